This is an optimization exercise on Yosys and OpenROAD, whose aim is small area, not a production implementation.
Function was checked by simulation only, so behaviour that the tests miss may differ from the original.
Order is by start time. A run may have started before the one above it ended, and the first run may already hold edits.
The series may have gaps, and a smaller design here may also do less where the tests do not look.
No activity file was given, so power comes from the tool's default toggle rates.

**design/flow/run.sh**
```bash
#!/bin/bash
# synth_recipe.tcl (not shown) runs the flow's synth.tcl, then flattens the netlist and writes it again
# the make line also repeats each setting of config.mk as NAME=value (left out here)
make -C /OpenROAD-flow-scripts/flow DESIGN_CONFIG=/design/flow/config.mk WORK_HOME=/design/flow/orfs CLKGATE_MAP_FILE= SYNTH_SCRIPT=/design/flow/synth_recipe.tcl finish
```
**design/flow/design.v**
```verilog
module collector (
    input                      clk,
    input                      rstn,
    input [DATAIN-1:0]         datain,
    output reg [INT_WID-1:0]   int_o,
    output reg [FREC_WID-1:0]  frec_o,
    output reg [FLOAT_WID-1:0] float_o,
    output reg [APP-1:0]       app,
    output reg [SIZE-1:0]      size,
    output reg                 clk_en_1,
    output reg                 clk_en_2,
    output reg                 clk_en_3,
    output reg                 clk_en_4,
    output reg                 clk_en_5,
    output reg                 clk_en_6
);
parameter INT_WID = 40;
parameter FREC_WID = 40;
parameter FLOAT_WID = 80;
parameter DATAIN = 48;
parameter APP = 2;
parameter SIZE = 3;
reg [2:0] packet;
reg [39:0] data;
always @(posedge clk or negedge rstn) begin
  if (~rstn) begin
    int_o <= 0;
    frec_o <= 0;
    float_o <= 0;
    app <= 0;
    size <= 0;
    packet <= 0;
    data <= 0;
    clk_en_1 <= 1'b0;
    clk_en_2 <= 1'b0;
    clk_en_3 <= 1'b0;
    clk_en_4 <= 1'b0;
    clk_en_5 <= 1'b0;
    clk_en_6 <= 1'b0;
  end else begin
    app <= datain[47:46];
    size <= datain[45:43];
    packet <= datain[42:40];
    data <= datain[39:0];
    if (app == 2'b01) begin
        if (size == 3'b001 && packet == 3'b000) begin
            float_o <= data[39:8];
            clk_en_1 <= 1'b1;
            clk_en_2 <= 1'b0;
            clk_en_3 <= 1'b0;
            clk_en_4 <= 1'b0;
            clk_en_5 <= 1'b0;
            clk_en_6 <= 1'b0;
        end else if (size == 3'b010) begin
            if (packet == 3'b001) begin
                float_o[79:40] <= data[39:0];
                clk_en_1 <= 1'b0;
                clk_en_2 <= 1'b1;
                clk_en_3 <= 1'b0;
                clk_en_4 <= 1'b0;
                clk_en_5 <= 1'b0;
                clk_en_6 <= 1'b0;
            end else if (packet == 3'b010) begin
                float_o[39:0] <= data[39:0];
                clk_en_1 <= 1'b0;
                clk_en_2 <= 1'b1;
                clk_en_3 <= 1'b0;
                clk_en_4 <= 1'b0;
                clk_en_5 <= 1'b0;
                clk_en_6 <= 1'b0;
            end
        end else if (size == 3'b011) begin
            if (packet == 3'b001) begin
                float_o[79:40] <= data[39:0];
                clk_en_1 <= 1'b0;
                clk_en_2 <= 1'b0;
                clk_en_3 <= 1'b0;
                clk_en_4 <= 1'b0;
                clk_en_5 <= 1'b0;
                clk_en_6 <= 1'b1;
            end else if (packet == 3'b010) begin
                float_o[39:0] <= data[39:0];
                clk_en_1 <= 1'b0;
                clk_en_2 <= 1'b0;
                clk_en_3 <= 1'b0;
                clk_en_4 <= 1'b0;
                clk_en_5 <= 1'b0;
                clk_en_6 <= 1'b1;
            end
        end else begin
            clk_en_1 <= 1'b0;
            clk_en_2 <= 1'b0;
            clk_en_6 <= 1'b0;
        end
    end else if (app == 2'b10) begin
        if (size == 3'b001 && packet == 3'b000) begin
            int_o <= data[39:24];
            frec_o <= data[23:8];
            clk_en_1 <= 1'b0;
            clk_en_2 <= 1'b0;
            clk_en_3 <= 1'b1;
            clk_en_4 <= 1'b0;
            clk_en_5 <= 1'b0;
            clk_en_6 <= 1'b0;
        end else if (size == 3'b010) begin
            if (packet == 3'b001) begin
                int_o <= data[39:8];
                clk_en_1 <= 1'b0;
                clk_en_2 <= 1'b0;
                clk_en_3 <= 1'b0;
                clk_en_4 <= 1'b1;
                clk_en_5 <= 1'b0;
                clk_en_6 <= 1'b0;
            end else if (packet == 3'b010) begin
                frec_o <= data[39:8];
                clk_en_1 <= 1'b0;
                clk_en_2 <= 1'b0;
                clk_en_3 <= 1'b0;
                clk_en_4 <= 1'b1;
                clk_en_5 <= 1'b0;
                clk_en_6 <= 1'b0;
            end
        end else if (size == 3'b011) begin
            if (packet == 3'b001) begin
                int_o <= data[39:0];
                clk_en_1 <= 1'b0;
                clk_en_2 <= 1'b0;
                clk_en_3 <= 1'b0;
                clk_en_4 <= 1'b0;
                clk_en_5 <= 1'b1;
                clk_en_6 <= 1'b0;
            end else if (packet == 3'b010) begin
                frec_o <= data[39:0];
                clk_en_1 <= 1'b0;
                clk_en_2 <= 1'b0;
                clk_en_3 <= 1'b0;
                clk_en_4 <= 1'b0;
                clk_en_5 <= 1'b1;
                clk_en_6 <= 1'b0;
            end
        end else begin
            clk_en_3 <= 1'b0;
            clk_en_4 <= 1'b0;
            clk_en_5 <= 1'b0;
        end
    end else begin
        clk_en_3 <= 1'b0;
        clk_en_4 <= 1'b0;
        clk_en_1 <= 1'b0;
        clk_en_2 <= 1'b0;
        clk_en_5 <= 1'b0;
        clk_en_6 <= 1'b0;
    end
  end
end
endmodule
module float_to_fixed#(
    parameter FLOAT_FMT ="byte_10" ,
    parameter INT_WID =40  ,
    parameter FRA_WID =40 ,
    parameter FLOAT_WID = FLOAT_FMT == "float" ? 32 : FLOAT_FMT == "double" ? 64 :FLOAT_FMT == "byte_10" ? 80 : 0
) (
    input                             clk,
    input                             rstn,
    input                             clk_en,
    input             [FLOAT_WID-1:0] float_val,
    output reg                        overflow,
    output reg                        underflow,
    output reg                        nan,
    output reg                        infinity,
    output reg                        denorm,
    output reg                        zero,
    output reg        [  FRA_WID-1:0] fixed_fraction,
    output reg signed [  INT_WID-1:0] fixed_integer,
    output reg                        done
);
reg [3:0] count;
localparam SIGN_BIT = FLOAT_FMT == "float" ? 31 : FLOAT_FMT == "double" ? 63 : FLOAT_FMT == "byte_10" ? 79 :0;
localparam EXP_WID = FLOAT_FMT == "float" ? 8 : FLOAT_FMT == "double" ? 11 : FLOAT_FMT == "byte_10" ? 15 : 0;
localparam MANT_WID = FLOAT_FMT == "float" ? 23 : FLOAT_FMT == "double" ? 52 :FLOAT_FMT == "byte_10" ? 64 : 0;
localparam EXP_BIAS = FLOAT_FMT == "float" ? 8'd127 : FLOAT_FMT == "double" ? 11'd1023 : FLOAT_FMT == "byte_10" ? 15'd16383 : 0;
localparam EXP_UPPER_BOUND = INT_WID-1-1;  
localparam EXP_LOWER_BOUND = FRA_WID + 1;   
localparam SHIFT_RNG = EXP_UPPER_BOUND + EXP_LOWER_BOUND;
localparam SHIFT_RNG_WID = $clog2(SHIFT_RNG + 1);
localparam [0:0] MIN_FLOAT_SIGN = 1'd1;
localparam [7:0] MIN_FLOAT_EXPONENT = EXP_BIAS - 1'b1 + INT_WID;
localparam [22:0] MIN_FLOAT_MANTISSA = 23'd0;
localparam [31:0] MIN_FLOAT_VALUE = {MIN_FLOAT_SIGN, MIN_FLOAT_EXPONENT, MIN_FLOAT_MANTISSA};
localparam [0:0] MIN_DOUBLE_SIGN = 1'd1;
localparam [10:0] MIN_DOUBLE_EXPONENT = EXP_BIAS - 1'b1 + INT_WID;
localparam [51:0] MIN_DOUBLE_MANTISSA = 52'd0;
localparam [63:0] MIN_DOUBLE_VALUE = {
    MIN_DOUBLE_SIGN, MIN_DOUBLE_EXPONENT, MIN_DOUBLE_MANTISSA
};
localparam MIN_VALUE = FLOAT_FMT == "float" ? MIN_FLOAT_VALUE : 
                    FLOAT_FMT == "double" ? MIN_DOUBLE_VALUE :
                    0;
localparam NUM_SHIFT_WID_1ST = (SHIFT_RNG_WID / 3);
localparam SHIFT_BIT_WID_2ND = SHIFT_RNG_WID - NUM_SHIFT_WID_1ST;
localparam NUM_SHIFT_WID_2ND = ((SHIFT_RNG_WID - NUM_SHIFT_WID_1ST) / 2);
localparam SHIFT_BIT_WID_LAST = SHIFT_BIT_WID_2ND - NUM_SHIFT_WID_2ND;
localparam DATA_SHIFT_WID_1ST = (1 << NUM_SHIFT_WID_1ST) - 1;
localparam DATA_SHIFT_WID_2ND = (1 << (NUM_SHIFT_WID_1ST + NUM_SHIFT_WID_2ND)) - 1 - DATA_SHIFT_WID_1ST;
localparam DATA_SHIFT_WID_LAST = (1 << SHIFT_RNG_WID) - 1 - DATA_SHIFT_WID_1ST - DATA_SHIFT_WID_2ND;
localparam REM_WID = MANT_WID + 1;
localparam STORE_WID_R1 = REM_WID + DATA_SHIFT_WID_1ST;
localparam STORE_WID_R2 = STORE_WID_R1 + DATA_SHIFT_WID_2ND;
localparam STORE_WID_LAST = STORE_WID_R2 + DATA_SHIFT_WID_LAST;
localparam FRA_PART_WID_R3 = (FRA_WID / 4);
wire sign;
wire [EXP_WID-1:0] exponent;
wire [MANT_WID-1:0] mantissa;
assign sign     = float_val[SIGN_BIT];
assign exponent = float_val[MANT_WID+:EXP_WID];
assign mantissa = float_val[0+:MANT_WID];
reg [STORE_WID_R1-1:0]      mantissa_r1;
reg [SHIFT_BIT_WID_2ND-1:0] shift_bit_r1;
reg                         sign_r1;   
reg                         overflow_r1;
reg                         underflow_r1;
reg                         nan_r1;
reg                         zero_r1;
reg                         inf_r1;
reg                         denorm_r1;
reg                         min_r1;
wire [SHIFT_RNG_WID-1:0] shift_range;
assign shift_range = exponent - (EXP_BIAS - EXP_LOWER_BOUND);
reg  [       STORE_WID_R2-1:0] mantissa_r2;
reg  [ SHIFT_BIT_WID_LAST-1:0] shift_bit_r2;
reg                            sign_r2;
reg                            nan_r2;
reg                            inf_r2;
reg                            denorm_r2;
reg                            zero_r2;
reg                            result_clr_r2;
reg                            result_set_r2;
reg                            overflow_r2;
reg                            underflow_r2;
reg                             overflow_r3;
reg                             underflow_r3;
reg                             sign_r3;
reg                             nan_r3;
reg                             inf_r3;
reg                             denorm_r3;
reg                             zero_r3;
reg                             result_clr_r3;
reg                             result_set_r3;
reg [FRA_PART_WID_R3+1-1:0]     fraction_part_r3;
reg [INT_WID+(FRA_WID+1)-1:0]   mantissa_r3;
wire  [     STORE_WID_LAST-1:0] mantissa_shift_r3;
wire [INT_WID+(FRA_WID+1)-1:0]  mantissa_cut_r3;
assign mantissa_shift_r3 = {{DATA_SHIFT_WID_LAST{1'b0}}, mantissa_r2} << {shift_bit_r2[0+:SHIFT_BIT_WID_LAST], {(NUM_SHIFT_WID_2ND+NUM_SHIFT_WID_1ST){1'b0}}};
assign mantissa_cut_r3 = {1'b0, mantissa_shift_r3[REM_WID-1+:(INT_WID-1)+(FRA_WID+1)]};
reg                 overflow_r4;
reg                 underflow_r4;
reg                 sign_r4;
reg                 nan_r4;
reg                 inf_r4;
reg                 denorm_r4;
reg                 zero_r4;
reg                 result_clr_r4;
reg                 result_set_r4;
reg [  INT_WID-1:0] fixed_integer_r4;
reg [  FRA_WID-1:0] fixed_fraction_r4;
reg [    FRA_WID:0] fixed_fraction_r4_twos;
reg [    FRA_WID:0] fraction_round_comb_r4;
reg [  INT_WID-1:0] integer_comb_r4;
reg [  FRA_WID-1:0] fixed_fraction_r5_comb;
reg [  INT_WID-1:0] fixed_integer_r5_comb;
generate
    if (NUM_SHIFT_WID_1ST == 0) begin
        always @(posedge clk or negedge rstn) begin : stage_1_mantissa
            if (~rstn) begin
                mantissa_r1 <= 0;
            end else if (clk_en) begin
                mantissa_r1 <= {1'b1, mantissa};
            end
        end
    end else begin
        always @(posedge clk or negedge rstn) begin : stage_1_mantissa
            if (~rstn) begin
                mantissa_r1 <= 0;
            end else if (clk_en) begin
                mantissa_r1  <= {{DATA_SHIFT_WID_1ST{1'b0}}, 1'b1, mantissa} << shift_range[0+:NUM_SHIFT_WID_1ST];
            end
        end
    end
endgenerate
always @(posedge clk or negedge rstn) begin : stage_1
    if (~rstn) begin
        shift_bit_r1 <= 0;
        count <= 0;
        done <= 0;
        sign_r1 <= 0;
        overflow_r1 <= 0;
        underflow_r1 <= 0;
        nan_r1 <= 0;
        zero_r1 <= 0;
        inf_r1 <= 0;
        denorm_r1 <= 0;
        min_r1 <= 0;
    end else if (clk_en) begin
        if (exponent == {EXP_WID{1'b0}} && mantissa == {MANT_WID{1'b0}}) zero_r1 <= 1;
        else zero_r1 <= 0;
        if (exponent == {EXP_WID{1'b0}} && mantissa != {MANT_WID{1'b0}}) denorm_r1 <= 1;
        else denorm_r1 <= 0;
        if (exponent == {EXP_WID{1'b1}} && mantissa != {MANT_WID{1'b0}}) nan_r1 <= 1;
        else nan_r1 <= 0;
        if (exponent == {EXP_WID{1'b1}} && mantissa == {MANT_WID{1'b0}}) inf_r1 <= 1;
        else inf_r1 <= 0;
        sign_r1      <= sign;
        shift_bit_r1 <= shift_range[NUM_SHIFT_WID_1ST+:SHIFT_BIT_WID_2ND];
        min_r1       <= 0;
        if (exponent > EXP_UPPER_BOUND + EXP_BIAS) begin
            if (float_val == MIN_VALUE) begin
                overflow_r1 <= 0;
                min_r1      <= 1;
            end else begin
                overflow_r1 <= 1;
            end
        end else begin
            overflow_r1 <= 0;
        end
        if (EXP_BIAS - EXP_LOWER_BOUND > exponent) underflow_r1 <= 1;
        else underflow_r1 <= 0;
        if(count<7)begin
            done <= 0;
            count <= count+1;
        end
         else if(count==7)begin
             done <= 1;
             count <= count+1;
        end
        else if(INT_WID==16 && count==8)begin
            done <= 0;
            count <= count+1;
        end
        else if((INT_WID==32 ||INT_WID==40) && count==8)begin
            done <= 1;
            count <= count+1;
        end
        else if(count>8)begin
            done <= 0;
        end
    end
    else if(!clk_en)count <= 0;
end
generate
    if (NUM_SHIFT_WID_2ND == 0) begin
        always @(posedge clk or negedge rstn) begin : stage_2_mantissa
            if (~rstn) begin
                mantissa_r2 <= 0;
            end else if (clk_en) begin
                mantissa_r2 <= mantissa_r2;
            end
        end
    end else begin
        always @(posedge clk or negedge rstn) begin : stage_2_mantissa
            if (~rstn) begin
                mantissa_r2 <= 0;
            end else if (clk_en) begin
                mantissa_r2  <= {{DATA_SHIFT_WID_2ND{1'b0}}, mantissa_r1} << {shift_bit_r1[0+:NUM_SHIFT_WID_2ND], {NUM_SHIFT_WID_1ST{1'b0}}};
            end
        end
    end
endgenerate
always @(posedge clk or negedge rstn) begin : stage_2
    if (~rstn) begin
        shift_bit_r2 <= 0;
        sign_r2 <= 0;
        nan_r2 <= 0;
        inf_r2 <= 0;
        denorm_r2 <= 0;
        zero_r2 <= 0;
        result_clr_r2 <= 0;
        result_set_r2 <= 0;
        overflow_r2 <= 0;
        underflow_r2 <= 0;
    end else if (clk_en) begin
        nan_r2            <= nan_r1;
        zero_r2           <= zero_r1;
        inf_r2            <= inf_r1;
        sign_r2           <= sign_r1;
        denorm_r2         <= denorm_r1;
        overflow_r2       <= overflow_r1;
        underflow_r2      <= underflow_r1;
        if (zero_r1 | nan_r1 | denorm_r1 | underflow_r1)   
            result_clr_r2 <= 1;
        else result_clr_r2 <= 0;
        if (inf_r1 | overflow_r1 | min_r1) result_set_r2 <= 1;
        else result_set_r2 <= 0;
        shift_bit_r2 <= shift_bit_r1[NUM_SHIFT_WID_2ND+:SHIFT_BIT_WID_LAST];
    end
end
generate
    if (FRA_PART_WID_R3 == 0) begin
        always @(posedge clk or negedge rstn) begin : stage_3_fraction
            if (~rstn)
                fraction_part_r3 <= 0;
            else 
                fraction_part_r3 <= {1'b0, mantissa_cut_r3[0]};
        end
    end else begin
        always @(posedge clk or negedge rstn) begin : stage_3_fraction
            if (~rstn)
                fraction_part_r3 <= 0;
            else 
                fraction_part_r3 <= {1'b0, mantissa_cut_r3[1+:FRA_PART_WID_R3]} + mantissa_cut_r3[0];
        end
    end
endgenerate
always @(posedge clk or negedge rstn) begin : stage_3
    if (~rstn) begin
        overflow_r3 <= 0;
        underflow_r3 <= 0;
        sign_r3 <= 0;
        nan_r3 <= 0;
        inf_r3 <= 0;
        denorm_r3 <= 0;
        zero_r3 <= 0;
        result_clr_r3 <= 0;
        result_set_r3 <= 0;
        mantissa_r3 <= 0;
    end else if (clk_en) begin
        overflow_r3 <= overflow_r2;
        underflow_r3 <= underflow_r2;
        sign_r3 <= sign_r2;
        nan_r3 <= nan_r2;
        zero_r3 <= zero_r2;
        inf_r3 <= inf_r2;
        denorm_r3 <= denorm_r2;
        result_clr_r3 <= result_clr_r2;
        result_set_r3 <= result_set_r2;
        mantissa_r3 <= mantissa_cut_r3;
    end
end
generate
    if (FRA_PART_WID_R3 != 0) begin
        always @(*) begin : stage_4_comb
            fraction_round_comb_r4  = {{1'b0, mantissa_r3[FRA_PART_WID_R3+1 +: (FRA_WID-FRA_PART_WID_R3)] } + fraction_part_r3[FRA_PART_WID_R3], 
                                    fraction_part_r3[0+:FRA_PART_WID_R3]};
            integer_comb_r4 = mantissa_r3[FRA_WID+1 +: INT_WID];
        end
    end else begin
        always @(*) begin : stage_4_comb
            fraction_round_comb_r4  = {{1'b0, mantissa_r3[FRA_PART_WID_R3+1 +: (FRA_WID-FRA_PART_WID_R3)] } + fraction_part_r3[FRA_PART_WID_R3]};
            integer_comb_r4 = mantissa_r3[FRA_WID+1 +: INT_WID];
        end
    end
endgenerate
always @(posedge clk or negedge rstn) begin : stage_4
    if (~rstn) begin
        overflow_r4 <= 0;
        underflow_r4 <= 0;
        sign_r4 <= 0;
        nan_r4 <= 0;
        inf_r4 <= 0;
        denorm_r4 <= 0;
        zero_r4 <= 0;
        result_clr_r4 <= 0;
        result_set_r4 <= 0;
        fixed_integer_r4 <= 0;
        fixed_fraction_r4 <= 0;
        fixed_fraction_r4_twos <= 0;
    end else if (clk_en) begin
        overflow_r4 <= overflow_r3;
        underflow_r4 <= underflow_r3;
        sign_r4 <= sign_r3;
        nan_r4 <= nan_r3;
        zero_r4 <= zero_r3;
        inf_r4 <= inf_r3;
        denorm_r4 <= denorm_r3;
        result_clr_r4 <= result_clr_r3;
        result_set_r4 <= result_set_r3;
        fixed_integer_r4 <= integer_comb_r4 + fraction_round_comb_r4[FRA_WID];  
        fixed_fraction_r4 <= fraction_round_comb_r4[0+:FRA_WID];
        fixed_fraction_r4_twos <= {1'b0, ~(fraction_round_comb_r4[0+:FRA_WID])} + 1'b1;
    end
end
always @(*) begin : stage_5_comb
    if (sign_r4)
        fixed_integer_r5_comb = ~(fixed_integer_r4) + fixed_fraction_r4_twos[FRA_WID];
    else fixed_integer_r5_comb = (fixed_integer_r4);
    if (sign_r4) fixed_fraction_r5_comb = fixed_fraction_r4_twos[0+:FRA_WID];
    else fixed_fraction_r5_comb = (fixed_fraction_r4[0+:FRA_WID]);
end
always @(posedge clk or negedge rstn) begin : stage_5
    if (~rstn) begin
        overflow       <= 0;
        underflow      <= 0;
        nan            <= 0;
        infinity       <= 0;
        denorm         <= 0;
        zero           <= 0;
        fixed_fraction <= 0;
        fixed_integer  <= 0;
    end else if (clk_en) begin
        nan            <= nan_r4;
        infinity       <= inf_r4;
        denorm         <= denorm_r4;
        zero           <= zero_r4;
        if (inf_r4) begin
            overflow  <= 1;
            underflow <= 0;
        end else if (zero_r4 | nan_r4 | denorm_r4) begin
            overflow  <= 0;
            underflow <= 0;
        end else begin
            overflow  <= overflow_r4;
            underflow <= underflow_r4;
        end
        if (result_clr_r4) begin
            fixed_integer  <= 0;
            fixed_fraction <= 0;
        end else if (result_set_r4) begin   
            fixed_integer  <= {1'b0, {(INT_WID - 1) {1'b1}}} + sign_r4;
            fixed_fraction <= {FRA_WID{1'b1}} + sign_r4;
        end else begin
            if (!sign_r4 && fixed_integer_r5_comb[INT_WID-1]) begin   
                fixed_integer  <= {1'b0, {(INT_WID - 1) {1'b1}}};
                fixed_fraction <= {FRA_WID{1'b1}};
            end else begin
                fixed_integer  <= fixed_integer_r5_comb;
                fixed_fraction <= fixed_fraction_r5_comb;
            end
        end
    end
end
endmodule
module fixed_to_float#(
    parameter FLOAT_FMT ="byte_10" ,
    parameter INT_WID =40  ,
    parameter FRA_WID =40 ,
    parameter FLOAT_WID = FLOAT_FMT == "float" ? 32 : FLOAT_FMT == "double" ? 64 :FLOAT_FMT == "byte_10" ? 80 : 0
) (
    input                          clk,
    input                          rstn,
    input                          clk_en,
    input        [FRA_WID-1:0] fixed_fraction,
    input signed [INT_WID-1:0] fixed_integer,
    output [FLOAT_WID-1:0] float_val,
    output reg             done
);
reg [3:0] count;
localparam SIGN_BIT = FLOAT_FMT == "float" ? 31 : FLOAT_FMT == "double" ? 63 : FLOAT_FMT == "byte_10" ? 79 :0;
localparam EXP_WID = FLOAT_FMT == "float" ? 8 : FLOAT_FMT == "double" ? 11 : FLOAT_FMT == "byte_10" ? 15 : 0;
localparam MANT_WID = FLOAT_FMT == "float" ? 23 : FLOAT_FMT == "double" ? 52 :FLOAT_FMT == "byte_10" ? 64 : 0;
localparam EXP_BIAS = FLOAT_FMT == "float" ? 8'd127 : FLOAT_FMT == "double" ? 11'd1023 : FLOAT_FMT == "byte_10" ? 15'd16383 : 0;
localparam FLOAT_EXP_START_PT = EXP_BIAS - (FRA_WID);
localparam SHIFT_RNG = INT_WID + FRA_WID;
localparam SHIFT_RNG_WID = $clog2(SHIFT_RNG);
localparam EXTEND_RNG = (1 << SHIFT_RNG_WID);
localparam MAX_SHIFT_RNG = EXTEND_RNG - 1;
localparam NUM_PAD = EXTEND_RNG - SHIFT_RNG;
localparam NUM_SHIFT_WID_1ST = (SHIFT_RNG_WID / 3);
localparam NUM_SHIFT_REM_WID_1ST = SHIFT_RNG_WID - NUM_SHIFT_WID_1ST;
localparam NUM_BLK_1ST = 1 << NUM_SHIFT_WID_1ST;
localparam BLOCK_WID_1ST = 1 << NUM_SHIFT_REM_WID_1ST;
localparam ACC_SHIFT_RNG_1ST = (1 << SHIFT_RNG_WID) - (1 << (NUM_SHIFT_REM_WID_1ST));
localparam MAX_SHIFT_BLK_1ST = (SHIFT_RNG - 1) / BLOCK_WID_1ST;
localparam NUM_SHIFT_WID_2ND = ((SHIFT_RNG_WID - NUM_SHIFT_WID_1ST) / 2);
localparam NUM_SHIFT_REM_WID_2ND = NUM_SHIFT_REM_WID_1ST - NUM_SHIFT_WID_2ND;
localparam NUM_BLK_2ND = 1 << NUM_SHIFT_WID_2ND;
localparam BLOCK_WID_2ND = 1 << NUM_SHIFT_REM_WID_2ND;
localparam ACC_SHIFT_RNG_2ND = ACC_SHIFT_RNG_1ST + (1<<NUM_SHIFT_REM_WID_1ST) - (1<<NUM_SHIFT_REM_WID_2ND);
localparam NUM_SHIFT_WID_LAST = NUM_SHIFT_REM_WID_2ND;
localparam NUM_BLK_LAST = 1 << NUM_SHIFT_WID_LAST;
localparam BLOCK_WID_LAST = 1 << 0;
localparam ADD_PARTIAL = 16;
localparam NUM_PAD_BACK = (MANT_WID - MAX_SHIFT_RNG) >= 0 ? MANT_WID - MAX_SHIFT_RNG + 1 : 0;
wire [EXTEND_RNG-1:0] fixed;
wire                  sign;
wire                  zero;
assign fixed = {{NUM_PAD{sign}}, fixed_integer, fixed_fraction};
assign sign  = fixed_integer[INT_WID-1];
assign zero  = (fixed_fraction == 0 && fixed_integer == 0) ? 1 : 0;
reg        [                    NUM_SHIFT_WID_1ST-1:0] shift_bit_r1_comb;
reg        [                           EXTEND_RNG-1:0] fixed_r1;
reg                                                    zero_r1;
reg                                                    sign_r1;
reg        [                    NUM_SHIFT_WID_1ST-1:0] shift_bit_r1;
reg        [                          NUM_BLK_2ND-1:0] shift_flag_r2_comb;
reg        [         EXTEND_RNG+ACC_SHIFT_RNG_1ST-1:0] mantissa_r2_comb;
reg        [         EXTEND_RNG+ACC_SHIFT_RNG_1ST-1:0] mantissa_r2_again_comb;
reg        [                    NUM_SHIFT_WID_2ND-1:0] shift_bit_r2_comb;
reg                                                    shift_again_r2_comb;
reg        [                          NUM_BLK_2ND-1:0] shift_flag_r2;
reg                                                    sign_r2;
reg        [         EXTEND_RNG+ACC_SHIFT_RNG_1ST-1:0] mantissa_r2;
reg        [                              EXP_WID-1:0] float_exp_r2;
reg        [       EXTEND_RNG + ACC_SHIFT_RNG_2ND-1:0] mantissa_r3_comb;
reg        [                   NUM_SHIFT_WID_LAST-1:0] shift_bit_r3_comb;
reg                                                    sign_r3;
reg        [       EXTEND_RNG + ACC_SHIFT_RNG_2ND-1:0] mantissa_r3;
reg        [                   NUM_SHIFT_WID_LAST-1:0] shift_bit_r3;
reg        [                              EXP_WID-1:0] float_exp_r3;
reg        [EXTEND_RNG+MAX_SHIFT_RNG+NUM_PAD_BACK-1:0] mantissa_r4_comb;
reg        [EXTEND_RNG+MAX_SHIFT_RNG+NUM_PAD_BACK-1:0] mantissa_r4_inv_comb;
reg                                                    sign_r4;
reg        [                 MANT_WID-ADD_PARTIAL-1:0] mantissa_r4_msb;
reg        [                            ADD_PARTIAL:0] mantissa_r4_lsb;
reg        [                              EXP_WID-1:0] float_exp_r4;
reg        [                               MANT_WID:0] mantissa_round_r5_comb;
reg                                                    float_sign_r5;
reg        [                              EXP_WID-1:0] float_exp_r5;
reg        [                             MANT_WID-1:0] float_mant_r5;
assign float_val = {float_sign_r5, float_exp_r5, float_mant_r5};
always @(*) begin : stage_1_comb
    shift_bit_r1_comb = 0;
    for (integer i = 1; i < NUM_BLK_1ST; i = i + 1) begin
        if (fixed[i*BLOCK_WID_1ST+:BLOCK_WID_1ST] != {BLOCK_WID_1ST{sign}}) begin
            shift_bit_r1_comb = i;
        end
    end
end
always @(posedge clk or negedge rstn) begin : stage_1
    if (~rstn) begin
        fixed_r1               <= 0;
        count <= 0;
        done <= 0;
        zero_r1                <= 1;
        sign_r1                <= 0;
        shift_bit_r1           <= 0;
    end else if (clk_en) begin
        zero_r1                <= zero;
        sign_r1                <= sign;
        fixed_r1               <= fixed - sign;
        shift_bit_r1           <= shift_bit_r1_comb;
        if(count<7)begin
            done <= 0;
            count <= count+1;
        end
        else if(count==7)begin
            done <= 1;
            count <= count+1;
        end
        else if(INT_WID==16 && count==8)begin
            done <= 0;
            count <= count+1;
        end
        else if((INT_WID==32 ||INT_WID==40) && count==8)begin
            done <= 1;
            count <= count+1;
        end
        else if(count>8)begin
            done <= 0;
        end
    end
    else if(!clk_en)count <= 0;
end
always @(*) begin : stage_2_comb
    mantissa_r2_comb = ({fixed_r1, {ACC_SHIFT_RNG_1ST{sign_r1}}}) >> 
                        {shift_bit_r1, {NUM_SHIFT_REM_WID_1ST{1'd0}}};
    if (sign_r1 != mantissa_r2_comb[ACC_SHIFT_RNG_1ST + NUM_BLK_2ND*BLOCK_WID_2ND] && shift_bit_r1 != MAX_SHIFT_BLK_1ST) begin
        mantissa_r2_again_comb = mantissa_r2_comb >> {1'b1, {NUM_SHIFT_REM_WID_1ST{1'd0}}};
        shift_again_r2_comb = 1;
    end else begin
        mantissa_r2_again_comb = mantissa_r2_comb;
        shift_again_r2_comb = 0;
    end
    for (integer i = 1; i < NUM_BLK_2ND; i = i + 1) begin
        if (mantissa_r2_again_comb[ACC_SHIFT_RNG_1ST + i*BLOCK_WID_2ND+:BLOCK_WID_2ND] != {BLOCK_WID_2ND{sign_r1}}) begin
            shift_flag_r2_comb[i] = 1;
        end else begin
            shift_flag_r2_comb[i] = 0;
        end
    end
end
always @(posedge clk or negedge rstn) begin : stage_2
    if (~rstn) begin
        shift_flag_r2          <= 0;
        sign_r2                <= 0;
        mantissa_r2            <= 0;
        float_exp_r2           <= 0;
    end else if (clk_en) begin
        sign_r2                 <= sign_r1;
        mantissa_r2             <= mantissa_r2_again_comb;
        float_exp_r2            <= zero_r1 ? {shift_bit_r1, {NUM_SHIFT_REM_WID_1ST{1'd0}}} : 
                                    FLOAT_EXP_START_PT + {shift_bit_r1 + shift_again_r2_comb, {NUM_SHIFT_REM_WID_1ST{1'd0}}};
        shift_flag_r2           <= shift_flag_r2_comb;
    end
end
always @(*) begin : stage_3_comb
    shift_bit_r2_comb = 0;
    for (integer i = 1; i < NUM_BLK_2ND; i = i + 1) begin
        if (shift_flag_r2[i]) begin
            shift_bit_r2_comb = i;
        end
    end
    mantissa_r3_comb = {
        (mantissa_r2), 
        {(ACC_SHIFT_RNG_2ND - ACC_SHIFT_RNG_1ST){sign_r2}}
    } >> {shift_bit_r2_comb, {{NUM_SHIFT_REM_WID_2ND{1'd0}}}};
    shift_bit_r3_comb = 0;
    for (integer i = 1; i < NUM_BLK_LAST; i = i + 1) begin
        if (mantissa_r3_comb[ACC_SHIFT_RNG_2ND+i*BLOCK_WID_LAST+:BLOCK_WID_LAST] != sign_r2) begin
            shift_bit_r3_comb = i;
        end
    end
end
always @(posedge clk or negedge rstn) begin : stage_3
    if (~rstn) begin
        sign_r3                <= 0;
        mantissa_r3            <= 0;
        shift_bit_r3           <= 0;
        float_exp_r3           <= 0;
    end else if (clk_en) begin
        sign_r3                 <= sign_r2;
        mantissa_r3             <= mantissa_r3_comb;
        float_exp_r3            <= float_exp_r2 + {shift_bit_r2_comb, {NUM_SHIFT_REM_WID_2ND{1'd0}}};
        shift_bit_r3            <= shift_bit_r3_comb;
    end
end
always @(*) begin : stage_4_comb
    mantissa_r4_comb = ({mantissa_r3, {(MAX_SHIFT_RNG - ACC_SHIFT_RNG_2ND + NUM_PAD_BACK){sign_r3}} }) >> {shift_bit_r3};
    if (sign_r3) mantissa_r4_inv_comb = ~mantissa_r4_comb;
    else         mantissa_r4_inv_comb = mantissa_r4_comb;
end
always @(posedge clk or negedge rstn) begin : stage_4
    if (~rstn) begin
        sign_r4                <= 0;
        mantissa_r4_msb        <= 0;
        mantissa_r4_lsb        <= 0;
        float_exp_r4           <= 0;
    end else if (clk_en) begin
        sign_r4                 <= sign_r3;
        float_exp_r4            <= float_exp_r3 + shift_bit_r3;
        mantissa_r4_lsb <= {
        1'b0, 
        mantissa_r4_inv_comb[NUM_PAD_BACK + MAX_SHIFT_RNG-1 - MANT_WID + ADD_PARTIAL -: ADD_PARTIAL]
    } + mantissa_r4_inv_comb[NUM_PAD_BACK + MAX_SHIFT_RNG-1-MANT_WID] ;
        mantissa_r4_msb <= mantissa_r4_inv_comb[NUM_PAD_BACK + MAX_SHIFT_RNG-1 -: (MANT_WID - ADD_PARTIAL)];
    end
end
always @(*) begin : stage_5_comb
    mantissa_round_r5_comb = {
        {1'b0, mantissa_r4_msb} + mantissa_r4_lsb[ADD_PARTIAL], 
        mantissa_r4_lsb[0 +: ADD_PARTIAL]
    };
end
always @(posedge clk or negedge rstn) begin : stage_5
    if (~rstn) begin
        float_sign_r5 <= 0;
        float_exp_r5  <= 0;
        float_mant_r5 <= 0;
    end else if (clk_en) begin
        float_sign_r5       <= sign_r4;
        float_exp_r5        <= float_exp_r4 + mantissa_round_r5_comb[MANT_WID];
        float_mant_r5       <= mantissa_round_r5_comb[0 +: MANT_WID];
    end
end
endmodule
module dout (
    input                    clk,
    input                    rstn,
    input [INT_WID-1:0]      int_1,
    input [INT_WID-1:0]      int_2,
    input [INT_WID-1:0]      int_3,
    input [FREC_WID-1:0]     frec_1,
    input [FREC_WID-1:0]     frec_2,
    input [FREC_WID-1:0]     frec_3,
    input [FLOAT_WID-1:0]    float_1,
    input [FLOAT_WID-1:0]    float_2,
    input [FLOAT_WID-1:0]    float_3,
    input [APP-1:0]          app,
    input [SIZE-1:0]         size,
    input                    done_1,
    input                    done_2,
    input                    done_3,
    input                    done_4,
    input                    done_5,
    input                    done_6,
    output reg [DATAOUT-1:0] dataout,
    output reg               wren
);
parameter INT_WID = 40;
parameter FREC_WID = 40;
parameter FLOAT_WID = 80;
parameter APP = 2;
parameter SIZE = 3;
parameter DATAOUT = 48;
reg [2:0] count;
always @(posedge clk or negedge rstn) begin
  if (~rstn) begin
    wren <= 0;
    dataout <= 48'b0;
    count <= 0;
  end else begin
    case (app)  
    	1: begin
    	    case (size) 
    		    1: begin
    	            if (done_1 == 1) begin
                        wren <= 1;
                        dataout <= {2'b01,3'b001,3'b000,
                    	            int_1[15:0],frec_1[15:0],
                    	            8'b0};
                    end else begin
                        wren <= 0;
                        dataout <= {2'b01,3'b001,3'b000,
                                    39'b0};
            	    end
    		    end
    		    2: begin
                    if (done_2 == 1) begin
                	    if (count == 2'b00) begin
                    	    wren <= 1;
                            dataout <= {2'b01,3'b010,3'b001,
                                        int_2[31:0],8'b0};
                            count <= count + 1;
                        end else if (count == 2'b01) begin
                    	    wren <= 1;
                    	    dataout <= {2'b01,3'b010,3'b010,
                                        frec_2[31:0],8'b0};
                    	    count <= 0;
                	    end
                    end else begin
                        wren <= 0;
                        dataout <= {2'b01,3'b010,3'b000,
                                 39'b0};
                    end
    		    end
    		    3: begin
    		        if (done_6 == 1) begin
                	    if (count == 2'b00) begin
                    	    wren <= 1;
                    	    dataout <= {2'b01,3'b011,3'b001,
                                        int_3};
                    	    count <= count + 1;
                	    end else if (count == 2'b01) begin
                    	    wren <= 1;
                    	    dataout <= {2'b01,3'b011,3'b010,
                    		            frec_3};
                    	    count <= 0;
                	    end
                    end else begin
                	    wren <=0;
                	    dataout <= {2'b01,3'b011,3'b000,
                	                39'b0};
            	    end
    		    end
    	    endcase
    	end
    	2: begin
    	    case (size) 
    	    	1: begin
    	    	    if (done_3 == 1) begin
                        wren <= 1;
                        dataout <= {2'b10,3'b001,3'b000,
                                    float_1[31:0],8'b0};
                    end else begin
                        wren <= 0;
                        dataout <= {2'b10,3'b001,3'b000,
                                    39'b0};
                    end
    	    	end
    	    	2: begin
    	    	    if (done_4 == 1) begin
                	if (count == 2'b00) begin
                    	wren <= 1;
                    	dataout <= {2'b10,3'b010,3'b001,
                    		        float_2[63:24]};
                    	count <= count + 1;
                	end else if (count == 2'b01) begin
                        wren <= 1;
                	    dataout <= {2'b10,3'b010,3'b010,
                	    	        float_2[23:0],16'b0};
                	    count <= 0;
                	end
            	    end else begin
                	    wren <= 0;
                	    dataout <= {2'b10,3'b010,3'b000,
                                    39'b0};
            	    end
    	    	end
    	    	3: begin
    	    	    if (done_5 == 1) begin
                	if (count == 2'b00) begin
                    	wren <= 1;
                    	dataout <= {2'b10,3'b011,3'b001,
                    	            float_3[79:40]};
                    	count <= count + 1;
                	end else if (count == 2'b01) begin
                    	wren <= 1;
                    	dataout <= {2'b10,3'b011,3'b010,
                        	        float_3[39:0]};
                	    count <= 0;
                	end
            	    end else begin
                	    wren <= 0;
                	    dataout <= {2'b11,3'b011,3'b000,
                                    39'b0};
            	    end
    	    	end
    	    endcase
    	end
    	default:begin
    	    wren <= 0;
            dataout <= 48'b0;
    	end
    endcase
  end
end
endmodule
module f_to_f (
    input                clk,
    input                rstn,
    input [DATAIN-1:0]   datain,
    input                empty,
    output [DATAOUT-1:0] dataout,
    output reg           rden,
    output               wren
);
parameter DATAIN = 48;
parameter DATAOUT = 48;
wire [39:0] int_in;
wire [39:0] frec_in;
wire [79:0] float_in;
wire [15:0] int_out_1;
wire [15:0] frec_out_1;
wire [31:0] float_out_1;
wire [31:0] int_out_2;
wire [31:0] frec_out_2;
wire [63:0] float_out_2;
wire [39:0] int_out_3;
wire [39:0] frec_out_3;
wire [79:0] float_out_3;
wire [1:0]  app;
wire [2:0]  size;
wire        clk_en_1;
wire        clk_en_2;
wire        clk_en_3;
wire        clk_en_4;
wire        clk_en_5;
wire        clk_en_6;
wire        done_1;
wire        done_2;
wire        done_3;
wire        done_4;
wire        done_5;
wire        done_6;
always @(posedge clk or negedge rstn) begin
    if (~rstn) rden <= 0;
    else if (empty == 0) rden <= 1;
    else if (empty == 1) rden <= 0;
end
collector uc (
    .clk      (clk),
    .rstn     (rstn),
    .datain   (datain),
    .int_o    (int_in),
    .frec_o   (frec_in),
    .float_o  (float_in),
    .app      (app),
    .size     (size),
    .clk_en_1 (clk_en_1),
    .clk_en_2 (clk_en_2),
    .clk_en_3 (clk_en_3),
    .clk_en_4 (clk_en_4),
    .clk_en_5 (clk_en_5),
    .clk_en_6 (clk_en_6)
);
float_to_fixed #(.FLOAT_FMT("float"), .INT_WID(16), .FRA_WID(16)) ufl1 (  
    .clk            (clk),
    .rstn           (rstn),
    .clk_en         (clk_en_1),
    .float_val      (float_in),
    .fixed_fraction (frec_out_1),
    .fixed_integer  (int_out_1),
    .done           (done_1)
);
float_to_fixed #(.FLOAT_FMT("double"), .INT_WID(32), .FRA_WID(32)) ufl2 (  
    .clk            (clk),
    .rstn           (rstn),
    .clk_en         (clk_en_2),
    .float_val      (float_in[79:16]),
    .fixed_fraction (frec_out_2),
    .fixed_integer  (int_out_2),
    .done           (done_2)
);
float_to_fixed #(.FLOAT_FMT("byte_10"), .INT_WID(40), .FRA_WID(40)) ufl3 (  
    .clk            (clk),
    .rstn           (rstn),
    .clk_en         (clk_en_6),
    .float_val      (float_in),
    .fixed_fraction (frec_out_3),
    .fixed_integer  (int_out_3),
    .done           (done_6)
);
fixed_to_float #(.FLOAT_FMT("float"), .INT_WID(16), .FRA_WID(16)) ufi1 (  
    .clk            (clk),
    .rstn           (rstn),
    .clk_en         (clk_en_3),
    .float_val      (float_out_1),
    .fixed_fraction (frec_in),
    .fixed_integer  (int_in),
    .done           (done_3)
);
fixed_to_float #(.FLOAT_FMT("double"), .INT_WID(32), .FRA_WID(32)) ufi2 (  
    .clk            (clk),
    .rstn           (rstn),
    .clk_en         (clk_en_4),
    .float_val      (float_out_2),
    .fixed_fraction (frec_in),
    .fixed_integer  (int_in),
    .done           (done_4)
);
fixed_to_float #(.FLOAT_FMT("byte_10"), .INT_WID(40), .FRA_WID(40)) ufi3 (  
    .clk            (clk),
    .rstn           (rstn),
    .clk_en         (clk_en_5),
    .float_val      (float_out_3),
    .fixed_fraction (frec_in),
    .fixed_integer  (int_in),
    .done           (done_5)
);
dout ud (
    .clk     (clk),
    .rstn    (rstn),
    .int_1   (int_out_1),
    .frec_1  (frec_out_1),
    .float_1 (float_out_1),
    .int_2   (int_out_2),
    .frec_2  (frec_out_2),
    .float_2 (float_out_2),
    .int_3   (int_out_3),
    .frec_3  (frec_out_3),
    .float_3 (float_out_3),
    .size    (size),
    .app     (app),
    .done_1  (done_1),
    .done_2  (done_2),
    .done_3  (done_3),
    .done_4  (done_4),
    .done_5  (done_5),
    .done_6  (done_6),
    .dataout (dataout),
    .wren    (wren)
);
endmodule
```
**design/flow/config.mk**
```make
export PLATFORM = sky130hd
export DESIGN_NAME = f_to_f
export DESIGN_NICKNAME = f_to_f
export VERILOG_FILES = /design/flow/design.v
export SDC_FILE = /design/flow/constraint.sdc
export NUM_CORES = 4
export LEC_CHECK = 0
export CAP_MARGIN = 20
export CORE_MARGIN = 2
export CORE_UTILIZATION = 45
export SLEW_MARGIN = 20
```
**design/flow/constraint.sdc**
```tcl
create_clock -name core_clock -period 10.0 [get_ports {clk}]
set_input_delay 2.0000 -clock core_clock [delete_from_list [all_inputs] [get_ports {clk}]]
set_output_delay 2.0000 -clock core_clock [all_outputs]
set_load 0.01 [all_outputs]
```
==> flow_metrics.tcl, run 1 <==
set metrics [dict create \
    remaining_drc_errors 0 \
    sw_frac_of_total_pct 38.4 \
    mappedNetlistArea_sq_um 128000 \
    totalNegativeSetupSlack_ns 0 \
    finalWeightedCongestion 0.949 \
    floorplan.io_pins 101 \
    postSynth.asyncResetShare_pct 100 \
    hold_viol_final 0 \
    post_drt_wl_per_cell_um 26.4 \
    routed-via-count 101000 \
    tritoncts "yes" \
    final.setup_skew_ns 0.0605 \
    synth_enable_flop_cells 0 \
    vdd_ir_drop_max_mv 0.313 \
    switchingPower_uw 13400 \
    power_density_nw_per_um2 248 \
    max_clock_freq_mhz 199 \
    drt.antenna.violating_nets 0 \
    first_global_vias 95600 \
    comb_power_share_pct 30.9 \
    cp-start-kind "flip-flop" \
    cts.repair.resized 0 \
    worst_max_slew_margin_expressed_relative_to_the_limit_pct 23.5 \
    holdCritPathClass "reg2reg" \
    clk_path_buf_depth 4 \
    placement_row_count 195 \
    firstDrtPassIters 7 \
    slew_viol_final 0 \
    hpwlAfterDp_um 321000 \
    critical_path_data_required_time_ns 10.72 \
    die_footprint_sq_um 289000 \
    report.final.setup_viol 0 \
    power_report.internal_total_uw 21500 \
    crit_fanout 8 \
    aggregate_global_route_resource_usage_pct 29.9 \
    dominantRegCellSynth "dfrtp_1" \
    cts-buffers-inserted 271 \
    synth-seq-area-share_pct 45.0 \
    synthMuxAreaShare_pct 16.5 \
    root_buffer "clkbuf_16" \
    criticalPathCategory "reg2reg" \
    worst_tran_pin_value_ns 1.15 \
    cellLeakagePower_uw 0.0595 \
    drive_above_1_share_pct 13.9 \
    cts-hold-fix-buffers 0 \
    totalWireLength_um 439000 \
    syn-mean-instance-area_sq_um 9.75 \
    power_consumption_uw 34900 \
    ys_seq_elements 2308 \
    whs_ns 0.470 \
    xor_xnor_share_of_the_synthesized_area_pct 5.61 \
    flow.area_growth_from_synthesis_pct 9.80 \
    cap_violations 0 \
    cts-htree-levels 5 \
    synthDistinctLibCells 97 \
    synthesized_instance_count 13200 \
    synth-simple-area-share_pct 13.5 \
    worst_setup_path_end_kind "flip-flop" \
    post-route-period-util_pct 50.3 \
    antenna_violations_before_repair 11 \
    clk_lat_worst_skew_ns 0.92 \
    part_of_the_total_power_dissipated_in_the_clock_network_pct 29.2 \
    initial_core_util_pct 45.3 \
    placement.io_buffers 100 \
    status "complete, no violations" \
    die_boundary_height_um 538 \
    num-nets-final 12800 \
    synth_top_family_by_area "multiplexers" \
    critical_path_arrival_ns 5.75 \
    post_synth_fa_ha_maj_area_fraction_pct 1.04 \
    synth_compound_gate_area_share_pct 14.2 \
    grt_start_max_net_pins 194 \
    grt_pass1_wl_um 651000 \
    core_region_area_sq_um 283000 \
    sequential_power_share_pct 39.9 \
    dr.first_iter.drc_count 11500 \
    yosys_warnings 23 \
    period_needed_ns 5.03 \
    clk_pin_slew_worst_paths_ns 0.06 \
    die_w_um 538 \
    post_drt_via_cell_ratio 6.08 \
    grt.overflow.total 0 \
    grt_setup_unrepaired "no" \
    cts.sinks 2308 \
    postCtsSetupRepairBufs 0 \
]
## per-stage QoR
step                      std cells  instance area, sq um  setup slack [ns]  utilization (%)
after global routing          16600                141000              4.38             49.8
after global placement        16100                132000              4.86             46.6
after detailed placement      16100                132000              5.03             46.6
after CTS                     16600                141000              4.98             49.8
after floorplan               13200                128000              6.11                -
final                         16600                141000              4.97             49.8
## sequential cells by signal (all words and copies together) (netlist names), 40 cells and up
signal,cells
ufl3.mantissa_r3,69
uc.int_o,40
ufi3.mantissa_r3,72
uc.data,40
ufi3.mantissa_r2,97
ufi2.mantissa_r3,56
ufl2.mantissa_r1,56
uc.float_o,80
ufi3.mantissa_r4_msb,48
ufi2.float_mant_r5,52
ufl3.mantissa_r1,68
ufi3.fixed_r1,128
ufi3.float_mant_r5,64
ufl3.fixed_integer_r4,40
ufl3.fixed_fraction,40
ufl3.fixed_integer,40
uc.frec_o,40
ufi2.fixed_r1,64
ufl3.mantissa_r2,80
ud.dataout,48
ufi2.mantissa_r2,64
ufl2.mantissa_r2,64
ufl2.mantissa_r3,55
ufl3.fixed_fraction_r4_twos,41
## worst paths after layout
| check | startpoint | to | slack, ns | cells past startpoint |
|---|---|---|---|---|
| setup / recovery | ufl3.mantissa_r3[11]$_DFFE_PN0P_ | ufl3.fixed_integer_r4[38]$_DFFE_PN0P_ | 4.97 | 16 |
| hold / removal | ufl3.fixed_fraction_r4[39]$_DFFE_PN0P_ | ufl3.fixed_fraction_r4[39]$_DFFE_PN0P_ | 0.47 | 1 |
| setup reg to reg | ufl3.mantissa_r3[11]$_DFFE_PN0P_ | ufl3.fixed_integer_r4[38]$_DFFE_PN0P_ | 4.97 | 16 |
| hold reg to reg | ufl3.fixed_fraction_r4[39]$_DFFE_PN0P_ | ufl3.fixed_fraction_r4[39]$_DFFE_PN0P_ | 0.47 | 1 |
| max in group asynchronous | rstn | ufi3.float_exp_r5[8]$_DFFE_PN0P_ | 6.61 | 3 |
| min in group asynchronous | rstn | rden$_DFF_PN0_ | 1.06 | 1 |
## power by group through the flow
stage	Clock (uW)	Combinational [uW]	Sequential, uW
2_1_floorplan	0	7820	12400
3_3_place_gp	0	10400	13900
3_5_place_dp	0	10600	14000
4_1_cts	10400	10600	13800
5_1_grt	10800	11700	14100
6_report	10200	10800	13900
## layout make-up
class	count	area, sq um
fill	25800	142000
multi-input combinational	9452	65300
sequential	2308	57800
clock buffer	378	7770
tap	3743	4680
timing repair buffer	269	2530
inverter	379	1430
clock inverter	99	1250
antenna	6	15.0
## logic make-up after synthesis
kind of cell,count (synthesis)
buffers and inverters,1397
and+or+nand+nor,3830
adders and majority gates,104
muxes,1684
xor gates and xnor gates,822
DFF,2308
AOI/OAI and AO/OA,3012
## critical path, stage by stage (launching register included)
cell and delay [ns]:
dfrtp_1 0.35, ha_1 0.23, ha_1 0.36, nand2_1 0.18, nor2_1 0.52, nand2_1 0.20
nor4_1 0.53, ha_1 0.30, ha_1 0.22, nand4_1 0.18, nor4_1 0.67, nand2_1 0.23
or3_1 0.41, nor2_1 0.16, nand2_1 0.09, xnor2_1 0.15, a21oi_1 0.08
## metal layers
| layer | part of all wire [%] | vias up | global-route usage, % |
|---|---|---|---|
| met5 | 0 | - | 0 |
| met1 | 47 | 50900 | 46.6 |
| met2 | 41 | 3928 | 41.0 |
| li1 | - | 45600 | - |
| met3 | 8.7 | 628 | 6.30 |
| met4 | 3.4 | 0 | 9.14 |
## synth_stat cells, types with 99 or more instances
library cell | instances | area (sq um)
xnor2_1 | 575 | 5040
dfrtp_1 | 2305 | 57700
o22ai_1 | 161 | 1010
o2bb2ai_1 | 147 | 1290
nor4_1 | 105 | 657
nand2_1 | 1224 | 4590
mux4_2 | 269 | 6060
o21ai_0 | 563 | 2820
clkbuf_1 | 808 | 3030
inv_1 | 366 | 1370
a211oi_1 | 161 | 1210
mux2i_1 | 646 | 6470
nor3_1 | 145 | 726
nor2b_1 | 200 | 1250
nand3_1 | 229 | 1150
mux2_2 | 759 | 8550
ha_1 | 99 | 1240
a21oi_1 | 1298 | 6500
nor2_1 | 1420 | 5330
buf_1 | 177 | 664
xor2_1 | 247 | 2160
## layout by cell type, fill, tap and decap left out, drive strengths merged, types with 46 or more instances in the layout
cell type,instances
dfrtp,2305
nor2,1422
a21oi,1298
nand2,1224
mux2,769
mux2i,646
o21ai,613
xnor2,575
inv,391
clkbuf,378
mux4,269
xor2,247
nand3,229
nor2b,200
buf,170
a211oi,162
o22ai,161
o2bb2ai,147
nor3,147
nor4,114
clkdlybuf4s50,99
ha,99
nand4,94
o31ai,76
a21o,72
and3,71
nand2b,59
clkinv,58
a31o,55
o21a,54
and2,53
or4,52
o211ai,51
or3,49
o22a,46
==> inputs of run 2 (changes only) <==
==> design/flow/design.v (replaced) <==
module f_to_f (
    input                clk,
    input                rstn,
    input [DATAIN-1:0]   datain,
    input                empty,
    output [DATAOUT-1:0] dataout,
    output reg           rden,
    output               wren
);
parameter DATAIN = 48;
parameter DATAOUT = 48;
always @(posedge clk or negedge rstn) begin
    if (~rstn) rden <= 0;
    else if (empty == 0) rden <= 1;
    else if (empty == 1) rden <= 0;
end
reg  [3:0]  t;         
reg         wr;        
reg         w2;        
reg         dir;       
reg  [1:0]  sz;        
reg         s;         
reg         clr;       
reg         sat;       
reg  [7:0]  C;         
reg  [79:0] R;
wire idle = ~(datain[47] ^ datain[46]);
wire cap  = (t == 4'd0) & ~idle;
wire ld   = (t == 4'd3);
wire stp  = (t >= 4'd4) & (t <= 4'd9);
wire fin  = (t == 4'd10);
wire s1 = (sz == 2'd1);
wire s2 = (sz == 2'd2);
wire s3 = (sz == 2'd3);
always @(posedge clk or negedge rstn) begin
    if (~rstn) begin
        t  <= 4'd0;
        wr <= 1'b0;
        w2 <= 1'b0;
    end else begin
        t  <= idle ? 4'd0 : (t == 4'd12 ? 4'd12 : t + 4'd1);
        wr <= (t == 4'd10) | ((t == 4'd11) & ~s1);
        w2 <= (t == 4'd11);
    end
end
assign wren = wr;
wire [14:0] e = s1 ? {7'd0, R[78:71]} : s2 ? {4'd0, R[78:68]} : R[78:64];
wire emax  = s1 ? (&R[78:71]) : s2 ? (&R[78:68]) : (&R[78:64]);
wire under = s1 ? (e < 15'd110)   : s2 ? (e < 15'd990)   : (e < 15'd16342);
wire over  = s1 ? (e > 15'd141)   : s2 ? (e > 15'd1053)  : (e > 15'd16421);
wire mnz   = s1 ? (|R[70:48]) : s2 ? ((|R[67:40]) | (|datain[39:16]))
                              : ((|R[63:40]) | (|datain[39:0]));
wire nan   = emax & mnz;
wire [6:0] kf = s1 ? 7'd6 : s2 ? 7'd19 : 7'd23;
wire [6:0] cf = kf + ~e[6:0];
wire [79:0] Rs = R ^ {80{s}};
reg  [3:0] lz;
integer j;
always @(*) begin
    lz = 4'd15;
    for (j = 64; j <= 78; j = j + 1)
        if (Rs[j]) lz = 78 - j;
end
wire [3:0] lzs = lz;
wire       fl  = &C[6:4];                      
wire [3:0] kfl = ~C[3:0] + 4'd1;               
wire [3:0] kfr = (|C[6:4]) ? 4'd15 : C[3:0];   
wire [3:0] k   = ~stp ? 4'd0 : dir ? lzs : (fl ? kfl : kfr);
wire       lft = dir | fl;
wire [79:0] sh0 = R;
wire [79:0] sh1 = k[0] ? (lft ? {sh0[78:0], 1'b0} : {1'b0, sh0[79:1]}) : sh0;
wire [79:0] sh2 = k[1] ? (lft ? {sh1[77:0], 2'b0} : {2'b0, sh1[79:2]}) : sh1;
wire [79:0] sh3 = k[2] ? (lft ? {sh2[75:0], 4'b0} : {4'b0, sh2[79:4]}) : sh2;
wire [79:0] sh4 = k[3] ? (lft ? {sh3[71:0], 8'b0} : {8'b0, sh3[79:8]}) : sh3;
wire [7:0] cn = (~dir & fl) ? 8'd0 : C - {4'd0, k};
wire xz = ~R[79] & ~R[78];
wire [14:0] ex = xz ? 15'd0 :
                 s1 ? {7'd0, C[7:0]} :
                 s2 ? {4'd0, C[7], {3{~C[7]}}, C[6:0]} :
                      {C[7], {7{~C[7]}}, C[6:0]};
wire z13 = ~|R[12:0];
wire z25 = z13 & ~|R[24:13];
wire z54 = z25 & ~|R[53:25];
wire xcin = s1 ? ((s & z54) | Rs[54]) : s2 ? ((s & z25) | Rs[25]) : ((s & z13) | Rs[13]);
wire fcin = s1 ? Rs[48] : s2 ? Rs[16] : Rs[0];
wire cin  = dir ? xcin : fcin;
reg [79:0] ia;
integer i;
always @(*) begin
    for (i = 0; i < 80; i = i + 1) begin
        if (i == 79)
            ia[i] = s;
        else if (~dir)
            ia[i] = Rs[i + 1];
        else if (s1)
            ia[i] = (i >= 71) ? ex[i - 71] : (i + 7 <= 79) ? Rs[i + 7] : 1'b0;
        else if (s2)
            ia[i] = (i >= 68) ? ex[i - 68] : (i + 10 <= 79) ? Rs[i + 10] : 1'b0;
        else
            ia[i] = (i >= 64) ? ex[i - 64] : Rs[i + 14];
    end
end
wire [79:0] inj = s1 ? ({79'd0, cin} << 48) : s2 ? ({79'd0, cin} << 16) : {79'd0, cin};
wire [79:0] io  = ia + inj;
wire hold4 = s3 | (~dir & s2);                
wire d0    = s3 | (~dir & s2);                
wire d8    = dir & s2;                         
reg [79:0] rl;
always @(*) begin
    rl = R;
    rl[47:40] = hold4 ? R[47:40] : d8 ? datain[39:32] : 8'd0;
    rl[39:16] = d0 ? datain[39:16] : d8 ? datain[31:8] : 24'd0;
    rl[15:0]  = s3 ? datain[15:0] : 16'd0;
    if (~dir) begin
        if (s1) begin rl[79:72] = 8'd0;  rl[71] = 1'b1; end
        else if (s2) begin rl[79:69] = 11'd0; rl[68] = 1'b1; end
        else begin rl[79:65] = 15'd0; rl[64] = 1'b1; end
    end
end
always @(posedge clk) begin
    if (cap) begin
        R[79:40] <= datain[39:0];
        dir <= datain[47];
        sz  <= datain[44:43];
    end else if (ld) begin
        R   <= rl;
        s   <= R[79];
        C   <= dir ? (s1 ? 8'd141 : s2 ? 8'd157 : 8'd165) : {1'b0, cf};
        clr <= under | nan;
        sat <= over & ~nan;
    end else if (stp) begin
        R <= sh4;
        C <= cn;
    end else if (fin) begin
        R <= io;
        sat <= sat | (~dir & ~s & io[79]);
    end
end
wire [39:0] base = w2 ? ((~dir & s2) ? R[47:8] : R[39:0]) : R[79:40];
wire        frc  = ~dir & (clr | sat);
wire [39:0] pat  = clr ? 40'd0 : {(~w2 & s) | (w2 & ~s), {39{~s}}};
wire [39:0] pl0  = frc ? pat : base;
wire        m7   = s1 | (~dir & s2) | (dir & s2 & w2);
wire        m15  = dir & s2 & w2;
wire [39:0] pl   = {pl0[39:16], pl0[15:8] & {8{~m15}}, pl0[7:0] & {8{~m7}}};
wire [2:0]  pkt  = s1 ? 3'd0 : w2 ? 3'd2 : 3'd1;
assign dataout = {dir ? 2'b10 : 2'b01, 1'b0, sz, pkt, pl};
endmodule
==> run 2 against run 1 <==
Still clean on timing, DRC and antenna; global-route usage is 21 points higher; critical path depth is 2 lower; register-to-register slack worse by 1.8 ns; non-clock buffer count decreased by 80; sequential cell count shrank 2207; sequential share of layout area down 28 points; fmax down 27%; first-iteration DRC count shrank 47%; routed wire length is 70% lower; hold slack better by 0.10 ns; core utilization decreased by 1.3 points; critical endpoint is now R[72]$_DFFE_PP_; largest power group is now combinational cells.
==> flow_metrics.tcl, run 2 <==
set metrics [dict create \
    cellLeakagePower_uw 0.00776 \
    finalWeightedCongestion 1.08 \
    max_clock_freq_mhz 145 \
    dr.first_iter.drc_count 6061 \
    cts-hold-fix-buffers 0 \
    multi_input_comb_area_sq_um 17300 \
    clk_lat_worst_skew_ns 0.41 \
    power_density_nw_per_um2 215 \
    worst_max_slew_margin_expressed_relative_to_the_limit_pct 18.6 \
    die_footprint_sq_um 50400 \
    yosys-top-cells-area "edfxtp_1, mux2i_1, nand2_1, o21ai_0, xnor2_1" \
    hpwlAfterDp_um 94500 \
    antenna_violations_before_repair 12 \
    clk_pin_slew_worst_paths_ns 0.08 \
    synth_top_area_share_pct 12.9 \
    r2r-end "R[72]$_DFFE_PP_" \
    postCtsSetupRepairBufs 0 \
    placement.io_buffers 94 \
    totalNegativeSetupSlack_ns 0 \
    cts-htree-levels 3 \
    final.setup_skew_ns 0.0198 \
    hold_path.startpoint "t[0]$_DFF_PN0_" \
    synth_common_cells "nand2_1, o21ai_0, nor2_1" \
    routed-via-count 28300 \
    worst_tran_pin_value_ns 1.21 \
    postSynth.asyncResetShare_pct 6.93 \
    fin_util_pct 48.5 \
    status "complete, no violations" \
    drt.antenna.violating_nets 0 \
    vdd_ir_drop_max_mv 0.200 \
    synthesized_instance_count 3148 \
    design_area_sq_um 23200 \
    mappedNetlistArea_sq_um 21900 \
    cts-buffers-inserted 9 \
    top_regs "R: 80 flops, C: 8 flops, t: 4 flops" \
    drive_above_1_share_pct 8.11 \
    flow.area_growth_from_synthesis_pct 6.09 \
    floorplan.io_pins 101 \
    cts.sinks 101 \
    post-synth-top-area-cell "edfxtp_1" \
    totalWireLength_um 133000 \
    max_ffs_per_register 80 \
    grt_pass1_wl_um 187000 \
    dominantRegCellSynth "edfxtp_1" \
    initial_core_util_pct 45.7 \
    remaining_drc_errors 0 \
    yosys_warnings 1 \
    place_area_sq_um 22900 \
    hold_viol_final 0 \
    worst-r2r-cell-count 14 \
    post-route-period-util_pct 68.8 \
    die_w_um 224 \
    clk_path_buf_depth 2 \
    r2r-start "R[66]$_DFFE_PP_" \
    root_buffer "clkbuf_16" \
    leading_cell_type_in_the_layout_fill_and_taps_excluded "nand2_1" \
    min_to "t[0]$_DFF_PN0_" \
    crit_path_start "R[66]$_DFFE_PP_" \
    syn-mean-instance-area_sq_um 6.95 \
    grt_setup_unrepaired "no" \
    num-nets-final 3063 \
    criticalPathCategory "reg2reg" \
    first_global_vias 25600 \
    most-common-layout-cells "nand2_1, o21ai_0, nor2_1, a21oi_1, mux2i_1" \
    critical_path_arrival_ns 7.02 \
    synth-seq-area-share_pct 13.7 \
    aggregate_global_route_resource_usage_pct 51.0 \
    worst_setup_path_end_kind "flip-flop" \
    minimum_setup_slack_among_reg_to_reg_paths_ns 3.12 \
    placement_row_count 80 \
    tritoncts "yes" \
    cp-start-kind "flip-flop" \
    report.final.setup_viol 0 \
    synth_enable_flop_cells 94 \
    critical_path_data_required_time_ns 10.14 \
    cap_violations 0 \
    grt.overflow.total 0 \
    cts.repair.resized 0 \
    firstDrtPassIters 7 \
    period_needed_ns 6.88 \
    largest_register "R" \
    hold_depth 1 \
    grt_start_max_net_pins 149 \
    die_boundary_height_um 224 \
    holdCritPathClass "reg2reg" \
    slew_viol_final 0 \
    synth_most_common_cell "nand2_1" \
    power_consumption_uw 4980 \
    post_drt_via_cell_ratio 7.83 \
    crit_fanout 67 \
    synthDistinctLibCells 114 \
    ff_latch_area_sq_um 3000 \
    ys_seq_elements 101 \
    layout.filler_cells 4923 \
    post_drt_wl_per_cell_um 36.8 \
    core_region_area_sq_um 47800 \
]
==> run 2: cell count changes in the layout (fill, tap and decap cells not counted), sizes merged, moves of 168 or more <==
cell    previous run  this run
clkbuf           378         9
xnor2            575       131
inv              391        41
o21ai            613       277
nor2b            200        32
xor2             247        32
nor2            1422       233
mux4             269         0
mux2i            646       207
nand2           1224       422
mux2             769        50
dfrtp           2305         7
a21oi           1298       215
==> run 2: report_power, final <==
group	switching [uW]	internal [uW]	leakage, uW
Combinational	2370	1170	0.00664
Clock	210	196	0.000147
Sequential	395	635	0.000971
Total	2980	2000	0.00776
==> run 2: routing by layer <==
| layer | vias to the layer above | part of all wire [%] | track usage, % |
|---|---|---|---|
| met4 | 4 | 11 | 45.2 |
| met5 | - | 0.020 | 0 |
| li1 | 11600 | - | - |
| met1 | 13200 | 35 | 61.9 |
| met3 | 776 | 14 | 15.3 |
| met2 | 2755 | 40 | 72.7 |
==> run 2: cell type report <==
cell class | count | share of cell area (%)
multi-input cells | 2648 | 74.4
flip-flops and latches | 101 | 12.9
repair buffers | 189 | 7.35
well taps | 615 | 3.32
clock buffers | 9 | 0.971
inverters | 41 | 0.674
clock inverters | 7 | 0.318
diodes | 5 | 0.0539
==> run 2: worst max path at each step <==
stage / endpoint / slack, ns / cells past startpoint
3_3_place_gp: R[72]$_DFFE_PP_ / 3.57 / 14
3_5_place_dp: R[72]$_DFFE_PP_ / 3.66 / 14
2_1_floorplan: R[0]$_DFFE_PP_ / 4.50 / 7
6_report: R[72]$_DFFE_PP_ / 3.12 / 14
5_1_grt: R[62]$_DFFE_PP_ / 3.20 / 14
4_1_cts: R[72]$_DFFE_PP_ / 3.62 / 14
==> run 2: cells by family (layout without fill, tap and decap cells) <==
family / Yosys count / in the layout / synth area share, %
adder cells (fa/ha/maj): 22 / 22 / 1.29
flip-flops: 101 / 101 / 13.7
AO/OA/AOI/OAI: 1135 / 1135 / 34.9
buffers and inverters: 400 / 246 / 8.22
other: 1 / 7 / 0.0171
XOR/XNOR: 163 / 163 / 6.53
multiplexers: 257 / 257 / 12.1
AND/OR/NAND/NOR: 1069 / 1069 / 23.2
==> run 2: stage by stage <==
| step | instances | setup slack (ns) | hold WS, ns |
|---|---|---|---|
| 2_1_floorplan | 3149 | 4.50 | 0.439 |
| 3_3_place_gp | 3593 | 3.57 | 0.521 |
| 3_5_place_dp | 3593 | 3.66 | 0.548 |
| 4_1_cts | 3609 | 3.62 | 0.558 |
| 5_1_grt | 3610 | 3.20 | 0.587 |
| 6_report | 3615 | 3.12 | 0.572 |
==> run 2: critical path: stages (launching register included) <==
cell and delay, ns:
edfxtp_1 1.05, inv_1 0.34, a2111oi_0 0.88, nor4_2 0.12, buf_4 0.23, o21ai_4 0.14, buf_4 0.57, inv_4 0.54
buf_12 0.39, mux2i_1 0.68, o22ai_1 0.18, a2111oi_0 0.72, o21ai_0 0.16, a21oi_1 0.41, nor3_2 0.10
==> inputs of run 3 (changes only) <==
==> design/flow/design.v (replaced) <==
module f_to_f (
    input                clk,
    input                rstn,
    input [DATAIN-1:0]   datain,
    input                empty,
    output [DATAOUT-1:0] dataout,
    output reg           rden,
    output               wren
);
parameter DATAIN = 48;
parameter DATAOUT = 48;
always @(posedge clk or negedge rstn) begin
    if (~rstn) rden <= 0;
    else if (empty == 0) rden <= 1;
    else if (empty == 1) rden <= 0;
end
reg  [3:0]  t;         
reg         wr;        
reg         w2;        
reg         dir;       
reg  [1:0]  sz;        
reg         s;         
reg         clr;       
reg         sat;       
reg  [7:0]  C;         
reg  [79:0] R;
reg  [3:0]  hb;        
wire idle = ~(datain[47] ^ datain[46]);
wire cap  = (t == 4'd0) & ~idle;
wire ld   = (t == 4'd3);
wire stp  = (t >= 4'd4) & (t <= 4'd9);
wire fst  = (t == 4'd4);
wire fin  = (t == 4'd10);
wire s1 = (sz == 2'd1);
wire s2 = (sz == 2'd2);
wire s3 = (sz == 2'd3);
always @(posedge clk or negedge rstn) begin
    if (~rstn) begin
        t  <= 4'd0;
        wr <= 1'b0;
        w2 <= 1'b0;
    end else begin
        t  <= idle ? 4'd0 : (t == 4'd12 ? 4'd12 : t + 4'd1);
        wr <= (t == 4'd10) | ((t == 4'd11) & ~s1);
        w2 <= (t == 4'd11);
    end
end
assign wren = wr;
wire [79:0] Rs = R ^ {80{s}};
wire [14:0] e = s1 ? {7'd0, R[78:71]} : s2 ? {4'd0, R[78:68]} : R[78:64];
wire emax  = s1 ? (&R[78:71]) : s2 ? (&R[78:68]) : (&R[78:64]);
wire under = s1 ? (e < 15'd110)   : s2 ? (e < 15'd990)   : (e < 15'd16342);
wire over  = s1 ? (e > 15'd141)   : s2 ? (e > 15'd1053)  : (e > 15'd16421);
wire mnz   = s1 ? (|R[70:48]) : s2 ? ((|R[67:40]) | (|datain[39:16]))
                              : ((|R[63:40]) | (|datain[39:0]));
wire nan   = emax & mnz;
wire [6:0] kd  = s1 ? 7'd123 : s2 ? 7'd110 : 7'd106;       
wire [6:0] D   = e[6:0] + kd;
wire [6:0] D13 = D + 7'd13;
wire [6:0] cf  = D13[6] ? D13 + 7'd80 : D13;
wire [6:0] H   = (s1 ? 7'd71 : s2 ? 7'd68 : 7'd64) + D;
reg  [3:0] lz;
reg  [14:0] win;
integer j;
always @(*) begin
    win = s3 ? Rs[78:64] : s2 ? {Rs[2:0], Rs[79:68]} : {Rs[5:0], Rs[79:71]};
    lz = 4'd15;
    for (j = 0; j < 15; j = j + 1)
        if (win[j]) lz = 14 - j;
end
wire [3:0] kf = (|C[6:4]) ? 4'd15 : C[3:0];
wire [3:0] kx = (fst & ~s3) ? (s2 ? 4'd4 : 4'd7) : lz;
wire [3:0] k  = ~stp ? 4'd0 : dir ? kx : kf;
wire       w79 = ~(dir & s3);           
wire       z3  = dir & s2;              
wire       z6  = dir & s1;              
wire [79:0] sh [0:4];
assign sh[0] = R;
genvar lv, b;
generate
    for (lv = 0; lv < 4; lv = lv + 1) begin : rot
        for (b = 0; b < 80; b = b + 1) begin : bit_
            localparam integer N   = 1 << lv;
            localparam integer SRC = (b + 80 - N) % 80;
            wire v = sh[lv][SRC];
            localparam C79 = (b < N);
            localparam C3  = (b > 3) && (b - N <= 3);
            localparam C6  = (b > 6) && (b - N <= 6);
            wire r = v & (C79 ? w79 : 1'b1) & (C3 ? ~z3 : 1'b1) & (C6 ? ~z6 : 1'b1);
            assign sh[lv + 1][b] = k[lv] ? r : sh[lv][b];
        end
    end
endgenerate
wire [79:0] sh4 = sh[4];
wire [7:0] cn = C - {4'd0, k};
wire xz = s3 ? ~R[79] & ~R[78] : s2 ? ~R[3] & ~R[2] : ~R[6] & ~R[5];
wire [14:0] ex = xz ? 15'd0 :
                 s1 ? {7'd0, C[7:0]} :
                 s2 ? {4'd0, C[7], {3{~C[7]}}, C[6:0]} :
                      {C[7], {7{~C[7]}}, C[6:0]};
wire za = ~|R[3:0];
wire zb = ~|R[6:4];
wire zc = ~|R[12:7];
wire zd = ~|R[28:13];
wire ze = ~|R[60:29];
wire zr = s1 ? (zc & zd & ze) : s2 ? (zb & zc & zd) : (za & zb & zc);
wire rb = s1 ? Rs[61] : s2 ? Rs[29] : Rs[13];
wire cin = rb | (dir & s & zr);
reg [79:0] ia;
integer i;
always @(*) begin
    for (i = 0; i < 80; i = i + 1) begin
        if (i == 79)
            ia[i] = s;
        else if (dir & s1 & (i >= 71))
            ia[i] = ex[i - 71];
        else if (dir & s2 & (i >= 68))
            ia[i] = ex[i - 68];
        else if (dir & s3 & (i >= 64))
            ia[i] = ex[i - 64];
        else if (~dir & ((i >> 3) > hb))
            ia[i] = s;
        else
            ia[i] = Rs[(i + 14) % 80];
    end
end
wire [79:0] inj = s1 ? ({79'd0, cin} << 48) : s2 ? ({79'd0, cin} << 16) : {79'd0, cin};
wire [79:0] io  = ia + inj;
function [39:0] fix;
    input [39:0] w;
    input a1, a2;
    begin
        fix = w;
        if (a1) begin fix[39:32] = 8'd0; fix[31] = 1'b1; fix[7:0] = 8'd0; end
        else if (a2) begin fix[39:29] = 11'd0; fix[28] = 1'b1; end
        else begin fix[39:25] = 15'd0; fix[24] = 1'b1; end
    end
endfunction
wire [39:0] lo = s3 ? datain[39:0] : s2 ? {datain[39:16], 16'd0} : 40'd0;
reg [79:0] rld;
always @(*) begin
    if (dir) begin
        if (s3) rld = {R[79:40], datain[39:0]};
        else if (s2) rld = {R[79:48], datain[39:8], 16'd0};
        else rld = {R[79:48], 48'd0};
    end else begin
        rld = {fix(R[79:40], s1, s2), lo};
    end
end
wire [7:0] c4 = dir ? (s3 ? 8'd165 : s2 ? 8'd161 : 8'd148)
                    : {1'b0, cf};
always @(posedge clk) begin
    R <= cap ? {datain[39:0], sh4[39:0]} : ld ? rld : fin ? io : sh4;
    if (cap) begin
        dir <= datain[47];
        sz  <= datain[44:43];
        s   <= datain[39];
    end
    if (ld) begin
        clr <= under | nan;
        hb  <= H[6:3];
    end
    if (ld | stp)
        C   <= ld ? c4 : cn;
    if (ld | fin)
        sat <= ld ? (over & ~nan) : (sat | (~dir & ~s & io[79]));
end
wire [39:0] base = w2 ? ((~dir & s2) ? R[47:8] : R[39:0]) : R[79:40];
wire        frc  = ~dir & (clr | sat);
wire [39:0] pat  = clr ? 40'd0 : {(~w2 & s) | (w2 & ~s), {39{~s}}};
wire [39:0] pl0  = frc ? pat : base;
wire        m7   = s1 | (~dir & s2) | (dir & s2 & w2);
wire        m15  = dir & s2 & w2;
wire [39:0] pl   = {pl0[39:16], pl0[15:8] & {8{~m15}}, pl0[7:0] & {8{~m7}}};
wire [2:0]  pkt  = s1 ? 3'd0 : w2 ? 3'd2 : 3'd1;
assign dataout = {dir ? 2'b10 : 2'b01, 1'b0, sz, pkt, pl};
endmodule
==> design/flow/flow/run.sh (new file) <==
#!/bin/bash
# Own flow: the standard layout, with only ABC's area script replaced by
# flow/abc_area.script (an area-oriented &nf mapping). Everything else --
# synthesis script, floorplan, power grid, placement, CTS, routing -- is the
# standard ORFS flow that standard.sh runs.
set -euo pipefail
work=$(pwd)
rm -rf "$work/scripts_own"
cp -r "$FLOW_HOME/scripts" "$work/scripts_own"
cp "$work/flow/abc_area.script" "$work/scripts_own/abc_area.script"
bash "$work/standard.sh" SCRIPTS_DIR="$work/scripts_own" finish > "$work/standard_flow.log" 2>&1
==> design/flow/flow/abc_area.script (new file) <==
strash
&get -n
&fraig -x
&put
scorr
dc2
dretime
strash
&get -n
&dch -f
&nf
&put
strash
&get -n
&dch -f
&nf
&put
==> design/flow/standard.sh (new file) <==
#!/bin/bash
# synth_recipe.tcl (not shown) runs the flow's synth.tcl, then flattens the netlist and writes it again
# the make line also repeats each setting of config.mk as NAME=value (left out here)
make -C /OpenROAD-flow-scripts/flow DESIGN_CONFIG=/design/flow/config.mk WORK_HOME=/design/flow/orfs CLKGATE_MAP_FILE= SYNTH_SCRIPT=/design/flow/synth_recipe.tcl "${@:-finish}"
--- a/design/flow/config.mk
+++ b/design/flow/config.mk
@@ -7,2 +7,3 @@
 export LEC_CHECK = 0
+export ABC_AREA = 1
 export CAP_MARGIN = 20
removed: design/flow/run.sh
==> run 3 against run 2 <==
Critical path type unchanged; hold slack improved by 0.0011 ns; global-route usage fell by 4.8 points; critical path depth rose by 15; still clean; clock power fell by 5.4%; largest cell class unchanged; die area fell by 38%; worst setup slack got worse by 1.5 ns; clock skew fell by 0.0043 ns; largest power group unchanged; via count fell by 39%; synthesized area fell by 38%; sequential share of layout area rose by 4.5 points.
==> flow_metrics.tcl, run 3 <==
set metrics [dict create \
    status "complete, no violations" \
    synthMuxAreaShare_pct 14.7 \
    placement_row_count 63 \
    initial_core_util_pct 45.6 \
    power_report.internal_total_uw 1900 \
    criticalPathCategory "reg2reg" \
    dominantRegCellSynth "edfxtp_1" \
    post_drt_wl_per_cell_um 30.3 \
    totalNegativeSetupSlack_ns 0 \
    hold_path.startpoint "t[2]$_DFF_PN0_" \
    cap_violations 0 \
    ys_seq_elements 105 \
    r2r-end "R[74]$_DFFE_PP_" \
    cts-hold-fix-buffers 0 \
    dr.first_iter.drc_count 2920 \
    worst_tran_pin_value_ns 1.19 \
    r2r-start "R[54]$_DFFE_PP_" \
    xor_xnor_share_of_the_synthesized_area_pct 9.00 \
    worst_max_slew_margin_expressed_relative_to_the_limit_pct 20.2 \
    grt_start_max_net_pins 101 \
    worst-r2r-cell-count 29 \
    synth_compound_gate_area_share_pct 28.9 \
    root_buffer "clkbuf_16" \
    slew_viol_final 0 \
    grt_setup_unrepaired "no" \
    grt.overflow.total 0 \
    routedLengthMet1_um 28100 \
    antenna_cells 0 \
    post-route-period-util_pct 83.5 \
    drt.antenna.violating_nets 0 \
    most-common-layout-cells "nand2_1, o21ai_0, a21oi_1, mux2i_1, nor2_1" \
    cts.sinks 105 \
    yosys_warnings 204 \
    largest_register "R" \
    num-nets-final 2107 \
    wl_met3_um 11100 \
    cts-buffers-inserted 9 \
    remaining_drc_errors 0 \
    report.final.setup_viol 0 \
    power_density_nw_per_um2 285 \
    die_w_um 177 \
    routed-via-count 17200 \
    part_of_the_total_power_dissipated_in_the_clock_network_pct 8.6 \
    sw_frac_of_total_pct 57.2 \
    minimum_setup_slack_among_reg_to_reg_paths_ns 1.65 \
    synth_top_family_by_area "compound AO/OA/AOI/OAI gates" \
    sequential_power_share_pct 25.4 \
    flow.area_growth_from_synthesis_pct 15.1 \
    hold_depth 1 \
    leading_cell_type_in_the_layout_fill_and_taps_excluded "nand2_1" \
    postCtsSetupRepairBufs 0 \
    core_region_area_sq_um 29600 \
    synth_enable_flop_cells 58 \
    mappedNetlistArea_sq_um 13500 \
    vdd_ir_drop_max_mv 0.116 \
    critical_path_data_required_time_ns 10.13 \
    tritoncts "yes" \
    layout.filler_cells 3073 \
    cp-start-kind "flip-flop" \
    period_needed_ns 8.35 \
    post-synth-top-area-cell "mux2i_1" \
    die_boundary_height_um 177 \
    comb_power_share_pct 66.0 \
    critical_path_arrival_ns 8.48 \
    placement.io_buffers 94 \
    top_signal_layer_used "met5" \
    firstDrtPassIters 9 \
    worst_setup_path_end_kind "flip-flop" \
    postSynth.asyncResetShare_pct 6.67 \
    totalWireLength_um 73500 \
    cpMaxStageDelayCell "nor4_1" \
    yosys-top-cells-area "mux2i_1, edfxtp_1, nand2_1, o21ai_0, a21oi_1" \
    max_ffs_per_register 80 \
    power_consumption_uw 4440 \
    hold_viol_final 0 \
    cts.repair.resized 0 \
    finalWeightedCongestion 1.08 \
    drive_above_1_share_pct 3.39 \
    synth_most_common_cell "nand2_1" \
    synthDistinctLibCells 64 \
    floorplan.io_pins 101 \
    placedCellCount 2408 \
    grt_pass1_wl_um 106000 \
    cellLeakagePower_uw 0.00528 \
    final.setup_skew_ns 0.0155 \
    min_to "t[2]$_DFF_PN0_" \
    clk_lat_worst_skew_ns 0.40 \
    top_regs "R: 80 flops, C: 8 flops" \
    aggregate_global_route_resource_usage_pct 46.2 \
    max_clock_freq_mhz 120 \
    syn-mean-instance-area_sq_um 7.17 \
    post_synth_fa_ha_maj_area_fraction_pct 2.46 \
    crit_fanout 5 \
    synthesized_instance_count 1887 \
    largest_incremental_delay_on_the_critical_path_ns 0.62 \
    clk_path_buf_depth 2 \
    first_global_vias 15800 \
    die_footprint_sq_um 31500 \
    hpwlAfterDp_um 54600 \
    antenna_violations_before_repair 1 \
    clk_pin_slew_worst_paths_ns 0.09 \
    cts-htree-levels 3 \
    synth_top_area_share_pct 13.9 \
    synth_common_cells "nand2_1, o21ai_0, a21oi_1" \
    synth-seq-area-share_pct 20.1 \
    post_drt_via_cell_ratio 7.11 \
    wl_met2_um 29700 \
    final-instance-count-excl-fill 2425 \
    synth-simple-area-share_pct 23.2 \
    holdCritPathClass "reg2reg" \
    switchingPower_uw 2540 \
]
run 3: power by group through the flow:
stage / combinational [uW] / sequential, uW / clock [uW]
floorplan: 1880 / 880 / 0
global placement: 2760 / 1080 / 0
detailed placement: 2800 / 1080 / 0
CTS: 2810 / 1070 / 386
global route: 3140 / 1110 / 398
finish: 2930 / 1130 / 384
run 3: worst max path at each step:
| stage | from | slack, ns | depth (start not counted) | end |
|---|---|---|---|---|
| 3_5_place_dp | sz[0]$_DFFE_PP_ | 1.89 | 32 | R[74]$_DFFE_PP_ |
| 6_report | R[54]$_DFFE_PP_ | 1.65 | 29 | R[74]$_DFFE_PP_ |
| 4_1_cts | sz[0]$_DFFE_PP_ | 1.83 | 32 | R[74]$_DFFE_PP_ |
| 5_1_grt | sz[0]$_DFFE_PP_ | 1.04 | 32 | R[74]$_DFFE_PP_ |
| 3_3_place_gp | sz[0]$_DFFE_PP_ | 1.90 | 32 | R[74]$_DFFE_PP_ |
| 2_1_floorplan | s$_DFFE_PP_ | 0.36 | 18 | R[44]$_DFFE_PP_ |
run 3: per-layer routing:
| layer | up-vias | track usage, % |
|---|---|---|
| met5 | - | 0 |
| met4 | 2 | 23.9 |
| met3 | 318 | 17.1 |
| met2 | 1420 | 66.1 |
| met1 | 8037 | 60.5 |
| li1 | 7456 | - |
run 3: critical path: cells and delay by family, from the launching register on:
kind / cells / cell delay, ns
buffers and inverters: 2 / 0.27
XOR/XNOR: 1 / 0.11
flip-flops: 1 / 0.48
adder cells (fa/ha/maj): 2 / 0.41
AO/OA/AOI/OAI: 6 / 1.09
AND/OR/NAND/NOR: 18 / 5.70
run 3: final cells by class:
cell class,instances,area (sq um),area share [%]
Sequential cell,105,2720,17.5
Clock inverter,6,53.8,0.346
Tap cell,390,488,3.14
Multi-Input combinational cell,1727,10600,68.2
Inverter,53,203,1.30
Timing Repair Buffer,134,1250,8.05
Clock buffer,10,229,1.47
run 3: per-stage QoR:
step | area [sq um] | util [%] | setup WS, ns | hold slack (ns)
after floorplan | 13500 | - | 0.362 | 0.518
after global placement | 15300 | 51.5 | 1.90 | 0.547
after detailed placement | 15300 | 51.5 | 1.89 | 0.560
after CTS | 15600 | 52.5 | 1.83 | 0.571
after global routing | 15600 | 52.5 | 1.04 | 0.626
final | 15600 | 52.5 | 1.65 | 0.574
run 3: logic make-up (layout without fill, tap and decap cells):
kind of cell,count (synthesis),count (layout)
multiplexers,197,197
buffers and inverters,56,203
XOR/XNOR,139,139
AND/OR/NAND/NOR,714,714
adder cells (fa/ha/maj),26,26
flip-flops,105,105
AO/OA/AOI/OAI,649,649
other,1,2
==> inputs of run 4 (changes only) <==
==> design/flow/run.sh (new file) <==
#!/bin/bash
# synth_recipe.tcl (not shown) runs the flow's synth.tcl, then flattens the netlist and writes it again
# the make line also repeats each setting of config.mk as NAME=value (left out here)
make -C /OpenROAD-flow-scripts/flow DESIGN_CONFIG=/design/flow/config.mk WORK_HOME=/design/flow/orfs CLKGATE_MAP_FILE= SYNTH_SCRIPT=/design/flow/synth_recipe.tcl finish
removed: design/flow/flow/run.sh
removed: design/flow/flow/abc_area.script
removed: design/flow/standard.sh
==> run 4 against run 3 <==
Clock skew up 0.0018 ns; critical endpoint is now dataout[25]; count of clock-buffer cells in the layout shrank 1; synthesized cell count up 52%; non-clock buffer count shrank 9; sequential cell count unchanged; synthesized area is 21% higher; sequential share of layout area down 2.0 points; largest cell class unchanged.
==> flow_metrics.tcl, run 4 <==
set metrics [dict create \
    cp-start-kind "flip-flop" \
    cts-htree-levels 3 \
    postCtsSetupRepairBufs 0 \
    post_synth_fa_ha_maj_area_fraction_pct 2.04 \
    post-route-period-util_pct 66.1 \
    floorplan.io_pins 101 \
    holdCritPathClass "reg2reg" \
    synthMuxAreaShare_pct 0.122 \
    drt.antenna.violating_nets 0 \
    postSynth.asyncResetShare_pct 6.67 \
    leading_cell_type_in_the_layout_fill_and_taps_excluded "nand2_1" \
    placement.io_buffers 94 \
    synth_common_cells "nand2_1, nand3_1, inv_1" \
    cts.sinks 105 \
    final.setup_skew_ns 0.0173 \
    cellLeakagePower_uw 0.00810 \
    max_clock_freq_mhz 151 \
    grt_setup_unrepaired "no" \
    top_regs "R: 80 flops, C: 8 flops" \
    hold_viol_final 0 \
    synth_compound_gate_area_share_pct 20.8 \
    aggregate_global_route_resource_usage_pct 43.0 \
    max_ffs_per_register 80 \
    final-instance-count-excl-fill 3313 \
    xor_xnor_share_of_the_synthesized_area_pct 5.52 \
    initial_core_util_pct 45.8 \
    pre_cts_ws_ns 4.08 \
    ys_seq_elements 105 \
    critical_path_arrival_ns 4.61 \
    synth_enable_flop_cells 58 \
    grt.overflow.total 0 \
    placedCellCount 3295 \
    post-synth-top-area-cell "nand2_1" \
    core_region_area_sq_um 35700 \
    totalNegativeSetupSlack_ns 0 \
    status "complete, no violations" \
    synth-seq-area-share_pct 16.6 \
    most-common-layout-cells "nand2_1, nand3_1, inv_1, o21ai_0, nor2_1" \
    drive_above_1_share_pct 5.30 \
    clk_path_buf_depth 2 \
    worst_setup_path_end_kind "output pin" \
    flow.area_growth_from_synthesis_pct 7.75 \
    worst_max_slew_margin_expressed_relative_to_the_limit_pct 24.5 \
    firstDrtPassIters 9 \
    totalWireLength_um 83800 \
    cts.repair.resized 0 \
    remaining_drc_errors 0 \
    dominantRegCellSynth "edfxtp_1" \
    die_footprint_sq_um 37900 \
    synth_top_family_by_area "simple AND/OR/NAND/NOR gates" \
    critical_path_data_required_time_ns 8.00 \
    postLayoutSetupSlackWorst_ns 3.39 \
    post_drt_wl_per_cell_um 25.3 \
    synth-simple-area-share_pct 43.4 \
    yosys_warnings 204 \
    finalWeightedCongestion 1.04 \
    report.final.setup_viol 0 \
    period_needed_ns 6.61 \
    grt_pass1_wl_um 121000 \
    die_boundary_height_um 195 \
    placement_row_count 69 \
    yosys-top-cells-area "nand2_1, nand3_1, edfxtp_1, o21ai_0, inv_1" \
    routed-via-count 21300 \
    dr.first_iter.drc_count 3028 \
    mappedNetlistArea_sq_um 16300 \
    fin_util_pct 49.4 \
    cts-buffers-inserted 9 \
    synthDistinctLibCells 76 \
    cap_violations 0 \
    largest_register "R" \
    clk_pin_slew_worst_paths_ns 0.09 \
    slew_viol_final 0 \
    num-nets-final 2922 \
    r2r-start "sz[0]$_DFFE_PP_" \
    hold_path.startpoint "t[0]$_DFF_PN0_" \
    grt_start_max_net_pins 95 \
    crit_path_start "sz[0]$_DFFE_PP_" \
    first_global_vias 19100 \
    clk_lat_worst_skew_ns 0.40 \
    cts-hold-fix-buffers 0 \
    criticalPathCategory "reg2out" \
    syn-mean-instance-area_sq_um 5.69 \
    synth_most_common_cell "nand2_1" \
    worst_tran_pin_value_ns 1.13 \
    synth_top_area_share_pct 18.5 \
    hpwlAfterDp_um 64000 \
    synthesized_instance_count 2875 \
    tritoncts "yes" \
    antenna_violations_before_repair 2 \
    vdd_ir_drop_max_mv 0.141 \
    crit_fanout 52 \
    power_density_nw_per_um2 305 \
    root_buffer "clkbuf_16" \
    post_drt_via_cell_ratio 6.44 \
    die_w_um 195 \
]
-- run 4: cell types whose count changed in the layout (fill, tap and decap cells not counted), moves of 37 or more --
cell,change
inv_1,+254
o21ai_1,+37
nand3_1,+343
mux2i_1,-186
clkinv_1,-40
nor2_1,+65
nand2_1,+484
-- run 4: final timing paths --
check | to | slack (ns) | cells past startpoint
max reg2reg | R[54]$_DFFE_PP_ | 3.87 | 32
max | dataout[25] | 3.39 | 12
min reg2reg | t[0]$_DFF_PN0_ | 0.54 | 1
min in group asynchronous | rden$_DFF_PN0_ | 1.86 | 1
max in group asynchronous | w2$_DFF_PN0_ | 7.90 | 1
min | t[0]$_DFF_PN0_ | 0.54 | 1
-- run 4: worst max-delay path, cell delays in order, from the launching register on --
cell             delay [ns]
edfxtp_1               0.45
inv_1                  0.13
ha_1                   0.16
buf_4                  0.23
inv_2                  0.16
nor2_1                 0.72
inv_1                  0.52
buf_4                  0.43
o21ai_0                0.50
o21ai_0                0.23
nand2_1                0.10
nand2_1                0.07
clkdlybuf4s50_1        0.49
-- run 4: logic make-up after synthesis --
kind of cell | after synthesis
and+or+nand+nor | 1602
AOI/OAI and AO/OA | 587
buffers and inverters | 449
DFF | 105
xor gates and xnor gates | 103
adders and majority gates | 26
muxes | 2
other | 1
-- run 4: routing by layer --
metal	global-route usage (%)	vias to the layer above	part of all wire, %
met5	0	-	0
met4	23.2	0	5.7
met3	12.0	294	15
met2	61.2	1635	40
met1	58.7	9797	40
li1	-	9595	-
-- run 4: final cells by class --
class / count / area (sq um)
Fill cell: 3919 / 18000
Multi-Input combinational cell: 2322 / 11800
Sequential cell: 105 / 2720
Timing Repair Buffer: 125 / 1170
Inverter: 282 / 1070
Tap cell: 461 / 577
Clock buffer: 9 / 225
Clock inverter: 7 / 53.8
Antenna cell: 2 / 5.00
-- run 4: report_power, final --
| group | internal (uW) | switching, uW |
|---|---|---|
| Sequential | 713 | 501 |
| Combinational | 1200 | 2570 |
| Clock | 172 | 219 |
-- run 4: metrics by stage --
step           total power [uW]  area, sq um  hold slack, ns
6_report                   5380        17600           0.536
5_1_grt                    5720        17600           0.572
4_1_cts                    5180        17600           0.537
3_5_place_dp               4780        17300           0.527
3_3_place_gp               4760        17300           0.514
2_1_floorplan              3520        16300           0.488
==> inputs of run 5 (changes only) <==
--- a/design/flow/design.v
+++ b/design/flow/design.v
@@ -27,2 +27,3 @@
 reg  [3:0]  hb;        
+reg         cr;        
 wire idle = ~(datain[47] ^ datain[46]);
@@ -33,2 +34,3 @@
 wire fin  = (t == 4'd10);
+wire fn2  = (t == 4'd11);
 wire s1 = (sz == 2'd1);
@@ -58,5 +60,5 @@
 wire [6:0] D   = e[6:0] + kd;
-wire [6:0] D13 = D + 7'd13;
+wire [6:0] D13 = D + (s2 ? 7'd5 : 7'd13);
 wire [6:0] cf  = D13[6] ? D13 + 7'd80 : D13;
-wire [6:0] H   = (s1 ? 7'd71 : s2 ? 7'd68 : 7'd64) + D;
+wire [6:0] H   = (s1 ? 7'd71 : s2 ? 7'd60 : 7'd64) + D;
 reg  [3:0] lz;
@@ -106,24 +108,35 @@
 wire zr = s1 ? (zc & zd & ze) : s2 ? (zb & zc & zd) : (za & zb & zc);
-wire rb = s1 ? Rs[61] : s2 ? Rs[29] : Rs[13];
+wire rb = s1 ? Rs[61] : s2 ? (dir ? Rs[29] : Rs[21]) : Rs[13];
 wire cin = rb | (dir & s & zr);
-reg [79:0] ia;
+wire [5:0] fa = s1 ? 6'd48 : s2 ? (dir ? 6'd16 : 6'd8) : 6'd0;
+wire [39:0] lr = R[53:14];
+wire l0 = &lr[7:0],   n0 = ~|lr[7:0];
+wire l1 = &lr[15:8],  n1 = ~|lr[15:8];
+wire l2 = &lr[39:16], n2 = ~|lr[39:16];
+wire lall = s ? (n2 & (fa[4] | (n1 & (fa[3] | n0)))) : (l2 & (fa[4] | (l1 & (fa[3] | l0))));
+wire lfrc = ~dir & (hb < 4'd4);               
+wire cl   = cin & lall & ~lfrc;
+reg [39:0] ia;
 integer i;
 always @(*) begin
-    for (i = 0; i < 80; i = i + 1) begin
-        if (i == 79)
+    for (i = 0; i < 40; i = i + 1) begin
+        if (fin & (i == 39))
             ia[i] = s;
-        else if (dir & s1 & (i >= 71))
-            ia[i] = ex[i - 71];
-        else if (dir & s2 & (i >= 68))
-            ia[i] = ex[i - 68];
-        else if (dir & s3 & (i >= 64))
-            ia[i] = ex[i - 64];
-        else if (~dir & ((i >> 3) > hb))
+        else if (fin & dir & s1 & (i >= 31))
+            ia[i] = ex[i - 31];
+        else if (fin & dir & s2 & (i >= 28))
+            ia[i] = ex[i - 28];
+        else if (fin & dir & s3 & (i >= 24))
+            ia[i] = ex[i - 24];
+        else if (~dir & ((((i >> 3) + (fin ? 5 : 0))) > hb))
             ia[i] = s;
         else
-            ia[i] = Rs[(i + 14) % 80];
+            ia[i] = Rs[(i + 54) % 80];
     end
 end
-wire [79:0] inj = s1 ? ({79'd0, cin} << 48) : s2 ? ({79'd0, cin} << 16) : {79'd0, cin};
-wire [79:0] io  = ia + inj;
+wire [5:0]  ip  = fin ? (s1 ? 6'd8 : 6'd0) : fa;
+wire        ic  = fin ? (s1 ? cin : cl) : cr;
+wire [39:0] inj = {39'd0, ic} << ip;
+wire [39:0] io  = ia + inj;
+wire [79:0] rf = fin ? {R[39:14], io, R[53:40]} : {R[79:54], io, R[13:0]};
 function [39:0] fix;
@@ -152,3 +165,3 @@
 always @(posedge clk) begin
-    R <= cap ? {datain[39:0], sh4[39:0]} : ld ? rld : fin ? io : sh4;
+    R <= cap ? {datain[39:0], sh4[39:0]} : ld ? rld : (fin | fn2) ? rf : sh4;
     if (cap) begin
@@ -164,6 +177,9 @@
         C   <= ld ? c4 : cn;
+    if (fin)
+        cr  <= cin;
     if (ld | fin)
-        sat <= ld ? (over & ~nan) : (sat | (~dir & ~s & io[79]));
+        sat <= ld ? (over & ~nan) : (sat | (~dir & ~s & io[39]));
 end
-wire [39:0] base = w2 ? ((~dir & s2) ? R[47:8] : R[39:0]) : R[79:40];
+wire [39:0] ow   = R[53:14];
+wire [39:0] base = (~dir & s2 & ~w2) ? {ow[31:0], 8'd0} : ow;
 wire        frc  = ~dir & (clr | sat);
==> design/flow/flow/run.sh (new file) <==
#!/bin/bash
# Own flow: the standard layout, with only ABC's area script replaced by
# flow/abc_area.script (an area-oriented &nf mapping). Everything else --
# synthesis script, floorplan, power grid, placement, CTS, routing -- is the
# standard ORFS flow that standard.sh runs.
set -euo pipefail
work=$(pwd)
rm -rf "$work/scripts_own"
cp -r "$FLOW_HOME/scripts" "$work/scripts_own"
cp "$work/flow/abc_area.script" "$work/scripts_own/abc_area.script"
bash "$work/standard.sh" SCRIPTS_DIR="$work/scripts_own" finish > "$work/standard_flow.log" 2>&1
==> design/flow/flow/abc_area.script (new file) <==
strash
&get -n
&fraig -x
&put
scorr
dc2
dretime
strash
&get -n
&dch -f
&nf
&put
strash
&get -n
&dch -f
&nf
&put
==> design/flow/standard.sh (new file) <==
#!/bin/bash
# synth_recipe.tcl (not shown) runs the flow's synth.tcl, then flattens the netlist and writes it again
# the make line also repeats each setting of config.mk as NAME=value (left out here)
make -C /OpenROAD-flow-scripts/flow DESIGN_CONFIG=/design/flow/config.mk WORK_HOME=/design/flow/orfs CLKGATE_MAP_FILE= SYNTH_SCRIPT=/design/flow/synth_recipe.tcl "${@:-finish}"
removed: design/flow/run.sh
==> run 5 against run 4 <==
Still clean; via count shrank 28%; synthesized cell count shrank 43%; sequential cell count grew 1; global-route usage shrank 0.56 points; routed wire length shrank 25%; hold slack gained 0.069 ns; count of clock-buffer cells in the layout grew 4; first-iteration DRC count shrank 16%; synthesized area shrank 24%; non-clock buffer count is the same; core utilization grew 4.1 points; die area shrank 23%; critical endpoint is now R[53]$_DFFE_PP_; highest routed layer is now met5.
==> flow_metrics.tcl, run 5 <==
set metrics [dict create \
    report.final.setup_viol 0 \
    remaining_drc_errors 0 \
    status "complete, no violations" \
    hold_path.startpoint "t[3]$_DFF_PN0_" \
    postLayoutSetupSlackWorst_ns 1.44 \
    initial_core_util_pct 46.1 \
    cts-buffers-inserted 9 \
    part_of_the_total_power_dissipated_in_the_clock_network_pct 8.9 \
    routed-via-count 15300 \
    pre_cts_ws_ns 1.97 \
    wl_met2_um 25100 \
    yosys_warnings 85 \
    cts.sinks 106 \
    worst_setup_path_end_kind "flip-flop" \
    grt_start_max_net_pins 89 \
    placement_row_count 60 \
    postSynth.asyncResetShare_pct 6.60 \
    syn-mean-instance-area_sq_um 7.56 \
    postCtsSetupRepairBufs 0 \
    slew_viol_final 0 \
    worst_tran_pin_value_ns 1.09 \
    cts-htree-levels 3 \
    holdCritPathClass "reg2reg" \
    comb_power_share_pct 63.2 \
    top_regs "R: 80 flops, C: 8 flops" \
    worst-r2r-cell-count 25 \
    cap_violations 0 \
    finalWeightedCongestion 1.03 \
    min_to "t[3]$_DFF_PN0_" \
    critical-path-top-delay-family "simple AND/OR/NAND/NOR gates" \
    tritoncts "yes" \
    num-nets-final 1879 \
    r2r-start "R[51]$_DFFE_PP_" \
    synth_enable_flop_cells 73 \
    synthDistinctLibCells 61 \
    mappedNetlistArea_sq_um 12500 \
    antenna_cells 0 \
    die_footprint_sq_um 29100 \
    grt_pass1_wl_um 91200 \
    final.setup_skew_ns 0.0105 \
    sequential_power_share_pct 27.9 \
    largest_incremental_delay_on_the_critical_path_ns 0.75 \
    power_report.internal_total_uw 1890 \
    totalWireLength_um 62600 \
    routedLengthMet1_um 25000 \
    switchingPower_uw 2330 \
    antenna_violations_before_repair 2 \
    sw_frac_of_total_pct 55.3 \
    most-common-layout-cells "nand2_1, o21ai_0, mux2i_1, nor2_1, a21oi_1" \
    post_drt_via_cell_ratio 7.08 \
    dominantRegCellSynth "edfxtp_1" \
    wl_met3_um 8850 \
    drt.antenna.violating_nets 0 \
    vdd_ir_drop_max_mv 0.146 \
    top_signal_layer_used "met5" \
    yosys-top-cells-area "edfxtp_1, mux2i_1, o21ai_0, a21oi_1, nand2_1" \
    die_w_um 171 \
    placement.io_buffers 94 \
    grt_setup_unrepaired "no" \
    firstDrtPassIters 7 \
    cts.repair.resized 0 \
    first_global_vias 14000 \
    hold_depth 1 \
    ys_seq_elements 106 \
    path_common_cell "nor4_1" \
    crit_fanout 6 \
    hold_viol_final 0 \
    hpwlAfterDp_um 46600 \
    cts-hold-fix-buffers 0 \
    clk_pin_slew_worst_paths_ns 0.08 \
    dr.first_iter.drc_count 2550 \
    floorplan.io_pins 101 \
    die_boundary_height_um 171 \
    synth_common_cells "nand2_1, o21ai_0, mux2i_1" \
    leading_cell_type_in_the_layout_fill_and_taps_excluded "nand2_1" \
    max_ffs_per_register 80 \
    clk_path_buf_depth 2 \
    period_needed_ns 8.56 \
    synthesized_instance_count 1653 \
    drive_above_1_share_pct 3.40 \
    clk_lat_worst_skew_ns 0.37 \
    cellLeakagePower_uw 0.00486 \
    whs_ns 0.606 \
    largest_register "R" \
    synth-seq-area-share_pct 23.1 \
    worstPathBufferInverterCount 0 \
    max_clock_freq_mhz 117 \
    power_density_nw_per_um2 291 \
    totalNegativeSetupSlack_ns 0 \
    power_consumption_uw 4220 \
    synth_top_area_share_pct 17.6 \
    critical_path_arrival_ns 8.77 \
    post_drt_wl_per_cell_um 28.9 \
    minimum_setup_slack_among_reg_to_reg_paths_ns 1.44 \
    core_region_area_sq_um 27100 \
    flow.area_growth_from_synthesis_pct 16.0 \
    criticalPathCategory "reg2reg" \
    grt.overflow.total 0 \
    critical_path_data_required_time_ns 10.21 \
    worst_max_slew_margin_expressed_relative_to_the_limit_pct 26.9 \
    cp-start-kind "flip-flop" \
    post-synth-top-area-cell "edfxtp_1" \
    root_buffer "clkbuf_16" \
    synth_most_common_cell "nand2_1" \
    aggregate_global_route_resource_usage_pct 42.5 \
    post-route-period-util_pct 85.6 \
    r2r-end "R[53]$_DFFE_PP_" \
    cpMaxStageDelayCell "nor4_1" \
]
-- run 5: cell types whose count changed in the layout (fill, tap and decap cells not counted), sizes merged, moves of 33 or more --
| cell | before | now |
|---|---|---|
| nand2 | 822 | 227 |
| o21ai | 273 | 215 |
| inv | 275 | 5 |
| xor2 | 55 | 22 |
| nor2 | 249 | 193 |
| nand3 | 402 | 31 |
| o211ai | 51 | 13 |
| mux2i | 2 | 194 |
-- run 5: per-layer routing --
layer  track usage (%)  up-vias
met5                 0        -
met4              19.9        2
met3              12.0      251
met2              60.6     1211
met1              58.8     7238
li1                  -     6635
-- run 5: area by class of cell --
class / count / area, sq um
Multi-Input combinational cell: 1511 / 9530
Tap cell: 372 / 465
Clock inverter: 3 / 21.3
Inverter: 36 / 138
Sequential cell: 106 / 2890
Clock buffer: 13 / 262
Timing Repair Buffer: 125 / 1190
Fill cell: 2707 / 12600
-- run 5: worst max-delay path by stage --
stage / start / endpoint / slack, ns / cells past startpoint
final: R[51]$_DFFE_PP_ / R[53]$_DFFE_PP_ / 1.44 / 25
after global routing: R[51]$_DFFE_PP_ / sat$_DFFE_PP_ / 0.90 / 25
after CTS: R[50]$_DFFE_PP_ / R[53]$_DFFE_PP_ / 1.90 / 25
after detailed placement: R[51]$_DFFE_PP_ / R[53]$_DFFE_PP_ / 1.97 / 25
after global placement: R[51]$_DFFE_PP_ / R[53]$_DFFE_PP_ / 2.13 / 25
after floorplan: s$_DFFE_PP_ / C[6]$_DFFE_PP_ / 1.59 / 18
-- run 5: logic make-up (layout without fill, tap and decap cells) --
logic type | count (synthesis) | count (layout) | share of synthesized area (%)
xor gates and xnor gates | 80 | 80 | 5.61
DFF | 106 | 106 | 23.1
buffers and inverters | 39 | 177 | 1.26
other | 1 | 4 | 0.0300
adders and majority gates | 39 | 39 | 3.97
AOI/OAI and AO/OA | 611 | 611 | 29.8
and+or+nand+nor | 574 | 574 | 19.9
muxes | 203 | 203 | 16.4
-- run 5: power by group through the flow --
| stage | clock (uW) | combinational [uW] | sequential (uW) |
|---|---|---|---|
| 5_1_grt | 385 | 2860 | 1160 |
| 3_3_place_gp | 0 | 2520 | 1140 |
| 4_1_cts | 372 | 2560 | 1130 |
| 6_report | 375 | 2670 | 1180 |
| 3_5_place_dp | 0 | 2550 | 1140 |
| 2_1_floorplan | 0 | 1740 | 907 |
-- run 5: per-stage QoR --
stage,utilization [%],area (sq um),instances
3_3_place_gp,52.4,14200,2150
3_5_place_dp,52.4,14200,2150
6_report,53.5,14500,2166
5_1_grt,53.5,14500,2166
4_1_cts,53.4,14500,2166
2_1_floorplan,-,12500,1656
==> inputs of run 6 (changes only) <==
--- a/design/flow/design.v
+++ b/design/flow/design.v
@@ -51,6 +51,8 @@
 wire [79:0] Rs = R ^ {80{s}};
-wire [14:0] e = s1 ? {7'd0, R[78:71]} : s2 ? {4'd0, R[78:68]} : R[78:64];
+wire [6:0] el  = s1 ? R[77:71] : s2 ? R[74:68] : R[70:64];
+wire [14:0] e  = s1 ? {7'd0, R[78:71]} : s2 ? {4'd0, R[78:68]} : R[78:64];
+wire inh   = s1 | (s2 ? (R[78] ? ~|R[77:75] : &R[77:75]) : (R[78] ? ~|R[77:71] : &R[77:71]));
 wire emax  = s1 ? (&R[78:71]) : s2 ? (&R[78:68]) : (&R[78:64]);
-wire under = s1 ? (e < 15'd110)   : s2 ? (e < 15'd990)   : (e < 15'd16342);
-wire over  = s1 ? (e > 15'd141)   : s2 ? (e > 15'd1053)  : (e > 15'd16421);
+wire under = ~R[78] & (~inh | (el < (s1 ? 7'd110 : s2 ? 7'd94 : 7'd86)));
+wire over  =  R[78] & (~inh | (el > (s1 ? 7'd13  : s2 ? 7'd29 : 7'd37)));
 wire mnz   = s1 ? (|R[70:48]) : s2 ? ((|R[67:40]) | (|datain[39:16]))
@@ -59,3 +61,3 @@
 wire [6:0] kd  = s1 ? 7'd123 : s2 ? 7'd110 : 7'd106;       
-wire [6:0] D   = e[6:0] + kd;
+wire [6:0] D   = el + kd;
 wire [6:0] D13 = D + (s2 ? 7'd5 : 7'd13);
@@ -67,3 +69,3 @@
 always @(*) begin
-    win = s3 ? Rs[78:64] : s2 ? {Rs[2:0], Rs[79:68]} : {Rs[5:0], Rs[79:71]};
+    win = Rs[78:64];
     lz = 4'd15;
@@ -73,7 +75,6 @@
 wire [3:0] kf = (|C[6:4]) ? 4'd15 : C[3:0];
-wire [3:0] kx = (fst & ~s3) ? (s2 ? 4'd4 : 4'd7) : lz;
+wire       lst = (t == 4'd9);
+wire [3:0] kx = (lst & ~s3) ? (s2 ? 4'd4 : 4'd7) : lz;
 wire [3:0] k  = ~stp ? 4'd0 : dir ? kx : kf;
-wire       w79 = ~(dir & s3);           
-wire       z3  = dir & s2;              
-wire       z6  = dir & s1;              
+wire       w79 = ~dir | (lst & ~s3);    
 wire [79:0] sh [0:4];
@@ -87,6 +88,3 @@
             wire v = sh[lv][SRC];
-            localparam C79 = (b < N);
-            localparam C3  = (b > 3) && (b - N <= 3);
-            localparam C6  = (b > 6) && (b - N <= 6);
-            wire r = v & (C79 ? w79 : 1'b1) & (C3 ? ~z3 : 1'b1) & (C6 ? ~z6 : 1'b1);
+            wire r = (b < N) ? v & w79 : v;
             assign sh[lv + 1][b] = k[lv] ? r : sh[lv][b];
@@ -118,2 +116,10 @@
 wire cl   = cin & lall & ~lfrc;
+wire [3:0] bo = fin ? 4'd5 : 4'd0;
+wire [4:0] fb;
+genvar q;
+generate
+    for (q = 0; q < 5; q = q + 1) begin : fblk
+        assign fb[q] = ~dir & ((bo + q) > hb);
+    end
+endgenerate
 reg [39:0] ia;
@@ -130,6 +136,4 @@
             ia[i] = ex[i - 24];
-        else if (~dir & ((((i >> 3) + (fin ? 5 : 0))) > hb))
-            ia[i] = s;
         else
-            ia[i] = Rs[(i + 54) % 80];
+            ia[i] = (R[(i + 54) % 80] & ~fb[i >> 3]) ^ s;
     end
==> design/flow/flow/run.sh (replaced) <==
#!/bin/bash
# Own flow: the standard layout (standard.sh) with two changes:
#  - ABC's area script is flow/abc_area.script (an area-oriented &nf mapping);
#  - every input and output port still gets its buffer, but a buf_1 cell is
#    asked for instead of the resizer's default pick.
# Everything else -- synthesis script, floorplan, power grid, placement, CTS,
# routing -- is the standard ORFS flow. Each ORFS step writes its own log under
# orfs/logs; make's output goes to standard_flow.log.
set -euo pipefail
work=$(pwd)
rm -rf "$work/scripts_own"
cp -r "$FLOW_HOME/scripts" "$work/scripts_own"
cp "$work/flow/abc_area.script" "$work/scripts_own/abc_area.script"
bash "$work/standard.sh" SCRIPTS_DIR="$work/scripts_own" \
    "BUFFER_PORTS_ARGS=-buffer_cell sky130_fd_sc_hd__buf_1" finish > "$work/standard_flow.log" 2>&1
--- a/design/flow/config.mk
+++ b/design/flow/config.mk
@@ -8,5 +8,5 @@
 export ABC_AREA = 1
-export CAP_MARGIN = 20
+export CAP_MARGIN = 0
 export CORE_MARGIN = 2
-export CORE_UTILIZATION = 45
-export SLEW_MARGIN = 20
+export CORE_UTILIZATION = 40
+export SLEW_MARGIN = 0
==> run 6 against run 5 <==
Still clean; global-route usage is 4.0 points lower; hold slack lost 0.012 ns; final cell count increased by 1.6%; sequential share of layout area up 0.91 points; total power fell by 1.4%; fmax is 6.5% higher; register-to-register slack better by 0.52 ns; sequential power barely moved; worst setup slack improved by 0.52 ns; via count fell by 2.4%; synthesized area decreased by 0.41%.
==> flow_metrics.tcl, run 6 <==
set metrics [dict create \
    status "complete, no violations" \
    r2r-end "R[53]$_DFFE_PP_" \
    grt_pass1_wl_um 93600 \
    first_global_vias 13800 \
    yosys-top-cells-area "edfxtp_1, mux2i_1, o21ai_0, a21oi_1, nand2_1" \
    hpwlAfterDp_um 47500 \
    mappedNetlistArea_sq_um 12400 \
    r2r-start "t[0]$_DFF_PN0_" \
    antenna_violations_before_repair 2 \
    root_buffer "clkbuf_16" \
    post_synth_fa_ha_maj_area_fraction_pct 4.29 \
    dr.first_iter.drc_count 2398 \
    leading_cell_type_in_the_layout_fill_and_taps_excluded "nand2_1" \
    synthMuxAreaShare_pct 16.1 \
    final-instance-count-excl-fill 2200 \
    num-nets-final 1892 \
    synth-seq-area-share_pct 23.2 \
    global_route.usage.met2_pct 56.2 \
    critical_path_data_required_time_ns 10.15 \
    cap_violations 0 \
    hold_depth 1 \
    die_boundary_height_um 180 \
    synth_enable_flop_cells 73 \
    cp-start-kind "flip-flop" \
    largest_incremental_delay_on_the_critical_path_ns 0.71 \
    cts.repair.resized 0 \
    synth_top_family_by_area "compound AO/OA/AOI/OAI gates" \
    synthDistinctLibCells 65 \
    firstDrtPassIters 7 \
    multi_input_comb_area_sq_um 9400 \
    path_common_cell "ha_1" \
    placement.io_buffers 94 \
    period_needed_ns 8.04 \
    finalWeightedCongestion 1.00 \
    power_density_nw_per_um2 300 \
    drive_above_1_share_pct 3.38 \
    cellLeakagePower_uw 0.00480 \
    cts.sinks 106 \
    cp_cell_sequence "clkinv_1 > ha_1 > nand2_1 > clkinv_1 > ha_1 > nor2b_1 > o211ai_1 > nand2_1 > xnor2_1 > ha_1 > nand3_1 > nor4bb_1 > a41oi_1 > nor3_1 > a41o_1 > a21o_1 > nand4_1 > o41ai_1 > nand4_1 > nor3b_1 > xnor2_1 > nor2_1 > o21ai_0" \
    clk_path_buf_depth 2 \
    gr-usage-met1_pct 52.1 \
    busiest_layer "met2" \
    slew_viol_final 0 \
    crit_fanout 13 \
    flow.area_growth_from_synthesis_pct 11.4 \
    ff_latch_area_sq_um 2890 \
    layout.filler_cells 3235 \
    core_region_area_sq_um 30600 \
    cts-htree-levels 3 \
    cts-buffers-inserted 9 \
    synth-simple-area-share_pct 22.0 \
    ys_seq_elements 106 \
    initial_core_util_pct 40.7 \
    tritoncts "yes" \
    vdd_ir_drop_max_mv 0.149 \
    remaining_drc_errors 0 \
    most-common-layout-cells "nand2_1, mux2i_1, nor2_1, a21oi_1, o21ai_0" \
    cts-hold-fix-buffers 0 \
    syn-mean-instance-area_sq_um 7.49 \
    place_area_sq_um 13600 \
    hold_viol_final 0 \
    drt.antenna.violating_nets 0 \
    holdCritPathClass "reg2reg" \
    hold_path.startpoint "t[2]$_DFF_PN0_" \
    worst_setup_path_end_kind "flip-flop" \
    max_ffs_per_register 80 \
    worst-r2r-cell-count 23 \
    dominantRegCellSynth "edfxtp_1" \
    worst_max_slew_margin_expressed_relative_to_the_limit_pct 11.3 \
    synth_top_area_share_pct 17.6 \
    die_footprint_sq_um 32500 \
    floorplan.io_pins 101 \
    clk_pin_slew_worst_paths_ns 0.09 \
    critical-path-top-delay-family "simple AND/OR/NAND/NOR gates" \
    final.setup_skew_ns 0.0162 \
    min_to "t[2]$_DFF_PN0_" \
    whs_ns 0.594 \
    global_route.usage.met3_pct 10.5 \
    fin_util_pct 45.3 \
    post_drt_via_cell_ratio 6.81 \
    placedCellCount 2184 \
    worstPathBufferInverterCount 2 \
    largest_register "R" \
    grt_start_max_net_pins 75 \
    yosys_warnings 85 \
    xor_xnor_share_of_the_synthesized_area_pct 5.91 \
    post-route-period-util_pct 80.4 \
    post_drt_wl_per_cell_um 29.2 \
    top_regs "R: 80 flops, C: 8 flops" \
    design_area_sq_um 13900 \
    grt_setup_unrepaired "no" \
    aggregate_global_route_resource_usage_pct 38.5 \
    cpMaxStageDelayCell "o41ai_1" \
    criticalPathCategory "reg2reg" \
    worst_tran_pin_value_ns 1.32 \
    postSynth.asyncResetShare_pct 6.60 \
    grt.overflow.total 0 \
    synth_common_cells "nand2_1, nor2_1, mux2i_1" \
    report.final.setup_viol 0 \
    totalWireLength_um 64200 \
    synth_most_common_cell "nand2_1" \
    postCtsSetupRepairBufs 0 \
    max_clock_freq_mhz 124 \
    routed-via-count 15000 \
    totalNegativeSetupSlack_ns 0 \
    synth_compound_gate_area_share_pct 26.8 \
    minimum_setup_slack_among_reg_to_reg_paths_ns 1.96 \
    die_w_um 180 \
    post-synth-top-area-cell "edfxtp_1" \
    clk_lat_worst_skew_ns 0.40 \
    placement_row_count 64 \
    critical_path_arrival_ns 8.19 \
    antenna_cells 0 \
    synthesized_instance_count 1660 \
]
[run 6: cells by family after synthesis]
group / Yosys count
AO/OA/AOI/OAI: 558
XOR/XNOR: 84
adder cells (fa/ha/maj): 42
buffers and inverters: 52
flip-flops: 106
multiplexers: 200
other: 1
AND/OR/NAND/NOR: 617
[run 6: per-stage QoR]
| step | total power (uW) | setup slack [ns] |
|---|---|---|
| after global routing | 4370 | 1.42 |
| after floorplan | 2650 | 0.0258 |
| after detailed placement | 3640 | 2.14 |
| after CTS | 4030 | 2.11 |
| final | 4160 | 1.96 |
| after global placement | 3630 | 2.26 |
[run 6: how the worst max path moves through the flow]
stage	startpoint	end	slack, ns	depth (start not counted)
finish	t[0]$_DFF_PN0_	R[53]$_DFFE_PP_	1.96	23
detailed placement	t[0]$_DFF_PN0_	R[53]$_DFFE_PP_	2.14	23
global placement	t[0]$_DFF_PN0_	R[53]$_DFFE_PP_	2.26	23
CTS	t[0]$_DFF_PN0_	R[53]$_DFFE_PP_	2.11	23
floorplan	s$_DFFE_PP_	C[5]$_DFFE_PP_	0.03	13
global route	t[0]$_DFF_PN0_	sat$_DFFE_PP_	1.42	23
[run 6: layout make-up]
type	count	area share (%)
inverter	49	1.34
multi-input combinational	1505	67.9
sequential	106	20.8
timing repair buffer	128	4.39
clock buffer	9	1.63
clock inverter	7	0.370
tap	396	3.58
[run 6: where the power goes]
| group | total [uW] | switching (uW) | internal, uW |
|---|---|---|---|
| clock | 380 | 208 | 172 |
| sequential | 1210 | 496 | 715 |
| combinational | 2570 | 1670 | 896 |
[run 6: per-layer routing]
layer	share of wire, %	wire length [um]	up-vias
met5	0.040	26	-
met4	5.4	3450	4
li1	-	-	6578
met1	40	25800	7168
met3	12	7990	202
met2	42	27000	1023
==> inputs of run 7 (changes only) <==
--- a/design/flow/design.v
+++ b/design/flow/design.v
@@ -144,3 +144,3 @@
 wire [39:0] io  = ia + inj;
-wire [79:0] rf = fin ? {R[39:14], io, R[53:40]} : {R[79:54], io, R[13:0]};
+wire [79:0] rf = {R[39:14], io, R[53:40]};   
 function [39:0] fix;
==> run 7 against run 6 <==
Die area fell by 1.8%; sequential cell count did not move; first-iteration DRC count down 14%; combinational power about the same; still clean; synthesized area decreased by 1.8%; routed wire length decreased by 2.1%; final cell count shrank 1.0%; largest cell class unchanged.
==> flow_metrics.tcl, run 7 <==
set metrics [dict create \
    ys_seq_elements 106 \
    initial_core_util_pct 40.9 \
    period_needed_ns 8.09 \
    critical_path_arrival_ns 8.24 \
    post_drt_via_cell_ratio 6.79 \
    synthDistinctLibCells 57 \
    layout.filler_cells 3134 \
    cts-hold-fix-buffers 0 \
    synth-seq-area-share_pct 22.5 \
    criticalPathCategory "reg2reg" \
    grt.overflow.total 0 \
    totalWireLength_um 62900 \
    drive_above_1_share_pct 3.31 \
    root_buffer "clkbuf_16" \
    status "complete, no violations" \
    worst_tran_pin_value_ns 1.23 \
    mappedNetlistArea_sq_um 12200 \
    slew_viol_final 0 \
    cellLeakagePower_uw 0.00456 \
    core_region_area_sq_um 29900 \
    grt_setup_unrepaired "no" \
    global_route.usage.met2_pct 59.5 \
    cts-buffers-inserted 9 \
    drt.antenna.violating_nets 0 \
    yosys_warnings 85 \
    clk_pin_slew_worst_paths_ns 0.10 \
    grt_start_max_net_pins 75 \
    minimum_setup_slack_among_reg_to_reg_paths_ns 1.91 \
    synth_enable_flop_cells 59 \
    flow.area_growth_from_synthesis_pct 11.9 \
    final-instance-count-excl-fill 2178 \
    largest_incremental_delay_on_the_critical_path_ns 0.70 \
    syn-mean-instance-area_sq_um 7.44 \
    first_global_vias 13400 \
    placement.io_buffers 94 \
    report.final.setup_viol 0 \
    die_footprint_sq_um 31900 \
    clk_lat_worst_skew_ns 0.39 \
    cp-start-kind "flip-flop" \
    postCtsSetupRepairBufs 0 \
    cap_violations 0 \
    max_ffs_per_register 80 \
    dominantRegCellSynth "edfxtp_1" \
    aggregate_global_route_resource_usage_pct 38.8 \
    die_boundary_height_um 179 \
    totalNegativeSetupSlack_ns 0 \
    busiest_layer "met2" \
    post_drt_wl_per_cell_um 28.9 \
    cts-htree-levels 3 \
    post-synth-top-area-cell "mux2i_1" \
    multi_input_comb_area_sq_um 9360 \
    postSynth.asyncResetShare_pct 6.60 \
    whs_ns 0.629 \
    crit_fanout 16 \
    post-route-period-util_pct 80.9 \
    critical_path_data_required_time_ns 10.15 \
    global_route.usage.met3_pct 9.20 \
    grt_pass1_wl_um 89800 \
    routed-via-count 14800 \
    yosys-top-cells-area "mux2i_1, edfxtp_1, o21ai_0, a21oi_1, dfxtp_1" \
    leading_cell_type_in_the_layout_fill_and_taps_excluded "o21ai_0" \
    cts.repair.resized 0 \
    placedCellCount 2159 \
    finalWeightedCongestion 1.02 \
    final.setup_skew_ns 0.0161 \
    hpwlAfterDp_um 45800 \
    worst_max_slew_margin_expressed_relative_to_the_limit_pct 17.0 \
    place_area_sq_um 13400 \
    gr-usage-met1_pct 50.2 \
    clk_path_buf_depth 2 \
    max_clock_freq_mhz 124 \
    synthesized_instance_count 1640 \
    synth_most_common_cell "o21ai_0" \
    top_regs "R: 80 flops, C: 8 flops" \
    most-common-layout-cells "o21ai_0, nand2_1, mux2i_1, a21oi_1, nor2_1" \
    antenna_violations_before_repair 5 \
    tritoncts "yes" \
    num-nets-final 1873 \
    design_area_sq_um 13700 \
    ff_latch_area_sq_um 2750 \
    placement_row_count 63 \
    dr.first_iter.drc_count 2060 \
    synth_top_area_share_pct 16.8 \
    die_w_um 179 \
    largest_register "R" \
    cpMaxStageDelayCell "clkinv_1" \
    floorplan.io_pins 101 \
    remaining_drc_errors 0 \
    power_density_nw_per_um2 305 \
    firstDrtPassIters 6 \
    cts.sinks 106 \
    hold_viol_final 0 \
    synth_common_cells "o21ai_0, nand2_1, mux2i_1" \
    worst_setup_path_end_kind "flip-flop" \
    vdd_ir_drop_max_mv 0.127 \
    holdCritPathClass "reg2reg" \
]
## run 7: cell count changes in the layout (fill, tap and decap cells not counted), sizes merged, moves of 8 or more
cell,change
nor3,-30
nor2,-9
a31oi,+13
edfxtp,-14
o21ai,+43
clkinv,-10
a222oi,-10
nand2,-9
dfxtp,+14
a211oi,-8
a22oi,+12
mux2,+9
mux2i,+8
## run 7: cell families after synthesis
| group | synth area share [%] |
|---|---|
| AOI/OAI and AO/OA | 27.8 |
| and+or+nand+nor | 20.5 |
| muxes | 17.9 |
| DFF | 22.5 |
| xor gates and xnor gates | 5.52 |
| adders and majority gates | 4.37 |
| buffers and inverters | 1.38 |
| other | 0.0307 |
## run 7: layout make-up
cell class | count | area share, %
multi-input combinational | 1495 | 68.5
sequential | 106 | 20.1
tap | 390 | 3.57
inverter | 39 | 1.07
timing repair buffer | 129 | 4.50
clock buffer | 10 | 1.75
clock inverter | 6 | 0.476
antenna | 3 | 0.0549
## run 7: critical path, delay by kind of cell, from the launching register on
family | cells | cell delay [ns]
XOR/XNOR | 2 | 0.32
buffers and inverters | 3 | 1.07
AO/OA/AOI/OAI | 6 | 1.93
AND/OR/NAND/NOR | 10 | 3.05
adder cells (fa/ha/maj) | 4 | 1.06
flip-flops | 1 | 0.43
## run 7: path summary, 6_finish.rpt
kind / start / endpoint / cells after the start
worst max-delay path: t[0]$_DFF_PN0_ / R[52]$_DFFE_PP_ / 25
worst min-delay path: t[3]$_DFF_PN0_ / t[3]$_DFF_PN0_ / 2
worst max register to register: t[0]$_DFF_PN0_ / R[52]$_DFFE_PP_ / 25
worst min register to register: t[3]$_DFF_PN0_ / t[3]$_DFF_PN0_ / 2
max in group asynchronous: rstn / wr$_DFF_PN0_ / 1
min in group asynchronous: rstn / rden$_DFF_PN0_ / 1
## run 7: power breakdown
part	switching, uW	internal (uW)	leakage, uW	total (uW)
Clock	214	185	0.000150	399
Sequential	506	697	0.00104	1200
Combinational	1670	904	0.00337	2570
Total	2390	1790	0.00456	4170
## run 7: layer usage
layer | up-vias | wire, um
met5 | - | 39
met1 | 7068 | 24900
met4 | 6 | 3850
met3 | 230 | 6920
li1 | 6488 | -
met2 | 997 | 27100
## run 7: through the flow
step / total power [uW] / util, % / setup slack (ns)
2_1_floorplan: 2630 / - / 0.235
3_3_place_gp: 3620 / 44.7 / 2.21
3_5_place_dp: 3630 / 44.7 / 2.14
4_1_cts: 4030 / 45.7 / 2.10
5_1_grt: 4370 / 45.7 / 1.28
6_report: 4170 / 45.8 / 1.91

-- re-timing with driven ports --
How much do the figures lean on ideal ports? The routed layouts below were timed once more, with nothing changed but the port constraints. Step 1: set_driving_cell puts a clkbuf_16 on clk and a buf_2 on each other input, an assumption about the parent block. Step 2 times the ports against the registers' clock, not the clock port: input delays grow and output delays shrink by t, the midpoint of the rising clock arrivals with the driver on. a / b / c = no drivers / after step 1 / after step 2; a / b = the first two.
run	t, ns	setup WS [ns]	slew at the worst register clock pin (ns)	cell pins on the clock port's net
run 1	0.986	4.966 / 4.966 / 4.966	0.07 / 0.07	1
run 2	0.451	3.121 / 3.121 / 3.121	0.10 / 0.10	1
run 3	0.450	1.650 / 1.650 / 1.650	0.09 / 0.09	1
run 4	0.448	3.386 / 3.332 / 3.780	0.09 / 0.09	1
run 5	0.422	1.436 / 1.436 / 1.436	0.08 / 0.08	1
run 6	0.441	1.956 / 1.956 / 1.956	0.09 / 0.09	1
run 7	0.429	1.915 / 1.915 / 1.915	0.10 / 0.10	1
After both steps every run listed still meets setup and hold.
